Source: an optimization exercise on an open RTL-to-GDS flow (aim: small area). Production flows keep margins and buffers that such runs may drop. Where RTL was checked, it was by simulation tests only, not by an equivalence proof against the original. Order is by start time. A run may have started before the one above it ended, and the first run may already hold edits. Not every run is shown, and edits may drop behaviour that the tests do not exercise. Only the layout flow was run in run 1; the RTL was not checked for function there. No activity file was given, so power comes from the tool's default toggle rates.

==> flow/design.v <==
`timescale 1ns / 1ps
module Control_Unit(
	input [1:0]ins,  
	output [7:0]out  
    );
	assign out = (ins == 2'b00) ? 8'b11000001:
                 (ins == 2'b01) ? 8'b01101010:
                 (ins == 2'b10) ? 8'b00100100:
                 (ins == 2'b11) ? 8'b00010000:
                 8'b00000000;
endmodule
`timescale 1ns / 1ps
module Extender(
	input [1:0]bit_2,
	output [7:0]bit_8
    );
	assign bit_8[1:0] = bit_2;
	assign bit_8[7:2] = (bit_2[1] == 1'b1) ? 6'b111111 : 6'b000000;
endmodule
`timescale 1ns / 1ps
module adder8(
	input [7:0] A,
	input [7:0] B,
	output [7:0] Result
    );
	assign Result = A + B;
endmodule
`timescale 1ns / 1ps
module hexa_to_7(
        input [3:0] bcd,
        output reg [6:0] seg
    );
	 always@(bcd) begin
        case(bcd)
            4'd0: seg <= 7'b1111110;
            4'd1: seg <= 7'b0110000;
            4'd2: seg <= 7'b1101101;
            4'd3: seg <= 7'b1111001;
            4'd4: seg <= 7'b0110011;
            4'd5: seg <= 7'b1011011;
            4'd6: seg <= 7'b1011111;
            4'd7: seg <= 7'b1110000;
            4'd8: seg <= 7'b1111111;
            4'd9: seg <= 7'b1111011;
            4'd10: seg <= 7'b1110111;
            4'd11: seg <= 7'b0011111;
            4'd12: seg <= 7'b1001110;
            4'd13: seg <= 7'b0111101;
            4'd14: seg <= 7'b1001111;
            4'd15: seg <= 7'b1000111;
        endcase
	end
endmodule
`timescale 1ns / 1ps
module Register_Unit(
	input CLK,
	input Reset,
	input [1:0] ReadAddress1,
	output [7:0] ReadValue1,
	input [1:0] ReadAddress2,
	output [7:0] ReadValue2,
	input WriteControl,
	input [1:0] WriteAddress,
	input [7:0] WriteValue
    );
	reg [7:0] Register0, Register1, Register2, Register3;
	assign ReadValue1 = (ReadAddress1 == 2'd0) ? Register0 :
	                    (ReadAddress1 == 2'd1) ? Register1 :
	                    (ReadAddress1 == 2'd2) ? Register2 : Register3;
	assign ReadValue2 = (ReadAddress2 == 2'd0) ? Register0 :
	                    (ReadAddress2 == 2'd1) ? Register1 :
	                    (ReadAddress2 == 2'd2) ? Register2 : Register3;
	always@(posedge CLK or posedge Reset) begin
		if (Reset) begin
			Register0 <= 8'b0;
			Register1 <= 8'b0;
			Register2 <= 8'b0;
			Register3 <= 8'b0;
		end else if(WriteControl) begin
			case (WriteAddress)
				2'd0: Register0 <= WriteValue;
				2'd1: Register1 <= WriteValue;
				2'd2: Register2 <= WriteValue;
				default: Register3 <= WriteValue;
			endcase
		end
	end
endmodule
`timescale 1ns / 1ps
module Data_Unit(
	   input Reset,
	   input CLK,
	   input [7:0]Address,
	   output [7:0]ReadData,
	   input MemWrite,
	   input [7:0]WriteData
    );
    wire [255:0] memory_flat;
    wire in_range = (Address[7:5] == 3'b000);
    wire [7:0] word = memory_flat[Address[4:0]*8 +: 8];
	assign ReadData = in_range ? word : 8'b0;
    genvar i;
    generate
        for (i = 0; i < 32; i = i + 1) begin : g_word
            localparam [7:0] INIT = (i < 16) ? i : (16 - i);
            reg [7:0] memory;
            always @(posedge CLK or posedge Reset) begin
                if (Reset)
                    memory <= INIT;
                else if (MemWrite && in_range && Address[4:0] == i)
                    memory <= WriteData;
            end
            assign memory_flat[i*8 +: 8] = memory;
        end
    endgenerate
endmodule
`timescale 1ns / 1ps
module main(
        input Reset,
        input oscillator,
        output reg [7:0] pc_sampled,  
        input [7:0] instruction,  
        output [6:0] LED1,
        output [6:0] LED2,
        output [6:0] LED3,
        output [6:0] LED4,
        output [6:0] LED5,
        output [6:0] LED6
    );
    wire CLK = oscillator;
	wire [7:0]Control;
	wire RegDst, RegWrite, ALUSrc, Branch, MemRead, MemWrite, MemtoReg, ALUOp;
	Control_Unit Control_(instruction[7:6], Control);
	assign RegDst = Control[7];
	assign RegWrite = Control[6];
	assign ALUSrc = Control[5];
	assign Branch = Control[4];
	assign MemRead = Control[3];
	assign MemWrite = Control[2];
	assign MemtoReg = Control[1];
	assign ALUOp = Control[0];
	wire [1:0] WriteRegister;
	assign WriteRegister = RegDst ? instruction[1:0] : instruction[3:2];	
	wire [7:0]ReadRegisterResult1;
	wire [7:0]ReadRegisterResult2;
	wire [7:0]RegWriteData;
	Register_Unit Registers(
	   .CLK(CLK),
	   .Reset(Reset),
	   .ReadAddress1(instruction[5:4]),
	   .ReadValue1(ReadRegisterResult1),
	   .ReadAddress2(instruction[3:2]),
	   .ReadValue2(ReadRegisterResult2),
	   .WriteControl(RegWrite),
	   .WriteAddress(WriteRegister),
	   .WriteValue(RegWriteData)
   );
    wire [7:0]ExtendedValue;
    Extender Sign_Extend(.bit_2(instruction[1:0]), .bit_8(ExtendedValue));
	wire [7:0]ALUOutput;
	wire [7:0]ALU_B;
    assign ALU_B = ALUSrc ? ExtendedValue : ReadRegisterResult2;
    adder8 ALU(ReadRegisterResult1, ALU_B, ALUOutput);
	wire [7:0]pc_1;
	wire [7:0]pc_jump;
	wire [7:0]nextPC;
	adder8 Add_Left(8'b00000001, pc_sampled, pc_1);
	adder8 Add_Right(pc_1, ExtendedValue, pc_jump);
    assign nextPC = Branch ? pc_jump : pc_1;
    wire [7:0]ReadDataResult;
    Data_Unit Data_Memory(
       .Reset(Reset),
       .CLK(CLK),
       .Address(ALUOutput),
       .ReadData(ReadDataResult),
       .MemWrite(MemWrite),
       .WriteData(ReadRegisterResult2)
    );
    assign RegWriteData = MemtoReg ? ReadDataResult : ALUOutput;
	always@(posedge CLK or posedge Reset) begin
        if (Reset)
            pc_sampled <= 8'b0;
        else
            pc_sampled <= nextPC;
	end
    hexa_to_7 L1(RegWriteData[7:4], LED1);
    hexa_to_7 L2(RegWriteData[3:0], LED2);
    wire [6:0] LED3_sw;
    wire [6:0] LED4_sw;
    hexa_to_7 L3(ReadRegisterResult2[7:4], LED3_sw);
    hexa_to_7 L4(ReadRegisterResult2[3:0], LED4_sw);
    assign LED3 = (instruction[7:6] == 2'b00) ? 7'b0:
                  (instruction[7:6] == 2'b01) ? 7'b0:
                  (instruction[7:6] == 2'b10) ? LED3_sw:
                  (instruction[7:6] == 2'b11) ? 7'b0:
                  7'b00000000;
    assign LED4 = (instruction[7:6] == 2'b00) ? 7'b0000101:  
                  (instruction[7:6] == 2'b01) ? 7'b0000101:  
                  (instruction[7:6] == 2'b10) ? LED4_sw:     
                  (instruction[7:6] == 2'b11) ? 7'b1011000:  
                  7'b00000000;
    wire [7:0] LEDValue_Third;
    assign LEDValue_Third = (instruction[7:6] == 2'b00) ? {6'b0, WriteRegister}:  
                            (instruction[7:6] == 2'b01) ? {6'b0, WriteRegister}:  
                            (instruction[7:6] == 2'b10) ? ALUOutput:  
                            (instruction[7:6] == 2'b11) ? nextPC:   
                            8'b00000000;
    hexa_to_7 L5(LEDValue_Third[7:4], LED5);
    hexa_to_7 L6(LEDValue_Third[3:0], LED6); 
endmodule
==> flow/run.sh <==
#!/bin/bash
# synth_recipe.tcl (not shown) runs the flow's synth.tcl, then flattens the netlist and writes it again
# the make line also repeats each setting of config.mk as NAME=value (left out here)
make -C /OpenROAD-flow-scripts/flow DESIGN_CONFIG=/design/flow/config.mk WORK_HOME=/design/flow/orfs CLKGATE_MAP_FILE= SYNTH_SCRIPT=/design/flow/synth_recipe.tcl finish
==> flow/config.mk <==
export PLATFORM = sky130hd
export DESIGN_NAME = main
export DESIGN_NICKNAME = main
export VERILOG_FILES = /design/flow/design.v
export SDC_FILE = /design/flow/constraint.sdc
export NUM_CORES = 4
export LEC_CHECK = 0
export CAP_MARGIN = 20
export CORE_MARGIN = 2
export CORE_UTILIZATION = 40
export SLEW_MARGIN = 20
==> flow/constraint.sdc <==
create_clock -name core_clock -period 7.8 [get_ports {oscillator}]
set_input_delay 1.5600 -clock core_clock [delete_from_list [all_inputs] [get_ports {oscillator}]]
set_output_delay 1.5600 -clock core_clock [all_outputs]
set_load 0.01 [all_outputs]
==> results by group, run 1 <==
Placement
  • Dpl ws: -0.6385 ns
  • Final RePlAce weighted congestion: 0.8799
  • Detailed-placement wirelength estimate: 30,740 um
  • IO Port Bufs: 59

Timing
  • Clock Skew: 0.01990 ns
  • Worst-Margin Slew: 0.9543 ns
  • Setup tns final: 0 ns
  • RSZ-0062 raised after global routing: yes
  • Final setup fails: 0
  • Max Clock Freq: 129.9 MHz
  • Setup ws final: 0.09949 ns
  • Final Critical Period: 7.701 ns
  • Final hold viol count: 0
  • Final Max Slew Viols: 0
  • Worst slew margin: 0.3638
  • Hold WS: 0.4728 ns
  • Tcrit/Tclk final: 0.9872

Layout
  • Share of cells above drive strength 1: 0.3452
  • Synthesis-to-finish area growth: 21.52%
  • Filler instances: 3,646
  • Final Util: 0.4943
  • Final #Nets: 1,700
  • Antenna Cells: 0

Drt
  • Antenna viol nets, final: 0
  • DRC: 0
  • DRT iter0 DRCs: 797
  • Drt wl/cell: 20.78 um
  • Routed WL: 45,290 um
  • Pre-antenna DRT Iters: 5
  • Vias per cell: 5.504
  • DR vias: 11,990

GRT
  • Global-route wire length before repair: 71,060 um
  • Initial antenna violation count: 0
  • GRT overflow: 0
  • Largest net degree at the start of global routing: 149
  • GRT Total Usage: 0.2198
  • Vias in the first global route: 12,020

Synthesis
  • Most instantiated cells after synthesis: nand2_1 (249), o21ai_0 (221), dfrtp_1 (172), dfstp_2 (124), mux2_2 (89)
  • Avg Cell Area, Syn: 10.89 um2
  • Yosys top cell area share: 0.2657
  • Post-synthesis async set-or-reset flop share: 1.000
  • Mapped Area: 0.01620 mm2
  • Prevailing post-synth register cell: dfrtp_1
  • Most numerous cell in the Yosys netlist: nand2_1
  • Sequential area share after synthesis: 0.4669
  • Top cells by area, synth: dfrtp_1 (27%), dfstp_2 (20%), mux4_2 (12%)
  • Distinct cells, synth: 64
  • Post-synthesis register bit count: 296
  • Synthesized Nets: 1,559
  • Syn Inst Count: 1,488
  • Biggest area consumer among synthesized cells: dfrtp_1
  • Number of synthesized flops with an enable pin: 0
  • Warnings from Yosys: 4

Pwr
  • Clock share of power: 0.151
  • Net Switching: 4.047 mW
  • Total power: 10.22 mW
  • Comb pwr share: 0.587
  • Worst vdd ir: 0.2921 mV
  • Power Internal: 6.174 mW
  • Share of power burned in registers: 0.262
  • Pleak: 8.292 nW
  • Sw Ratio: 0.3959
  • Pwr Density: 519.2 mW/mm2

Clock tree
  • Clk buf depth: 3
  • Clock-pin slew on the worst setup and hold paths: 0.06 ns
  • Clk Latency, worst-skew pair: 0.59 ns
  • CTS tree: done
  • Total CTS buffers: 31
  • CTS Hold Bufs: 0
  • CTS root buffer: clkbuf_16
  • H-tree levels: 1
  • Total clock sinks: 296

Status
  • Status: timing/DRC/antenna clean

Floorplanning
  • Std-Cell Core Area: 0.03982 mm2
  • Die area: 0.04212 mm2
  • Die height: 205.2 um
  • Site row count: 73
  • Die Wd: 205.2 um
  • I/O Pins: 60
  • Initial Util: 0.4067

Min path
  • Hold wc startpoint: Data_Memory.g_word[9].memory[5]
  • Hold Path Class: reg2reg

Setup path
  • Worst Path Class, Setup: in2out
  • Worst EP required: 6.24 ns
  • CP startpoint: instruction[4]
  • Critical Path Fanout Max: 13
  • Critical path arrival: 6.14 ns
  • Worst setup SP type: primary input
  • Slowest cell delay on critical path: 0.89 ns
  • CP Cell Sequence: clkdlybuf4s50_1 -> buf_4 -> mux4_2 -> inv_1 -> fa_4 -> buf_6 -> bufbuf_16 -> mux4_2 -> mux2i_2 -> mux2i_2 -> mux2_4 -> a31oi_2 -> buf_4 -> buf_6 -> buf_4 -> mux2i_1 -> a22oi_1 -> clkdlybuf4s15_1
  • CP Capture Type: output port
  • RR Startpoint: Registers.Register0[0]
  • Crit path max-delay cell type: fa_4
  • Cell mode on critical path: buf_4

Job
  • Max-cap viol count: 0
==> placed cells by master (no fill, tap or decap), drive strengths merged, types with 5 or more instances in the layout <==
| cell | instances |
|---|---|
| a211oi | 7 |
| a21oi | 49 |
| a22oi | 13 |
| a31oi | 7 |
| and2 | 5 |
| buf | 148 |
| clkbuf | 55 |
| clkdlybuf4s15 | 6 |
| clkdlybuf4s50 | 40 |
| clkinv | 10 |
| dfrtp | 172 |
| dfstp | 124 |
| dlygate4sd2 | 6 |
| ha | 59 |
| inv | 35 |
| mux2 | 89 |
| mux2i | 42 |
| mux4 | 85 |
| nand2 | 249 |
| nand2b | 16 |
| nand3 | 13 |
| nand4 | 8 |
| nor2 | 67 |
| nor2b | 5 |
| nor3 | 13 |
| o211ai | 6 |
| o21a | 5 |
| o21ai | 227 |
| or2 | 7 |
| xnor2 | 14 |
| xor2 | 9 |
==> per-layer routing <==
| metal | track usage | up-vias | part of all wire |
|---|---|---|---|
| li1 | - | 5585 | - |
| met1 | 0.3143 | 6049 | 0.46 |
| met2 | 0.3514 | 291 | 0.46 |
| met3 | 0.02962 | 69 | 0.049 |
| met4 | 0.06192 | 0 | 0.028 |
| met5 | 0 | - | 0 |
==> state kept, by name, indices dropped and copies added (netlist names) <==
register,count
Registers.Register2,8
Data_Memory.g_word.memory,256
Registers.Register0,8
pc_sampled,8
Registers.Register1,8
Registers.Register3,8
==> power groups by stage <==
| stage | registers, mW | logic [mW] | clock network (mW) |
|---|---|---|---|
| 2_1_floorplan | 2.58 | 3.30 | 0 |
| 3_3_place_gp | 2.67 | 5.52 | 0 |
| 3_5_place_dp | 2.70 | 5.63 | 0 |
| 4_1_cts | 2.68 | 5.89 | 1.57 |
| 5_1_grt | 2.76 | 6.46 | 1.64 |
| 6_report | 2.68 | 6.00 | 1.54 |
==> per-stage QoR <==
stage,instance area (um2),instances
finish,19680,2179
global route,19680,2179
CTS,19600,2176
detailed placement,18290,2107
global placement,18290,2107
floorplan,16240,1488
==> final cells by class <==
class	instances	area, um2	share of cell area
Multi-Input combinational cell	1050	8333	0.4233
Sequential cell	296	7562	0.3842
Timing Repair Buffer	210	1913	0.09719
Clock buffer	48	919.6	0.04672
Tap cell	525	656.9	0.03337
Inverter	40	156.4	0.007946
Clock inverter	10	142.6	0.007246
==> worst max-delay path: cells and delay by family <==
family,cells,cell delay [ns]
adder cells (fa/ha/maj),1,0.89
AO/OA/AOI/OAI,2,0.26
multiplexers,6,1.61
buffers and inverters,9,1.80
==> path summary, 6_finish.rpt <==
check	to	slack (ns)	cells past startpoint
max in group asynchronous	Registers.Register2[7]	4.99	3
worst min-delay path	Data_Memory.g_word[9].memory[5]	0.47	2
min in group asynchronous	Data_Memory.g_word[24].memory[1]	1.44	2
worst max-delay path	LED1[1]	0.1	18
worst max register to register	Data_Memory.g_word[15].memory[5]	3.00	17
worst min register to register	Data_Memory.g_word[9].memory[5]	0.47	2
==> repair_timing <==
action | 4_1_cts | 5_1_grt
resized for setup | 50 | 34
endpoints found under the setup margin | 14 | 14
buffers inserted | 8 | 2
pin swaps | 4 | 5
gates cloned | 3 | 0
==> cells by family (layout without fill, tap and decap cells) <==
group                    after synthesis  in the layout  synth area share
AND/OR/NAND/NOR                      400            400            0.1098
AO/OA/AOI/OAI                        350            350            0.1220
flip-flops                           296            296            0.4669
multiplexers                         216            216            0.2060
buffers and inverters                142            308           0.03437
adder cells (fa/ha/maj)               61             61           0.04805
XOR/XNOR                              23             23           0.01290
==> run 2: changes to the inputs <==
==> flow/design.v (replaced) <==
`timescale 1ns / 1ps
module main(
        input Reset,
        input oscillator,
        output reg [7:0] pc_sampled,
        input [7:0] instruction,
        output [6:0] LED1,
        output [6:0] LED2,
        output [6:0] LED3,
        output [6:0] LED4,
        output [6:0] LED5,
        output [6:0] LED6
    );
    wire CLK = oscillator;
    function [6:0] seg;
        input [3:0] v;
        case (v)
            4'h0: seg = 7'b1111110;
            4'h1: seg = 7'b0110000;
            4'h2: seg = 7'b1101101;
            4'h3: seg = 7'b1111001;
            4'h4: seg = 7'b0110011;
            4'h5: seg = 7'b1011011;
            4'h6: seg = 7'b1011111;
            4'h7: seg = 7'b1110000;
            4'h8: seg = 7'b1111111;
            4'h9: seg = 7'b1111011;
            4'hA: seg = 7'b1110111;
            4'hB: seg = 7'b0011111;
            4'hC: seg = 7'b1001110;
            4'hD: seg = 7'b0111101;
            4'hE: seg = 7'b1001111;
            default: seg = 7'b1000111;
        endcase
    endfunction
    wire [1:0] op  = instruction[7:6];
    wire [1:0] rs  = instruction[5:4];
    wire [1:0] rt  = instruction[3:2];
    wire [1:0] imm = instruction[1:0];
    wire is_add = (op == 2'b00);
    wire is_lw  = (op == 2'b01);
    wire is_sw  = (op == 2'b10);
    wire is_j   = (op == 2'b11);
    wire [7:0] ext = {{6{imm[1]}}, imm};
    reg [7:0] R0, R1, R2, R3;
    wire [7:0] A  = rs[1] ? (rs[0] ? R3 : R2) : (rs[0] ? R1 : R0);
    wire [7:0] Bt = rt[1] ? (rt[0] ? R3 : R2) : (rt[0] ? R1 : R0);
    wire [7:0] alu = A + ((op[1] ^ op[0]) ? ext : Bt);
    reg valid;
    always @(posedge CLK or posedge Reset)
        if (Reset) valid <= 1'b0;
        else       valid <= 1'b1;
    wire in_range = (alu[7:5] == 3'b000);
    wire [31:0] sel;
    wire [255:0] rd_terms;
    genvar i;
    generate
        for (i = 0; i < 32; i = i + 1) begin : g_word
            localparam [7:0] INIT = (i < 16) ? i : (16 - i);
            reg [7:0] memory;
            assign sel[i] = in_range && (alu[4:0] == i);
            wire we = is_sw && sel[i];
            always @(posedge CLK)
                memory <= we ? (Bt ^ INIT) : (memory & {8{valid}});
            assign rd_terms[i*8 +: 8] = {8{sel[i]}} & memory;
        end
    endgenerate
    reg [7:0] rd_x;
    integer k;
    always @(*) begin
        rd_x = 8'b0;
        for (k = 0; k < 32; k = k + 1) rd_x = rd_x | rd_terms[k*8 +: 8];
    end
    wire [7:0] init_rd = alu[4] ? (8'd16 - {3'b0, alu[4:0]}) : {4'b0, alu[3:0]};
    wire [7:0] rdata = (rd_x & {8{valid}}) ^ (in_range ? init_rd : 8'b0);
    wire [7:0] wd = is_lw ? rdata : alu;
    wire [1:0] wa = op[0] ? rt : imm;
    wire rwe = ~op[1];
    always @(posedge CLK or posedge Reset) begin
        if (Reset) begin
            R0 <= 8'b0; R1 <= 8'b0; R2 <= 8'b0; R3 <= 8'b0;
        end else if (rwe) begin
            case (wa)
                2'd0: R0 <= wd;
                2'd1: R1 <= wd;
                2'd2: R2 <= wd;
                default: R3 <= wd;
            endcase
        end
    end
    wire [7:0] npc = pc_sampled + (is_j ? ext + 8'd1 : 8'd1);
    always @(posedge CLK or posedge Reset)
        if (Reset) pc_sampled <= 8'b0;
        else       pc_sampled <= npc;
    wire [7:0] third = is_sw ? alu : is_j ? npc : {6'b0, wa};
    assign LED1 = seg(wd[7:4]);
    assign LED2 = seg(wd[3:0]);
    assign LED3 = is_sw ? seg(Bt[7:4]) : 7'b0000000;
    assign LED4 = is_sw ? seg(Bt[3:0]) : is_j ? 7'b1011000 : 7'b0000101;
    assign LED5 = seg(third[7:4]);
    assign LED6 = seg(third[3:0]);
endmodule
==> run 2 against run 1 <==
  * Now fails the layout checks on negative setup slack
  * Largest cell class unchanged
  * Cell count is 27% higher
  * Power is 15% higher
  * Sequential share of layout area is 10 points lower
  * Setup slack worse by 0.35 ns
  * Via count is 36% higher
  * Worst hold slack worse by 0.0052 ns
==> results by group, run 2 <==
Status
  • Status: complete, but fails checks (was timing/DRC/antenna clean)
  • Fail Reasons: negative setup slack

Setup path
  • Critical R2R Capture: R2[6] (was Data_Memory.g_word[15].memory[5])
  • Worst EP required: 6.24 ns (about the same)
  • Cell mode on critical path: buf_6 (was buf_4)
  • Critical path arrival: 6.49 ns (was 6.14 ns)
  • RR Startpoint: R2[0] (was Registers.Register0[0])
  • CP Capture Type: output port (unchanged)
  • Worst Path Class, Setup: in2out (unchanged)
  • Slowest cell delay on critical path: 0.52 ns (was 0.89 ns)
  • CP startpoint: instruction[3] (was instruction[4])
  • Worst R2R Setup Slack: 2.85 ns (was 3.00 ns)
  • Critical Path Fanout Max: 7 (was 13)
  • Worst setup path end: LED1[3] (was LED1[1])
  • Worst Reg-to-Reg Cells: 23 (was 17)
  • Crit path max-delay cell type: o41ai_4 (was fa_4)
  • Worst setup SP type: primary input (unchanged)

Synthesis
  • Yosys top cell area share: 0.3211 (was 0.2657)
  • Post-synthesis async set-or-reset flop share: 0.1380 (was 1.000)
  • Top cells by area, synth: dfxtp_1 (32%), o21ai_0 (9.3%), nand3_1 (7.0%) (was dfrtp_1 (27%), dfstp_2 (20%), mux4_2 (12%))
  • Most instantiated cells after synthesis: o21ai_0 (296), nand2_1 (264), dfxtp_1 (256), nand3_1 (223), clkbuf_1 (118) (was nand2_1 (249), o21ai_0 (221), dfrtp_1 (172), dfstp_2 (124), mux2_2 (89))
  • Post-synthesis compound-gate area fraction: 0.2485 (was 0.1220)
  • Main combinational cell family by area after synthesis: compound AO/OA/AOI/OAI gates (was multiplexers)
  • Post-synthesis xor/xnor area fraction: 0.01474 (was 0.01290)
  • Prevailing post-synth register cell: dfxtp_1 (was dfrtp_1)
  • Avg Cell Area, Syn: 8.287 um2 (was 10.89 um2)
  • Synthesized Nets: 1,998 (was 1,559)
  • Synth Area in Simple Gates: 0.1922 (was 0.1098)
  • Syn Inst Count: 1,926 (was 1,488)
  • Sequential area share after synthesis: 0.3854 (was 0.4669)
  • Biggest area consumer among synthesized cells: dfxtp_1 (was dfrtp_1)
  • Mapped Area: 0.01596 mm2 (was 0.01620 mm2)
  • Number of synthesized flops with an enable pin: 0 (unchanged)
  • Warnings from Yosys: 1 (was 4)
  • Post-synthesis register bit count: 297 (was 296)
  • Distinct cells, synth: 104 (was 64)
  • Mux cell area share after synthesis: 0.05393 (was 0.2060)
  • Adder-Cell Fraction of Synth Area: 0.04954 (was 0.04805)
  • Most numerous cell in the Yosys netlist: o21ai_0 (was nand2_1)

Timing
  • Tcrit/Tclk final: 1.032 (was 0.9872)
  • Clock Skew: 0.02637 ns (was 0.01990 ns)
  • Setup tns final: -2.158 ns (was 0 ns)
  • Final setup fails: 14 (was 0)
  • Hold WS: 0.4676 ns (was 0.4728 ns)
  • Worst slew margin: 0.3416 (was 0.3638)
  • Final Critical Period: 8.048 ns (was 7.701 ns)
  • Setup ws final: -0.2479 ns (was 0.09949 ns)
  • RSZ-0062 raised after global routing: yes (unchanged)
  • Final Max Slew Viols: 0 (unchanged)
  • Final hold viol count: 0 (unchanged)
  • Worst-Margin Slew: 0.9876 ns (was 0.9543 ns)
  • Max Clock Freq: 124.3 MHz (was 129.9 MHz)

Clock tree
  • Clk buf depth: 3 (unchanged)
  • Total CTS buffers: 34 (was 31)
  • CTS tree: done (unchanged)
  • H-tree levels: 2 (was 1)
  • CTS root buffer: clkbuf_16 (unchanged)
  • Total clock sinks: 297 (was 296)
  • Clock-pin slew on the worst setup and hold paths: 0.06 ns (about the same)
  • Clk Latency, worst-skew pair: 0.57 ns (was 0.59 ns)
  • CTS Hold Bufs: 0 (unchanged)

Pwr
  • Pleak: 8.198 nW (was 8.292 nW)
  • Total power: 11.78 mW (was 10.22 mW)
  • Worst vdd ir: 0.5694 mV (was 0.2921 mV)
  • Pwr Density: 541.7 mW/mm2 (was 519.2 mW/mm2)

Layout
  • Share of cells above drive strength 1: 0.2974 (was 0.3452)
  • Post-Layout Cell Count: 2,768 (was 2,179)
  • Commonest non-fill, non-tap cell in the layout: buf_4 (was nand2_1)
  • Max reg flops: 256 (unchanged)
  • Filler instances: 3,573 (was 3,646)
  • Antenna Cells: 0 (unchanged)
  • Most frequent cells in the layout: buf_4 (318), o21ai_0 (283), nand2_1 (259) (was nand2_1 (247), o21ai_0 (216), dfrtp_1 (172))
  • Final Util: 0.5500 (was 0.4943)
  • Biggest register: g_word.memory (was Data_Memory.g_word.memory)
  • Final #Nets: 2,291 (was 1,700)
  • Synthesis-to-finish area growth: 36.27% (was 21.52%)
  • Post-route cell area: 0.02175 mm2 (was 0.01968 mm2)

Placement
  • Detailed-placement wirelength estimate: 46,270 um (was 30,740 um)
  • Final RePlAce weighted congestion: 0.9887 (was 0.8799)
  • Post-DP Area: 0.01921 mm2 (was 0.01829 mm2)
  • Cells after DPL: 2,666 (was 2,107)
  • Dpl ws: -1.601 ns (was -0.6385 ns)
  • IO Port Bufs: 59 (unchanged)

Drt
  • DRT iter0 DRCs: 1,655 (was 797)
  • DR vias: 16,340 (was 11,990)
  • Vias per cell: 5.901 (was 5.504)
  • Antenna viol nets, final: 0 (unchanged)
  • Routed WL: 65,630 um (was 45,290 um)
  • Pre-antenna DRT Iters: 5 (unchanged)
  • DRC: 0 (unchanged)
  • Drt wl/cell: 23.71 um (was 20.78 um)

Floorplanning
  • Initial Util: 0.4036 (was 0.4067)
  • Std-Cell Core Area: 0.03955 mm2 (was 0.03982 mm2)
  • Die height: 203.8 um (was 205.2 um)
  • Site row count: 73 (unchanged)
  • Die area: 0.04152 mm2 (was 0.04212 mm2)
  • Die Wd: 203.8 um (was 205.2 um)
  • I/O Pins: 60 (unchanged)

Min path
  • Hold Path Class: reg2reg (unchanged)

GRT
  • Initial antenna violation count: 1 (was 0)
  • Global-route wire length before repair: 98,600 um (was 71,060 um)
  • GRT overflow: 0 (unchanged)
  • GRT Total Usage: 0.3137 (was 0.2198)
  • Vias in the first global route: 15,580 (was 12,020)
  • Largest net degree at the start of global routing: 81 (was 149)

Job
  • Max-cap viol count: 0 (unchanged)
run 2: cell count changes after synthesis, sizes merged, moves of 37 or more:
cell and change:
a22oi +37, clkbuf +46, dfrtp -131, dfstp -124, dfxtp +256, mux2 -60, mux4 -75, nand3 +210
o21ai +75
run 2: timing repair:
| action | CTS | global route |
|---|---|---|
| setup buffers | 37 | 11 |
| gates resized for setup | 232 | 59 |
| cloned | 2 | 0 |
| endpoints found under the hold margin | 0 | 0 |
| endpoints found under the setup margin | 14 | 14 |
| pin swaps | 67 | 25 |
run 2: per-layer routing:
metal | global-route usage | wire (um)
met5 | 0 | 10
met4 | 0.1676 | 3666
met2 | 0.4790 | 28990
met1 | 0.4248 | 28060
met3 | 0.05081 | 4904
run 2: worst max-delay path: cells and delay by family:
kind / cells / cell delay (ns)
buf+inv: 8 / 1.02
xor+xnor: 1 / 0.23
fa+ha+maj: 3 / 0.78
mux: 4 / 1.02
simple gates: 3 / 0.34
compound gates: 7 / 1.54
run 2: kinds of logic after synthesis:
group	Yosys count
compound gates	609
other cells	1
fa+ha+maj	62
flops	297
xor+xnor	20
buf+inv	206
mux	68
simple gates	663
run 2: worst min-delay path by stage:
stage / start / endpoint / cells past startpoint
6_report: g_word[23].memory[0] / g_word[23].memory[0] / 2
5_1_grt: g_word[23].memory[0] / g_word[23].memory[0] / 2
4_1_cts: g_word[23].memory[0] / g_word[23].memory[0] / 2
3_5_place_dp: g_word[23].memory[0] / g_word[23].memory[0] / 2
3_3_place_gp: g_word[23].memory[0] / g_word[23].memory[0] / 2
2_1_floorplan: g_word[31].memory[4] / g_word[31].memory[4] / 2
run 2: cell type report:
| type | instances | area (um2) | area share |
|---|---|---|---|
| well taps | 525 | 656.9 | 0.03020 |
| inverters | 41 | 158.9 | 0.007306 |
| clock inverters | 12 | 185.2 | 0.008514 |
| clock buffers | 48 | 1005 | 0.04619 |
| multi-input cells | 1424 | 10020 | 0.4606 |
| flip-flops and latches | 297 | 6155 | 0.2830 |
| repair buffers | 421 | 3572 | 0.1642 |
run 2: where the power goes:
group          internal (mW)  total [mW]  leakage, nW  switching (mW)
clock                   1.04        1.74        0.585           0.698
sequential              1.66        1.77         2.54           0.110
combinational           3.72        8.28         5.07            4.55
total                   6.42        11.8         8.20            5.36
==> run 3: changes to the inputs <==
--- a/flow/config.mk
+++ b/flow/config.mk
@@ -10,2 +10,4 @@
 export CORE_UTILIZATION = 40
+export CTS_BUF_LIST = sky130_fd_sc_hd__clkbuf_4 sky130_fd_sc_hd__clkbuf_8
+export GPL_TIMING_DRIVEN = 0
 export SLEW_MARGIN = 20
==> run 3 against run 2 <==
  * Still fails the layout checks on negative setup slack
  * Non-clock buffer count fell by 150
  * Synthesized cell count unchanged
  * Register-to-register slack worse by 0.80 ns
  * Combinational power fell by 14%
  * Fmax is 9.7% lower
  * Power down 11%
  * Worst hold slack better by 0.0053 ns
  * Utilization shrank 4.8 points
  * Critical endpoint is now LED2[3]
  * Largest cell class unchanged
  * Largest power group unchanged
  * Highest routed layer is now met4
==> results by group, run 3 <==
Layout
  • Most frequent cells in the layout: o21ai_0 (289), nand2_1 (257), dfxtp_1 (256) (was buf_4 (318), o21ai_0 (283), nand2_1 (259))
  • Post-route cell area: 0.01985 mm2 (was 0.02175 mm2)
  • Final #Nets: 2,160 (was 2,291)
  • Synthesis-to-finish area growth: 24.33% (was 36.27%)
  • Commonest non-fill, non-tap cell in the layout: o21ai_0 (was buf_4)
  • Max reg flops: 256 (unchanged)
  • Share of cells above drive strength 1: 0.1961 (was 0.2974)
  • Biggest register: g_word.memory (unchanged)

Clock tree
  • CTS tree: done (unchanged)
  • H-tree levels: 2 (unchanged)
  • Total clock sinks: 297 (unchanged)
  • CTS root buffer: clkbuf_8 (was clkbuf_16)
  • Clk buf depth: 3 (unchanged)
  • Clock-pin slew on the worst setup and hold paths: 0.06 ns (about the same)
  • Clk Latency, worst-skew pair: 0.67 ns (was 0.57 ns)
  • CTS Hold Bufs: 0 (unchanged)
  • Total CTS buffers: 53 (was 34)

Timing
  • Clock Skew: 0.04839 ns (was 0.02637 ns)
  • Worst-Margin Slew: 1.250 ns (was 0.9876 ns)
  • Final Max Slew Viols: 0 (unchanged)
  • Max Clock Freq: 112.2 MHz (was 124.3 MHz)
  • RSZ-0062 raised after global routing: yes (unchanged)
  • Final setup fails: 14 (unchanged)
  • Final Critical Period: 8.911 ns (was 8.048 ns)
  • Worst slew margin: 0.1665 (was 0.3416)
  • Tcrit/Tclk final: 1.142 (was 1.032)
  • Setup ws final: -1.111 ns (was -0.2479 ns)
  • Final hold viol count: 0 (unchanged)
  • Setup tns final: -13.17 ns (was -2.158 ns)

GRT
  • GRT overflow: 0 (unchanged)
  • Global-route wire length before repair: 112,500 um (was 98,600 um)
  • Largest net degree at the start of global routing: 34 (was 81)
  • GRT Total Usage: 0.3784 (was 0.3137)
  • Vias in the first global route: 15,850 (was 15,580)
  • Initial antenna violation count: 5 (was 1)

Pwr
  • Comb pwr share: 0.674 (was 0.703)
  • Pwr Density: 531.2 mW/mm2 (was 541.7 mW/mm2)
  • Clock share of power: 0.158 (was 0.147)
  • Net Switching: 5.576 mW (was 5.361 mW)
  • Worst vdd ir: 0.6360 mV (was 0.5694 mV)
  • Sw Ratio: 0.5289 (was 0.4550)
  • Power Internal: 4.967 mW (was 6.421 mW)
  • Pleak: 7.096 nW (was 8.198 nW)
  • Share of power burned in registers: 0.168 (was 0.150)

Min path
  • Hold Path Class: reg2reg (unchanged)
  • Hold path cells: 2 (unchanged)

Placement
  • Final RePlAce weighted congestion: 1.025 (was 0.9887)
  • Post-DP Area: 0.01746 mm2 (was 0.01921 mm2)
  • Detailed-placement wirelength estimate: 58,780 um (was 46,270 um)
  • IO Port Bufs: 56 (was 59)

Setup path
  • CP startpoint: instruction[3] (unchanged)
  • Worst R2R Setup Slack: 2.05 ns (was 2.85 ns)
  • Worst setup SP type: primary input (unchanged)
  • Critical path arrival: 7.35 ns (was 6.49 ns)
  • Worst EP required: 6.24 ns (about the same)
  • Critical R2R Capture: g_word[7].memory[5] (was R2[6])
  • Worst setup path end: LED2[3] (was LED1[3])
  • CP Capture Type: output port (unchanged)
  • Cell mode on critical path: buf_4 (was buf_6)
  • Slowest cell delay on critical path: 0.63 ns (was 0.52 ns)
  • Worst Reg-to-Reg Cells: 18 (was 23)
  • Worst Path Class, Setup: in2out (unchanged)
  • Critical Path Fanout Max: 10 (was 7)
  • RR Startpoint: R0[0] (was R2[0])
  • Crit path max-delay cell type: nor3_4 (was o41ai_4)

Synthesis
  • Yosys top cell area share: 0.3211 (unchanged)
  • Avg Cell Area, Syn: 8.287 um2 (unchanged)
  • Top cells by area, synth: dfxtp_1 (32%), o21ai_0 (9.3%), nand3_1 (7.0%) (unchanged)
  • Warnings from Yosys: 1 (unchanged)
  • Sequential area share after synthesis: 0.3854 (unchanged)
  • Post-synthesis async set-or-reset flop share: 0.1380 (unchanged)
  • Syn Inst Count: 1,926 (unchanged)
  • Distinct cells, synth: 104 (unchanged)
  • Prevailing post-synth register cell: dfxtp_1 (unchanged)
  • Biggest area consumer among synthesized cells: dfxtp_1 (unchanged)
  • Most numerous cell in the Yosys netlist: o21ai_0 (unchanged)
  • Mapped Area: 0.01596 mm2 (unchanged)
  • Number of synthesized flops with an enable pin: 0 (unchanged)
  • Synthesized Nets: 1,998 (unchanged)
  • Post-synthesis register bit count: 297 (unchanged)
  • Most instantiated cells after synthesis: o21ai_0 (296), nand2_1 (264), dfxtp_1 (256), nand3_1 (223), clkbuf_1 (118) (unchanged)

Drt
  • Wl on met1: 32,280 um (was 28,060 um)
  • Routed WL: 79,350 um (was 65,630 um)
  • DR vias: 16,960 (was 16,340)
  • Drt wl/cell: 29.82 um (was 23.71 um)
  • Antenna viol nets, final: 0 (unchanged)
  • Pre-antenna DRT Iters: 6 (was 5)
  • Metal2 WL: 33,390 um (was 28,990 um)
  • Met3 Routed Length: 8590 um (was 4904 um)
  • DRC: 0 (unchanged)
  • Highest routing layer actually used: met4 (was met5)
  • DRT iter0 DRCs: 2,043 (was 1,655)
  • Vias per cell: 6.375 (was 5.901)

Floorplanning
  • Site row count: 73 (unchanged)
  • Die area: 0.04152 mm2 (unchanged)
  • Std-Cell Core Area: 0.03955 mm2 (unchanged)
  • Initial Util: 0.4036 (unchanged)
  • I/O Pins: 60 (unchanged)
  • Die height: 203.8 um (unchanged)
  • Die Wd: 203.8 um (unchanged)

Job
  • Max-cap viol count: 0 (unchanged)

Status
  • Fail Reasons: negative setup slack (unchanged)
  • Status: complete, but fails checks (unchanged)
==> run 3: changes by cell type in the layout (fill, tap and decap cells not counted), moves of 6 or more <==
cell / delta
buf_4: -257
clkbuf_1: +87
clkbuf_8: +69
clkbuf_16: -34
clkbuf_4: +27
a22oi_1: +12
a22oi_2: -12
buf_12: -11
buf_6: -8
clkdlybuf4s50_1: +7
nor2_1: -7
ha_1: +6
ha_4: -6
o21ai_0: +6
==> run 3: worst max-delay path, delay by kind of cell <==
| family | cells | cell delay [ns] |
|---|---|---|
| AOI/OAI and AO/OA | 7 | 1.51 |
| adders and majority gates | 2 | 0.50 |
| buffers and inverters | 9 | 1.61 |
| muxes | 4 | 0.94 |
| and+or+nand+nor | 5 | 1.20 |
==> run 3: how the worst min path moves through the flow <==
| stage | start | to | slack (ns) |
|---|---|---|---|
| 2_1_floorplan | g_word[31].memory[4] | g_word[31].memory[4] | 0.44 |
| 3_3_place_gp | g_word[14].memory[3] | g_word[14].memory[3] | 0.46 |
| 3_5_place_dp | g_word[22].memory[1] | g_word[22].memory[1] | 0.46 |
| 4_1_cts | g_word[31].memory[0] | g_word[31].memory[0] | 0.47 |
| 5_1_grt | g_word[14].memory[3] | g_word[14].memory[3] | 0.49 |
| 6_report | g_word[31].memory[0] | g_word[31].memory[0] | 0.47 |
==> run 3: repair_timing <==
item	in CTS	in global routing
endpoints found under the setup margin	114	21
buffers inserted	43	9
pin swaps	38	8
cloned	1	0
resized for setup	214	37
==> run 3: cells by family after synthesis <==
group           after synthesis  synth area share
xor+xnor                     20           0.01474
buf+inv                     206           0.05550
other cells                   1         0.0002349
simple gates                663            0.1922
compound gates              609            0.2485
fa+ha+maj                    62           0.04954
mux                          68           0.05393
flops                       297            0.3854
==> run 3: layer usage <==
metal	up-vias	track usage
met4	0	0.2190
li1	7381	-
met5	-	0
met3	259	0.09460
met2	1048	0.5494
met1	8275	0.5084
==> run 3: metrics by stage <==
step                  util  setup slack (ns)  cells  power (mW)  hold slack (ns)
finish              0.5018            -1.111   2661       10.54           0.4728
global route        0.5016            -1.240   2658       10.78           0.4914
CTS                 0.4963           -0.9593   2649       10.08           0.4750
detailed placement  0.4416            -3.865   2509       7.693           0.4638
global placement    0.4405            -4.096   2507       7.694           0.4573
floorplan                -          -0.02876   1926       5.131           0.4357
==> run 3: layout make-up <==
type / count / area, um2
timing repair inverter: 1 / 6.256
sequential: 297 / 6151
tap: 525 / 656.9
multi-input combinational: 1423 / 9651
timing repair buffer: 109 / 962.2
clock inverter: 14 / 147.6
inverter: 41 / 187.7
clock buffer: 85 / 1064
antenna: 4 / 10.01
buffer: 162 / 1010
fill: 3881 / 19700
==> run 3: power by group through the flow <==
stage / clock network [mW] / registers [mW] / logic [mW]
floorplan: 0 / 1.77 / 3.36
global placement: 0 / 1.79 / 5.90
detailed placement: 0 / 1.80 / 5.90
CTS: 1.67 / 1.77 / 6.65
global route: 1.74 / 1.79 / 7.26
finish: 1.67 / 1.77 / 7.11
==> run 4: changes to the inputs <==
--- a/flow/config.mk
+++ b/flow/config.mk
@@ -10,3 +10,2 @@
 export CORE_UTILIZATION = 40
-export CTS_BUF_LIST = sky130_fd_sc_hd__clkbuf_4 sky130_fd_sc_hd__clkbuf_8
 export GPL_TIMING_DRIVEN = 0
==> run 4 against run 3 <==
  * Still fails the layout checks on negative setup slack
  * Combinational power grew 6.2%
  * Flip-flop and latch count is the same
  * Synthesized cell count is the same
  * First-iteration DRC count grew 7.6%
  * Clock power grew 5%
  * Non-clock buffer count grew 22
  * Wire length grew 0.63%
  * Fmax shrank 0.46%
  * Setup slack lost 0.042 ns
  * Cell count shrank 0.53%
  * Count of clock-buffer cells in the layout shrank 31
  * Die area is the same
==> results by group, run 4 <==
Status
  • Status: complete, but fails checks (unchanged)
  • Fail Reasons: negative setup slack (unchanged)

Pwr
  • Sw Ratio: 0.5210 (was 0.5289)
  • Pwr Density: 545.4 mW/mm2 (was 531.2 mW/mm2)
  • Clock share of power: 0.158 (about the same)
  • Share of power burned in registers: 0.160 (was 0.168)
  • Pleak: 7.204 nW (was 7.096 nW)
  • Worst vdd ir: 0.6131 mV (was 0.6360 mV)
  • Power Internal: 5.302 mW (was 4.967 mW)
  • Net Switching: 5.767 mW (was 5.576 mW)
  • Comb pwr share: 0.682 (was 0.674)

Timing
  • Tcrit/Tclk final: 1.148 (was 1.142)
  • Max Clock Freq: 111.7 MHz (was 112.2 MHz)
  • RSZ-0062 raised after global routing: yes (unchanged)
  • Final Critical Period: 8.952 ns (was 8.911 ns)
  • Clock Skew: 0.02241 ns (was 0.04839 ns)
  • Final setup fails: 14 (unchanged)
  • Final hold viol count: 0 (unchanged)
  • Setup ws final: -1.152 ns (was -1.111 ns)
  • Worst-Margin Slew: 1.227 ns (was 1.250 ns)
  • Worst slew margin: 0.1756 (was 0.1665)
  • Final Max Slew Viols: 0 (unchanged)

Clock tree
  • H-tree levels: 2 (unchanged)
  • CTS tree: done (unchanged)
  • CTS root buffer: clkbuf_16 (was clkbuf_8)
  • Clock-pin slew on the worst setup and hold paths: 0.05 ns (was 0.06 ns)
  • Total CTS buffers: 35 (was 53)
  • Clk buf depth: 3 (unchanged)
  • Total clock sinks: 297 (unchanged)
  • Clk Latency, worst-skew pair: 0.58 ns (was 0.67 ns)
  • CTS Hold Bufs: 0 (unchanged)

Setup path
  • Crit path max-delay cell type: a222oi_1 (was nor3_4)
  • Crit path max-delay family: compound AO/OA/AOI/OAI gates (was buffers and inverters)
  • Worst Reg-to-Reg Cells: 18 (unchanged)
  • Worst setup path end: LED1[2] (was LED2[3])
  • Worst setup SP type: primary input (unchanged)
  • CP Capture Type: output port (unchanged)
  • Worst R2R Setup Slack: 1.93 ns (was 2.05 ns)
  • Bufs and invs on worst path: 9 (unchanged)
  • CP startpoint: instruction[3] (unchanged)
  • Critical Path Fanout Max: 10 (unchanged)
  • Cell mode on critical path: buf_4 (unchanged)
  • Worst Path Class, Setup: in2out (unchanged)
  • Slowest cell delay on critical path: 0.63 ns (about the same)
  • Critical R2R Capture: g_word[7].memory[5] (unchanged)
  • Critical path arrival: 7.39 ns (was 7.35 ns)
  • Worst EP required: 6.24 ns (about the same)
  • RR Startpoint: R0[0] (unchanged)
  • Crit path depth: 26 (was 27)

Synthesis
  • Post-synthesis register bit count: 297 (unchanged)
  • Syn Inst Count: 1,926 (unchanged)
  • Post-synthesis async set-or-reset flop share: 0.1380 (unchanged)
  • Mapped Area: 0.01596 mm2 (unchanged)
  • Yosys top cell area share: 0.3211 (unchanged)
  • Avg Cell Area, Syn: 8.287 um2 (unchanged)
  • Prevailing post-synth register cell: dfxtp_1 (unchanged)
  • Synthesized Nets: 1,998 (unchanged)
  • Biggest area consumer among synthesized cells: dfxtp_1 (unchanged)
  • Top cells by area, synth: dfxtp_1 (32%), o21ai_0 (9.3%), nand3_1 (7.0%) (unchanged)
  • Warnings from Yosys: 1 (unchanged)
  • Distinct cells, synth: 104 (unchanged)
  • Most instantiated cells after synthesis: o21ai_0 (296), nand2_1 (264), dfxtp_1 (256), nand3_1 (223), clkbuf_1 (118) (unchanged)
  • Most numerous cell in the Yosys netlist: o21ai_0 (unchanged)
  • Sequential area share after synthesis: 0.3854 (unchanged)
  • Number of synthesized flops with an enable pin: 0 (unchanged)

Drt
  • Vias per cell: 6.435 (was 6.375)
  • DR vias: 17,030 (was 16,960)
  • DRC: 0 (unchanged)
  • DRT iter0 DRCs: 2,198 (was 2,043)
  • Routed WL: 79,850 um (was 79,350 um)
  • Antenna viol nets, final: 0 (unchanged)
  • Drt wl/cell: 30.17 um (was 29.82 um)
  • Pre-antenna DRT Iters: 8 (was 6)

Layout
  • Final #Nets: 2,164 (was 2,160)
  • Share of cells above drive strength 1: 0.1955 (was 0.1961)
  • Synthesis-to-finish area growth: 27.16% (was 24.33%)
  • Biggest register: g_word.memory (unchanged)
  • Post-Layout Cell Count: 2,647 (was 2,661)
  • Commonest non-fill, non-tap cell in the layout: o21ai_0 (unchanged)
  • Most frequent cells in the layout: o21ai_0 (289), nand2_1 (258), dfxtp_1 (256) (was o21ai_0 (289), nand2_1 (257), dfxtp_1 (256))
  • Post-route cell area: 0.02030 mm2 (was 0.01985 mm2)
  • Max reg flops: 256 (unchanged)

Placement
  • Post-DP Area: 0.01746 mm2 (unchanged)
  • IO Port Bufs: 56 (unchanged)
  • Final RePlAce weighted congestion: 1.025 (unchanged)
  • Cells after DPL: 2,509 (unchanged)
  • Detailed-placement wirelength estimate: 58,780 um (unchanged)

Floorplanning
  • Die height: 203.8 um (unchanged)
  • Die area: 0.04152 mm2 (unchanged)
  • I/O Pins: 60 (unchanged)
  • Std-Cell Core Area: 0.03955 mm2 (unchanged)
  • Initial Util: 0.4036 (unchanged)
  • Site row count: 73 (unchanged)
  • Die Wd: 203.8 um (unchanged)

GRT
  • Largest net degree at the start of global routing: 34 (unchanged)
  • Vias in the first global route: 15,720 (was 15,850)
  • GRT Total Usage: 0.3776 (was 0.3784)
  • GRT overflow: 0 (unchanged)
  • Initial antenna violation count: 4 (was 5)
  • Global-route wire length before repair: 112,200 um (was 112,500 um)

Job
  • Max-cap viol count: 0 (unchanged)

Min path
  • Hold path cells: 2 (unchanged)
  • Hold Path Class: reg2reg (unchanged)
## run 4: cell counts after synthesis
No cell type changed its count.
## run 4: logic make-up (layout without fill, tap and decap cells)
family / after synthesis / after routing / synth area share
and+or+nand+nor: 663 / 663 / 0.1922
buffers and inverters: 206 / 398 / 0.05550
AOI/OAI and AO/OA: 609 / 609 / 0.2485
adders and majority gates: 62 / 62 / 0.04954
DFF: 297 / 297 / 0.3854
xor gates and xnor gates: 20 / 20 / 0.01474
other: 1 / 5 / 0.0002349
muxes: 68 / 68 / 0.05393
## run 4: tightest hold or removal path, stage by stage, from the launching register on
cell and delay, ns:
dfxtp_1 0.30, nand2_1 0.06, o21ai_0 0.06
## run 4: layout make-up
| type | count | area, um2 |
|---|---|---|
| inverters | 41 | 190.2 |
| repair inverters | 1 | 6.256 |
| repair buffers | 131 | 1157 |
| clock inverters | 9 | 162.7 |
| fillers | 3803 | 19250 |
| clock buffers | 54 | 1037 |
| multi-input cells | 1423 | 9916 |
| plain buffers | 162 | 1010 |
| well taps | 525 | 656.9 |
| flip-flops and latches | 297 | 6151 |
| diodes | 4 | 10.01 |
## run 4: repair_timing
| action | in CTS | in global routing |
|---|---|---|
| setup buffers | 46 | 27 |
| pin swaps | 38 | 21 |
| cloned | 1 | 0 |
| resized for setup | 214 | 88 |
| setup endpoints to repair | 150 | 21 |
## run 4: power by group through the flow
stage / registers [mW] / logic, mW / clock network [mW]
after floorplan: 1.77 / 3.36 / 0
after global placement: 1.79 / 5.90 / 0
after global routing: 1.79 / 7.67 / 1.82
after detailed placement: 1.80 / 5.90 / 0
after CTS: 1.77 / 6.72 / 1.75
final: 1.77 / 7.55 / 1.75
## run 4: per-layer routing
layer | up-vias | routed length, um | global-route usage
met2 | 1049 | 33760 | 0.5517
met4 | 4 | 5171 | 0.2224
met3 | 249 | 8537 | 0.08229
met5 | - | 23 | 0
li1 | 7382 | - | -
met1 | 8350 | 32360 | 0.5105
## run 4: per-stage QoR
| step | util | power, mW | hold slack (ns) | worst slack [ns] | setup TNS, ns |
|---|---|---|---|---|---|
| 2_1_floorplan | - | 5.131 | 0.4357 | -0.02876 | -0.02876 |
| 3_3_place_gp | 0.4405 | 7.694 | 0.4573 | -4.096 | -202.52 |
| 3_5_place_dp | 0.4416 | 7.693 | 0.4638 | -3.865 | -196.32 |
| 4_1_cts | 0.4971 | 10.23 | 0.4749 | -0.9593 | -11.25 |
| 5_1_grt | 0.5130 | 11.28 | 0.4915 | -1.185 | -13.98 |
| 6_report | 0.5132 | 11.07 | 0.4760 | -1.152 | -12.84 |
## run 4: worst min path at each step
stage / startpoint / end / slack, ns
floorplan: g_word[31].memory[4] / g_word[31].memory[4] / 0.44
global placement: g_word[14].memory[3] / g_word[14].memory[3] / 0.46
detailed placement: g_word[22].memory[1] / g_word[22].memory[1] / 0.46
CTS: g_word[31].memory[0] / g_word[31].memory[0] / 0.47
global route: g_word[14].memory[3] / g_word[14].memory[3] / 0.49
finish: g_word[23].memory[1] / g_word[23].memory[1] / 0.48
==> run 5: changes to the inputs <==
--- a/flow/design.v
+++ b/flow/design.v
@@ -47,3 +47,5 @@
     wire [7:0] Bt = rt[1] ? (rt[0] ? R3 : R2) : (rt[0] ? R1 : R0);
-    wire [7:0] alu = A + ((op[1] ^ op[0]) ? ext : Bt);
+    wire [7:0] addr = A + ext;
+    wire [7:0] sum  = A + Bt;
+    wire [7:0] alu  = (op[1] ^ op[0]) ? addr : sum;
     reg valid;
@@ -52,5 +54,4 @@
         else       valid <= 1'b1;
-    wire in_range = (alu[7:5] == 3'b000);
-    wire [31:0] sel;
-    wire [255:0] rd_terms;
+    wire in_range = (addr[7:5] == 3'b000);
+    wire [255:0] flat;
     genvar i;
@@ -60,17 +61,12 @@
             reg [7:0] memory;
-            assign sel[i] = in_range && (alu[4:0] == i);
-            wire we = is_sw && sel[i];
+            wire we = is_sw && in_range && (addr[4:0] == i);
+            wire hold = valid & ~we;
             always @(posedge CLK)
-                memory <= we ? (Bt ^ INIT) : (memory & {8{valid}});
-            assign rd_terms[i*8 +: 8] = {8{sel[i]}} & memory;
+                memory <= (memory & {8{hold}}) | ((Bt ^ INIT) & {8{we}});
+            assign flat[i*8 +: 8] = memory;
         end
     endgenerate
-    reg [7:0] rd_x;
-    integer k;
-    always @(*) begin
-        rd_x = 8'b0;
-        for (k = 0; k < 32; k = k + 1) rd_x = rd_x | rd_terms[k*8 +: 8];
-    end
-    wire [7:0] init_rd = alu[4] ? (8'd16 - {3'b0, alu[4:0]}) : {4'b0, alu[3:0]};
-    wire [7:0] rdata = (rd_x & {8{valid}}) ^ (in_range ? init_rd : 8'b0);
+    wire [7:0] rd_x = flat[addr[4:0]*8 +: 8];
+    wire [7:0] init_rd = addr[4] ? (8'd16 - {3'b0, addr[4:0]}) : {4'b0, addr[3:0]};
+    wire [7:0] rdata = in_range ? ((rd_x & {8{valid}}) ^ init_rd) : 8'b0;
     wire [7:0] wd = is_lw ? rdata : alu;
@@ -94,3 +90,3 @@
         else       pc_sampled <= npc;
-    wire [7:0] third = is_sw ? alu : is_j ? npc : {6'b0, wa};
+    wire [7:0] third = is_sw ? addr : is_j ? npc : {6'b0, wa};
     assign LED1 = seg(wd[7:4]);
==> flow/flow/run.sh (new file) <==
#!/bin/bash
# Own layout flow: the standard ORFS flow, with two changes in synthesis
# (the register mapping is untouched, so the registers keep the standard
# synthesis's names and cell types):
#  - the combinational logic is mapped by ABC with flow/area.abc
#  - Yosys's extract_fa step (fixed half/full adder cells) is skipped
# Every tool's output goes to a log file in this folder (make_*.log) and in
# orfs/logs/.
set -euo pipefail
HERE=$(pwd)
F=$HERE/flow
{
  echo "proc abc {args} {"
  echo "  set i [lsearch \$args -script]"
  echo "  lset args [expr {\$i+1}] $F/area.abc"
  echo "  set j [lsearch \$args -D]"
  echo "  if {\$j >= 0} { set args [lreplace \$args \$j [expr {\$j+1}]] }"
  echo "  yosys abc {*}\$args"
  echo "}"
  echo "proc extract_fa {args} { puts \"extract_fa skipped\" }"
  cat "$HERE/synth_recipe.tcl"
} > "$HERE/own_synth.tcl"
KNOBS=()
if [[ -f "$F/knobs.txt" ]]; then
  while read -r line; do [[ -n "$line" ]] && KNOBS+=("$line"); done < "$F/knobs.txt"
fi
TARGET=finish
[[ -n "${FP_ONLY:-}" ]] && TARGET=floorplan
make -C "$FLOW_HOME" DESIGN_CONFIG="$HERE/config.mk" WORK_HOME="$HERE/orfs" CLKGATE_MAP_FILE= \
  SYNTH_SCRIPT="$HERE/own_synth.tcl" "${KNOBS[@]}" $TARGET > "$HERE/make_$TARGET.log" 2>&1
[[ -n "${FP_ONLY:-}" ]] && exit 0
R=$HERE/orfs/results/${FLOW_PLATFORM:-sky130hd}/main/base
: # left out here: write the final layout as DEF
==> flow/flow/area.abc (new file) <==
&get -n
&st
&dch
&nf
&put
topo
==> flow/flow/knobs.txt (new file) <==
BUFFER_PORTS_ARGS=-buffer_cell sky130_fd_sc_hd__buf_2
==> flow/standard.sh (new file) <==
#!/bin/bash
# synth_recipe.tcl (not shown) runs the flow's synth.tcl, then flattens the netlist and writes it again
# the make line also repeats each setting of config.mk as NAME=value (left out here)
make -C /OpenROAD-flow-scripts/flow DESIGN_CONFIG=/design/flow/config.mk WORK_HOME=/design/flow/orfs CLKGATE_MAP_FILE= SYNTH_SCRIPT=/design/flow/synth_recipe.tcl "${@:-finish}"
--- a/flow/config.mk
+++ b/flow/config.mk
@@ -10,3 +10,2 @@
 export CORE_UTILIZATION = 40
-export GPL_TIMING_DRIVEN = 0
 export SLEW_MARGIN = 20
removed: flow/run.sh
==> run 5 against run 4 <==
  * Now clean on timing, DRC and antenna
  * Via count is 30% lower
  * Sequential share of layout area is 7.6 points higher
  * Power is 32% lower
  * Flip-flop and latch count stayed put
  * Global-route usage is 13 points lower
  * Critical path type unchanged
  * Critical endpoint is now LED2[3]
  * Largest cell class unchanged
==> results by group, run 5 <==
Status
  • Status: timing/DRC/antenna clean (was complete, but fails checks)

Job
  • Max-cap viol count: 0 (unchanged)

Synthesis
  • Post-synthesis register bit count: 297 (unchanged)
  • Most instantiated cells after synthesis: dfxtp_1 (256), a22o_1 (169), nor2_1 (150), nand2_1 (80), o21ai_0 (66) (was o21ai_0 (296), nand2_1 (264), dfxtp_1 (256), nand3_1 (223), clkbuf_1 (118))
  • Adder-Cell Fraction of Synth Area: 0.002952 (was 0.04954)
  • Avg Cell Area, Syn: 10.45 um2 (was 8.287 um2)
  • Post-synthesis xor/xnor area fraction: 0.03358 (was 0.01474)
  • Yosys top cell area share: 0.3778 (was 0.3211)
  • Mapped Area: 0.01356 mm2 (was 0.01596 mm2)
  • Top cells by area, synth: dfxtp_1 (38%), a22o_1 (11%), mux4_2 (9.6%) (was dfxtp_1 (32%), o21ai_0 (9.3%), nand3_1 (7.0%))
  • Post-synthesis compound-gate area fraction: 0.2624 (was 0.2485)
  • Number of synthesized flops with an enable pin: 0 (unchanged)
  • Main combinational cell family by area after synthesis: compound AO/OA/AOI/OAI gates (unchanged)
  • Warnings from Yosys: 1 (unchanged)
  • Prevailing post-synth register cell: dfxtp_1 (unchanged)
  • Distinct cells, synth: 55 (was 104)
  • Synthesized Nets: 1,308 (was 1,998)
  • Post-synthesis async set-or-reset flop share: 0.1380 (unchanged)
  • Synth Area in Simple Gates: 0.1185 (was 0.1922)
  • Syn Inst Count: 1,298 (was 1,926)
  • Biggest area consumer among synthesized cells: dfxtp_1 (unchanged)
  • Sequential area share after synthesis: 0.4535 (was 0.3854)
  • Mux cell area share after synthesis: 0.1246 (was 0.05393)
  • Most numerous cell in the Yosys netlist: dfxtp_1 (was o21ai_0)

Timing
  • Worst-Margin Slew: 1.013 ns (was 1.227 ns)
  • Final Critical Period: 7.496 ns (was 8.952 ns)
  • Setup ws final: 0.3041 ns (was -1.152 ns)
  • Setup tns final: 0 ns (was -12.84 ns)
  • Final hold viol count: 0 (unchanged)
  • Max Clock Freq: 133.4 MHz (was 111.7 MHz)
  • Tcrit/Tclk final: 0.9610 (was 1.148)
  • RSZ-0062 raised after global routing: no (was yes)
  • Final setup fails: 0 (was 14)
  • Hold WS: 0.4484 ns (was 0.4760 ns)
  • Worst slew margin: 0.3220 (was 0.1756)
  • Final Max Slew Viols: 0 (unchanged)
  • Clock Skew: 0.01767 ns (was 0.02241 ns)

Drt
  • Pre-antenna DRT Iters: 5 (was 8)
  • Antenna viol nets, final: 0 (unchanged)
  • DR vias: 11,850 (was 17,030)
  • Routed WL: 43,380 um (was 79,850 um)
  • DRT iter0 DRCs: 1,156 (was 2,198)
  • Vias per cell: 6.122 (was 6.435)
  • Drt wl/cell: 22.41 um (was 30.17 um)
  • DRC: 0 (unchanged)

GRT
  • GRT Total Usage: 0.2429 (was 0.3776)
  • Met1 usage: 0.3477 (was 0.5105)
  • Most Used Layer, Global Route: met2 (unchanged)
  • GRT overflow: 0 (unchanged)
  • Global-route wire length before repair: 67,530 um (was 112,200 um)
  • Largest net degree at the start of global routing: 44 (was 34)
  • Vias in the first global route: 11,510 (was 15,720)
  • Initial antenna violation count: 0 (was 4)
  • GR Util met2: 0.3657 (was 0.5517)
  • Routing usage on met3: 0.03968 (was 0.08229)

Pwr
  • Sw Ratio: 0.4485 (was 0.5210)
  • Net Switching: 3.353 mW (was 5.767 mW)
  • Power Internal: 4.124 mW (was 5.302 mW)
  • Comb pwr share: 0.548 (was 0.682)
  • Pwr Density: 461.2 mW/mm2 (was 545.4 mW/mm2)
  • Share of power burned in registers: 0.234 (was 0.160)
  • Worst vdd ir: 0.4664 mV (was 0.6131 mV)
  • Pleak: 6.107 nW (was 7.204 nW)
  • Clock share of power: 0.218 (was 0.158)

Layout
  • Max reg flops: 256 (unchanged)
  • Multi-input combinational cell area: 0.007422 mm2 (was 0.009916 mm2)
  • Final #Nets: 1,475 (was 2,164)
  • Synthesis-to-finish area growth: 19.52% (was 27.16%)
  • Filler instances: 3,091 (was 3,803)
  • Biggest register: g_word.memory (unchanged)
  • Antenna Cells: 0 (was 4)
  • FF/Latch Area: 0.006151 mm2 (unchanged)
  • Share of cells above drive strength 1: 0.1653 (was 0.1955)
  • Commonest non-fill, non-tap cell in the layout: dfxtp_1 (was o21ai_0)
  • Most frequent cells in the layout: dfxtp_1 (256), a22o_1 (169), nor2_1 (149) (was o21ai_0 (289), nand2_1 (258), dfxtp_1 (256))

Floorplanning
  • Site row count: 67 (was 73)
  • Std-Cell Core Area: 0.03345 mm2 (was 0.03955 mm2)
  • Die area: 0.03540 mm2 (was 0.04152 mm2)
  • Die height: 188.2 um (was 203.8 um)
  • I/O Pins: 60 (unchanged)
  • Die Wd: 188.2 um (was 203.8 um)
  • Initial Util: 0.4055 (was 0.4036)

Placement
  • Detailed-placement wirelength estimate: 29,860 um (was 58,780 um)
  • Final RePlAce weighted congestion: 0.9039 (was 1.025)
  • Dpl ws: 0.2067 ns (was -3.865 ns)
  • IO Port Bufs: 59 (was 56)

Setup path
  • Critical R2R Capture: g_word[0].memory[3] (was g_word[7].memory[5])
  • Critical Path Fanout Max: 16 (was 10)
  • Slowest cell delay on critical path: 0.60 ns (was 0.63 ns)
  • CP Cell Sequence: buf_2 -> mux4_2 -> nand2_1 -> o31ai_1 -> buf_4 -> xnor2_2 -> nor2_1 -> o31a_1 -> o41a_1 -> or4_1 -> a31oi_1 -> nor2_2 -> a221oi_1 -> nor2_1 -> buf_2
  • CP startpoint: instruction[4] (was instruction[3])
  • RR Startpoint: R3[1] (was R0[0])
  • Worst setup SP type: primary input (unchanged)
  • Crit path max-delay cell type: mux4_2 (was a222oi_1)
  • Worst R2R Setup Slack: 2.96 ns (was 1.93 ns)
  • Worst Reg-to-Reg Cells: 13 (was 18)
  • CP Capture Type: output port (unchanged)
  • Critical path arrival: 5.94 ns (was 7.39 ns)
  • Worst Path Class, Setup: in2out (unchanged)
  • Worst EP required: 6.24 ns (about the same)
  • Worst setup path end: LED2[3] (was LED1[2])

Clock tree
  • CTS root buffer: clkbuf_16 (unchanged)
  • H-tree levels: 2 (unchanged)
  • Total CTS buffers: 34 (was 35)
  • Total clock sinks: 297 (unchanged)
  • Clk Latency, worst-skew pair: 0.54 ns (was 0.58 ns)
  • CTS tree: done (unchanged)
  • Clk buf depth: 3 (unchanged)
  • CTS Hold Bufs: 0 (unchanged)
  • Clock-pin slew on the worst setup and hold paths: 0.06 ns (was 0.05 ns)

Min path
  • Hold Path Class: reg2reg (unchanged)
-- run 5: cell types whose count changed in the layout (fill, tap and decap cells not counted), sizes merged, moves of 60 or more --
cell	change
clkbuf	-119
a22o	+151
nand2	-187
ha	-60
nor2	+77
nand3	-213
o21ai	-236
-- run 5: kinds of logic after synthesis --
| kind of cell | Yosys count |
|---|---|
| XOR/XNOR | 52 |
| adder cells (fa/ha/maj) | 4 |
| buffers and inverters | 15 |
| multiplexers | 94 |
| other | 1 |
| flip-flops | 297 |
| AO/OA/AOI/OAI | 474 |
| AND/OR/NAND/NOR | 361 |
-- run 5: metal layers --
metal | share of wire | wire [um]
met5 | 0 | 0
met4 | 0.039 | 1696
met3 | 0.069 | 2973
met2 | 0.44 | 18890
met1 | 0.46 | 19830
-- run 5: repair_timing --
item,in CTS,in global routing
setup buffers,0,2
resized for setup,0,2
endpoints found under the setup margin,0,8
-- run 5: worst min path at each step --
stage / start / to / cells past startpoint
6_report: g_word[13].memory[0] / g_word[13].memory[0] / 2
5_1_grt: g_word[24].memory[4] / g_word[24].memory[4] / 1
4_1_cts: g_word[13].memory[0] / g_word[13].memory[0] / 2
3_5_place_dp: g_word[13].memory[0] / g_word[13].memory[0] / 2
3_3_place_gp: g_word[29].memory[6] / g_word[29].memory[6] / 2
2_1_floorplan: g_word[13].memory[0] / g_word[13].memory[0] / 2
-- run 5: area by class of cell --
cell class                      count  area share
Clock inverter                      8     0.01073
Tap cell                          448     0.03458
Inverter                           15    0.003473
Multi-Input combinational cell    986      0.4578
Clock buffer                       51     0.06012
Sequential cell                   297      0.3794
Timing Repair Buffer              131     0.05387
-- run 5: power by group through the flow --
stage	clock network [mW]	registers, mW	logic (mW)
final	1.63	1.75	4.10
after global routing	1.71	1.77	4.40
after CTS	1.66	1.75	4.02
after detailed placement	0	1.78	4.00
after global placement	0	1.78	3.97
after floorplan	0	1.76	2.53
-- run 5: worst max-delay path, delay by kind of cell --
| family | cells | cell delay, ns |
|---|---|---|
| AND/OR/NAND/NOR | 5 | 1.47 |
| AO/OA/AOI/OAI | 5 | 1.37 |
| multiplexers | 1 | 0.60 |
| buffers and inverters | 3 | 0.47 |
| XOR/XNOR | 1 | 0.45 |
-- run 5: metrics by stage --
step           power (mW)  instance area, um2  utilization  cells
2_1_floorplan       4.287               13600            -   1298
3_5_place_dp        5.779               15050       0.4498   1875
3_3_place_gp        5.742               15050       0.4498   1875
4_1_cts             7.429               16190       0.4842   1934
5_1_grt             7.876               16210       0.4847   1936
6_report            7.477               16210       0.4847   1936
==> run 6: changes to the inputs <==
==> flow/flow/area.abc (replaced) <==
&get -n
&st
&dch -f
&nf -R 1000
&put
&get -n
&st
&dch -f
&nf -R 1000
&put
&get -n
&st
&dch -f
&nf -R 1000
&put
&get -n
&st
&dch -f
&nf -R 1000
&put
topo
==> flow/flow/knobs.txt (replaced) <==
BUFFER_PORTS_ARGS=-buffer_cell sky130_fd_sc_hd__buf_1
CTS_ARGS=-sink_clustering_enable -repair_clock_nets -sink_clustering_size 10 -sink_clustering_max_diameter 40 -buf_list sky130_fd_sc_hd__clkbuf_4 -dont_use_dummy_load
CAP_MARGIN=10
SLEW_MARGIN=10
CORE_UTILIZATION=60
==> run 6 against run 5 <==
  * Via count up 4.2%
  * Synthesized area down 5.4%
  * Sequential power about the same
  * First-iteration DRC count down 7.1%
  * Critical path type unchanged
  * Die area down 36%
  * Flip-flop and latch count unchanged
  * Highest routed layer unchanged
  * Utilization up 20 points
  * Critical path depth up 8
  * Sequential share of layout area up 4.9 points
  * Power down 8.5%
  * Combinational power up 6.6%
==> results by group, run 6 <==
Placement
  • Detailed-placement wirelength estimate: 26,740 um (was 29,860 um)
  • IO Port Bufs: 59 (unchanged)
  • Dpl ws: -0.1156 ns (was 0.2067 ns)
  • Cells after DPL: 1,837 (was 1,875)
  • Final RePlAce weighted congestion: 0.9438 (was 0.9039)

Clock tree
  • CTS tree: done (unchanged)
  • Clk Latency, worst-skew pair: 0.69 ns (was 0.54 ns)
  • Total CTS buffers: 41 (was 34)
  • CTS Hold Bufs: 0 (unchanged)
  • Clk buf depth: 3 (unchanged)
  • CTS root buffer: clkbuf_4 (was clkbuf_16)
  • Total clock sinks: 297 (unchanged)
  • Clock-pin slew on the worst setup and hold paths: 0.07 ns (was 0.06 ns)
  • H-tree levels: 2 (unchanged)

Synthesis
  • Top cells by area, synth: dfxtp_1 (40%), o21ai_0 (9.4%), dfrtp_1 (8.0%) (was dfxtp_1 (38%), a22o_1 (11%), mux4_2 (9.6%))
  • Prevailing post-synth register cell: dfxtp_1 (unchanged)
  • Most numerous cell in the Yosys netlist: dfxtp_1 (unchanged)
  • Biggest area consumer among synthesized cells: dfxtp_1 (unchanged)
  • Most instantiated cells after synthesis: dfxtp_1 (256), o21ai_0 (241), nand2_1 (221), o22ai_1 (117), a22o_1 (114) (was dfxtp_1 (256), a22o_1 (169), nor2_1 (150), nand2_1 (80), o21ai_0 (66))
  • Post-synthesis async set-or-reset flop share: 0.1380 (unchanged)
  • Mapped Area: 0.01284 mm2 (was 0.01356 mm2)
  • Distinct cells, synth: 48 (was 55)
  • Avg Cell Area, Syn: 8.927 um2 (was 10.45 um2)
  • Yosys top cell area share: 0.3992 (was 0.3778)
  • Synthesized Nets: 1,448 (was 1,308)
  • Sequential area share after synthesis: 0.4791 (was 0.4535)
  • Warnings from Yosys: 1 (unchanged)
  • Number of synthesized flops with an enable pin: 0 (unchanged)
  • Post-synthesis register bit count: 297 (unchanged)
  • Syn Inst Count: 1,438 (was 1,298)

Floorplanning
  • I/O Pins: 60 (unchanged)
  • Std-Cell Core Area: 0.02102 mm2 (was 0.03345 mm2)
  • Initial Util: 0.6107 (was 0.4055)
  • Die area: 0.02258 mm2 (was 0.03540 mm2)
  • Site row count: 53 (was 67)
  • Die Wd: 150.3 um (was 188.2 um)
  • Die height: 150.3 um (was 188.2 um)

Pwr
  • Pwr Density: 476.4 mW/mm2 (was 461.2 mW/mm2)
  • Pleak: 5.252 nW (was 6.107 nW)
  • Worst vdd ir: 0.4394 mV (was 0.4664 mV)

Timing
  • Worst-Margin Slew: 1.176 ns (was 1.013 ns)
  • Worst slew margin: 0.2099 (was 0.3220)
  • Clock Skew: 0.1283 ns (was 0.01767 ns)
  • Final setup fails: 0 (unchanged)
  • Setup ws final: 0.2368 ns (was 0.3041 ns)
  • Final Critical Period: 7.563 ns (was 7.496 ns)
  • Final Max Slew Viols: 0 (unchanged)
  • Max Clock Freq: 132.2 MHz (was 133.4 MHz)
  • Tcrit/Tclk final: 0.9696 (was 0.9610)
  • Final hold viol count: 0 (unchanged)

Drt
  • Pre-antenna DRT Iters: 8 (was 5)
  • Antenna viol nets, final: 0 (unchanged)
  • DRT iter0 DRCs: 1,074 (was 1,156)
  • Drt wl/cell: 21.69 um (was 22.41 um)
  • DRC: 0 (unchanged)
  • Vias per cell: 6.568 (was 6.122)
  • Routed WL: 40,810 um (was 43,380 um)
  • DR vias: 12,360 (was 11,850)

Setup path
  • Worst EP required: 6.24 ns (about the same)
  • CP Cell Sequence: clkbuf_2 -> buf_4 -> mux4_2 -> nand2_1 -> o21ai_0 -> o21ai_1 -> buf_4 -> nand2_1 -> o21ai_0 -> o21ai_1 -> maj3_1 -> mux2i_1 -> o21ai_0 -> xnor2_1 -> or3_4 -> nor2_2 -> a21oi_2 -> inv_2 -> o21ai_0 -> nor2b_4 -> buf_4 -> a32oi_1 -> buf_1 (was buf_2 -> mux4_2 -> nand2_1 -> o31ai_1 -> buf_4 -> xnor2_2 -> nor2_1 -> o31a_1 -> o41a_1 -> or4_1 -> a31oi_1 -> nor2_2 -> a221oi_1 -> nor2_1 -> buf_2)
  • Worst setup SP type: primary input (unchanged)
  • Cell mode on critical path: o21ai_0
  • Critical Path Fanout Max: 5 (was 16)
  • Critical path arrival: 6.00 ns (was 5.94 ns)
  • Worst Path Class, Setup: in2out (unchanged)
  • CP Capture Type: output port (unchanged)
  • Crit path max-delay cell type: mux4_2 (unchanged)
  • Worst Reg-to-Reg Cells: 18 (was 13)
  • Slowest cell delay on critical path: 0.51 ns (was 0.60 ns)

GRT
  • Largest net degree at the start of global routing: 59 (was 44)
  • Vias in the first global route: 11,300 (was 11,510)
  • Routing usage on met3: 0.06667 (was 0.03968)
  • Global-route wire length before repair: 63,100 um (was 67,530 um)
  • GRT overflow: 0 (unchanged)
  • Initial antenna violation count: 1 (was 0)
  • GR Util met2: 0.5382 (was 0.3657)
  • Met1 usage: 0.5080 (was 0.3477)
  • Most Used Layer, Global Route: met2 (unchanged)
  • GRT Total Usage: 0.3596 (was 0.2429)

Min path
  • Hold path cells: 2 (unchanged)
  • Hold Path Class: reg2reg (unchanged)

Job
  • Max-cap viol count: 0 (unchanged)

Layout
  • FF/Latch Area: 0.006151 mm2 (unchanged)
  • Share of cells above drive strength 1: 0.09034 (was 0.1653)
  • Filler instances: 1,823 (was 3,091)
  • Commonest non-fill, non-tap cell in the layout: dfxtp_1 (unchanged)
  • Biggest register: g_word.memory (unchanged)
  • Final #Nets: 1,617 (was 1,475)
  • Most frequent cells in the layout: dfxtp_1 (256), o21ai_0 (236), nand2_1 (217) (was dfxtp_1 (256), a22o_1 (169), nor2_1 (149))
  • Multi-input combinational cell area: 0.006743 mm2 (was 0.007422 mm2)
  • Post-Layout Cell Count: 1,881 (was 1,936)
  • Synthesis-to-finish area growth: 11.91% (was 19.52%)
  • Max reg flops: 256 (unchanged)

Status
  • Status: timing/DRC/antenna clean (unchanged)
run 6: cell type report:
class,instances,area share
diodes,1,0.0001742
repair buffers,126,0.05408
clock buffers,41,0.02142
flip-flops and latches,297,0.4281
multi-input cells,1130,0.4693
well taps,275,0.02395
inverters,11,0.002874
run 6: final timing paths:
| check | to | slack [ns] | start |
|---|---|---|---|
| max in group asynchronous | R1[1] | 6.35 | Reset |
| worst min register to register | g_word[25].memory[4] | 0.46 | g_word[25].memory[4] |
| worst min-delay path | g_word[25].memory[4] | 0.46 | g_word[25].memory[4] |
| worst max-delay path | LED1[5] | 0.24 | instruction[4] |
| worst max register to register | g_word[6].memory[3] | 2.01 | R3[1] |
| min in group asynchronous | R3[2] | 1.00 | Reset |
run 6: routing by layer:
metal | routed length, um | vias to the layer above
met5 | 0 | -
met4 | 1899 | 0
met3 | 3946 | 126
met2 | 17630 | 627
met1 | 17330 | 5812
li1 | - | 5790
run 6: power breakdown:
part	total [mW]	internal [mW]	switching (mW)
clock network	0.734	0.242	0.492
logic	4.37	1.47	2.90
registers	1.75	1.65	0.0972
run 6: worst max-delay path: cells and delay by family:
| family | cells | cell delay, ns |
|---|---|---|
| AO/OA/AOI/OAI | 8 | 1.25 |
| AND/OR/NAND/NOR | 5 | 1.02 |
| buffers and inverters | 6 | 0.85 |
| multiplexers | 2 | 0.66 |
| adder cells (fa/ha/maj) | 1 | 0.42 |
| XOR/XNOR | 1 | 0.22 |
run 6: stage by stage:
stage | hold slack, ns | utilization | setup TNS, ns | cell area, um2 | total power [mW]
floorplan | 0.4240 | - | 0 | 12840 | 4.287
global placement | 0.4339 | 0.6645 | 0 | 13970 | 5.883
detailed placement | 0.4424 | 0.6645 | -0.3680 | 13970 | 5.910
CTS | 0.4589 | 0.6801 | 0 | 14300 | 6.662
global route | 0.4856 | 0.6834 | -0.04810 | 14370 | 7.212
finish | 0.4567 | 0.6834 | 0 | 14370 | 6.844
run 6: logic make-up (layout without fill, tap and decap cells):
kind of cell | after synthesis | in the layout | synth area share
fa+ha+maj | 3 | 3 | 0.002339
mux | 23 | 23 | 0.03070
xor+xnor | 51 | 51 | 0.03480
other cells | 1 | 2 | 0.0002921
simple gates | 436 | 436 | 0.1452
compound gates | 616 | 616 | 0.3043
flops | 297 | 297 | 0.4791
buf+inv | 11 | 178 | 0.003216
run 6: repair_timing:
| action | CTS | global route |
|---|---|---|
| endpoints found under the setup margin | 7 | 14 |
| pin swaps | 0 | 3 |
| setup buffers | 0 | 2 |
| resized for setup | 6 | 18 |
==> run 7: changes to the inputs <==
--- a/flow/flow/knobs.txt
+++ b/flow/flow/knobs.txt
@@ -4,2 +4,3 @@
 SLEW_MARGIN=10
-CORE_UTILIZATION=60
+CORE_UTILIZATION=70
+PLACE_DENSITY=0.7
==> run 7 against run 6 <==
  * Clock skew grew 0.018 ns
  * Register-to-register slack improved by 0.17 ns
  * Still clean on timing, DRC and antenna
  * Clock power is 3.3% lower
  * Wire length down 0.53%
  * Highest routed layer unchanged
  * Global-route usage grew 4.9 points
  * Critical endpoint is now LED1[3]
  * Flip-flop and latch count is the same
==> results by group, run 7 <==
Timing
  • Final Max Slew Viols: 0 (unchanged)
  • Clock Skew: 0.1467 ns (was 0.1283 ns)
  • Final Critical Period: 7.613 ns (was 7.563 ns)
  • Worst slew margin: 0.2181 (was 0.2099)
  • RSZ-0062 raised after global routing: yes
  • Tcrit/Tclk final: 0.9761 (was 0.9696)
  • Final setup fails: 0 (unchanged)
  • Setup tns final: 0 ns (unchanged)
  • Final hold viol count: 0 (unchanged)
  • Worst-Margin Slew: 1.164 ns (was 1.176 ns)
  • Max Clock Freq: 131.4 MHz (was 132.2 MHz)

Floorplanning
  • Std-Cell Core Area: 0.01796 mm2 (was 0.02102 mm2)
  • Die area: 0.01944 mm2 (was 0.02258 mm2)
  • I/O Pins: 60 (unchanged)
  • Initial Util: 0.7146 (was 0.6107)
  • Die height: 139.4 um (was 150.3 um)
  • Site row count: 49 (was 53)
  • Die Wd: 139.4 um (was 150.3 um)

Synthesis
  • Yosys top cell area share: 0.3992 (unchanged)
  • Post-synthesis async set-or-reset flop share: 0.1380 (unchanged)
  • Distinct cells, synth: 48 (unchanged)
  • Prevailing post-synth register cell: dfxtp_1 (unchanged)
  • Number of synthesized flops with an enable pin: 0 (unchanged)
  • Mapped Area: 0.01284 mm2 (unchanged)
  • Syn Inst Count: 1,438 (unchanged)
  • Warnings from Yosys: 1 (unchanged)
  • Biggest area consumer among synthesized cells: dfxtp_1 (unchanged)
  • Top cells by area, synth: dfxtp_1 (40%), o21ai_0 (9.4%), dfrtp_1 (8.0%) (unchanged)
  • Sequential area share after synthesis: 0.4791 (unchanged)
  • Synthesized Nets: 1,448 (unchanged)
  • Avg Cell Area, Syn: 8.927 um2 (unchanged)
  • Most instantiated cells after synthesis: dfxtp_1 (256), o21ai_0 (241), nand2_1 (221), o22ai_1 (117), a22o_1 (114) (unchanged)
  • Most numerous cell in the Yosys netlist: dfxtp_1 (unchanged)
  • Post-synthesis register bit count: 297 (unchanged)

Drt
  • Vias per cell: 6.961 (was 6.568)
  • Antenna viol nets, final: 0 (unchanged)
  • Drt wl/cell: 22.11 um (was 21.69 um)
  • DR vias: 12,780 (was 12,360)
  • DRC: 0 (unchanged)
  • Pre-antenna DRT Iters: 8 (unchanged)
  • Routed WL: 40,590 um (was 40,810 um)
  • DRT iter0 DRCs: 1,547 (was 1,074)

Setup path
  • Worst Path Class, Setup: in2out (unchanged)
  • Worst setup SP type: primary input (unchanged)
  • CP Capture Type: output port (unchanged)
  • Critical Path Fanout Max: 7 (was 5)
  • Worst EP required: 6.24 ns (about the same)
  • Critical path arrival: 6.05 ns (was 6.00 ns)

Placement
  • Final RePlAce weighted congestion: 0.9604 (was 0.9438)
  • Detailed-placement wirelength estimate: 27,400 um (was 26,740 um)
  • IO Port Bufs: 59 (unchanged)

GRT
  • Global-route wire length before repair: 64,090 um (was 63,100 um)
  • Largest net degree at the start of global routing: 44 (was 59)
  • Initial antenna violation count: 1 (unchanged)
  • GRT overflow: 0 (unchanged)
  • GRT Total Usage: 0.4091 (was 0.3596)
  • Vias in the first global route: 12,020 (was 11,300)

Min path
  • Hold Path Class: reg2reg (unchanged)

Clock tree
  • Total clock sinks: 297 (unchanged)
  • Clock-pin slew on the worst setup and hold paths: 0.08 ns (was 0.07 ns)
  • Total CTS buffers: 39 (was 41)
  • CTS root buffer: clkbuf_4 (unchanged)
  • H-tree levels: 2 (unchanged)
  • CTS tree: done (unchanged)
  • Clk Latency, worst-skew pair: 0.70 ns (was 0.69 ns)
  • CTS Hold Bufs: 0 (unchanged)
  • Clk buf depth: 3 (unchanged)

Layout
  • Synthesis-to-finish area growth: 11.22% (was 11.91%)
  • Share of cells above drive strength 1: 0.08842 (was 0.09034)
  • Most frequent cells in the layout: dfxtp_1 (256), o21ai_0 (239), nand2_1 (217) (was dfxtp_1 (256), o21ai_0 (236), nand2_1 (217))
  • Multi-input combinational cell area: 0.006731 mm2 (was 0.006743 mm2)
  • FF/Latch Area: 0.006151 mm2 (unchanged)
  • Max reg flops: 256 (unchanged)
  • Commonest non-fill, non-tap cell in the layout: dfxtp_1 (unchanged)
  • Filler instances: 1,246 (was 1,823)
  • Biggest register: g_word.memory (unchanged)
  • Final #Nets: 1,618 (was 1,617)

Status
  • Status: timing/DRC/antenna clean (unchanged)

Pwr
  • Total power: 6.814 mW (was 6.844 mW)
  • Pleak: 5.227 nW (was 5.252 nW)
  • Pwr Density: 477.3 mW/mm2 (was 476.4 mW/mm2)
  • Worst vdd ir: 0.4839 mV (was 0.4394 mV)

Job
  • Max-cap viol count: 0 (unchanged)
-- run 7: worst paths after layout --
kind                       slack [ns]  cells past startpoint                  from              endpoint
setup / recovery                 0.19                     22        instruction[4]               LED1[3]
hold / removal                   0.46                      2  g_word[11].memory[4]  g_word[11].memory[4]
setup reg to reg                 2.18                     17                 R1[1]   g_word[8].memory[6]
hold reg to reg                  0.46                      2  g_word[11].memory[4]  g_word[11].memory[4]
max in group asynchronous        6.33                      3                 Reset                 R1[3]
min in group asynchronous        1.01                      3                 Reset                 R0[0]
-- run 7: worst max-delay path, cell delays in order --
cell and delay, ns:
buf_1 0.12, buf_4 0.21, mux4_2 0.53, nand2_1 0.14
o21ai_0 0.18, o21ai_2 0.25, nand2_1 0.07, o21ai_0 0.18
o21ai_1 0.17, maj3_1 0.42, mux2i_1 0.16, o21ai_0 0.13
xnor2_1 0.35, or3_4 0.24, nor2_4 0.06, a21oi_2 0.27
clkinv_1 0.21, o21ai_0 0.17, nor2b_4 0.26, nand2_1 0.07
a31oi_1 0.15, buf_1 0.16
-- run 7: cell families (layout without fill, tap and decap cells) --
family          count (synthesis)  after routing  share of synthesized area
other cells                     1              2                  0.0002921
flops                         297            297                     0.4791
buf+inv                        11            179                   0.003216
mux                            23             23                    0.03070
simple gates                  436            436                     0.1452
compound gates                616            616                     0.3043
xor+xnor                       51             51                    0.03480
fa+ha+maj                       3              3                   0.002339
-- run 7: report_power, final --
group | total (mW) | switching [mW] | leakage, nW | internal (mW)
clock | 0.710 | 0.480 | 0.179 | 0.231
sequential | 1.75 | 0.105 | 2.52 | 1.65
combinational | 4.35 | 2.88 | 2.52 | 1.47
total | 6.81 | 3.47 | 5.23 | 3.35
-- run 7: routing by layer --
layer,track usage,share of wire,wire (um),vias up
li1,-,-,-,5797
met4,0.1616,0.042,1701,0
met5,0,0,0,-
met2,0.6336,0.44,18000,902
met3,0.07777,0.12,4882,149
met1,0.5718,0.39,16010,5932
-- run 7: timing repair --
action,4_1_cts,5_1_grt
pin swaps,0,1
setup endpoints to repair,8,17
buffers inserted,0,2
gates resized for setup,3,15
-- run 7: final cells by class --
class                   count  area share
diodes                      1   0.0001753
multi-input cells        1130      0.4715
clock buffers              39     0.02051
inverters                  11    0.002892
repair buffers            129     0.05407
well taps                 229     0.02007
flip-flops and latches    297      0.4308
-- run 7: metrics by stage --
step | worst slack (ns) | hold slack, ns | util | area (um2) | instances
2_1_floorplan | 0.3639 | 0.4240 | - | 12840 | 1438
3_3_place_gp | -0.06060 | 0.4333 | 0.7743 | 13910 | 1794
3_5_place_dp | -0.2491 | 0.4428 | 0.7743 | 13910 | 1794
4_1_cts | 0.04791 | 0.4631 | 0.7910 | 14210 | 1833
5_1_grt | -0.1143 | 0.4864 | 0.7948 | 14280 | 1836
6_report | 0.1868 | 0.4594 | 0.7948 | 14280 | 1836

[separate check: timing with driven ports]
The flow's constraints put no driver on any port. The routed layouts listed below were extracted and timed again, unchanged, in two steps. Step 1 assumes that a clkbuf_16 drives the clock port and a buf_2 every other input. Step 2 adds t to the input delays and takes it off the output delays; t is the mean of the earliest and latest rising clock arrival at the registers after step 1. Input paths then give back, and output paths get back, about the clock's delay inside the block. a / b / c = ideal ports / drivers / drivers and shift; a / b = the first two.
run | t (ns) | slack for setup (ns) | hold WS [ns]
run 1 | 0.633 | 0.099 / 0.067 / 0.067 | 0.473 / 0.473 / 0.473
run 2 | 0.614 | -0.248 / -0.297 / -0.297 | 0.468 / 0.468 / 0.468
run 3 | 0.707 | -1.111 / -1.164 / -1.164 | 0.473 / 0.473 / 0.473
run 4 | 0.621 | -1.152 / -1.221 / -1.221 | 0.476 / 0.476 / 0.476
run 5 | 0.574 | 0.304 / 0.278 / 0.278 | 0.448 / 0.448 / 0.448
run 6 | 0.672 | 0.237 / 0.211 / 0.211 | 0.457 / 0.457 / 0.457
run 7 | 0.670 | 0.187 / 0.162 / 0.162 | 0.459 / 0.459 / 0.459
The setup slack of run 4, which loses most, moves by -0.069 ns with the drivers and by -0.069 ns with both steps.
